This is an optimization exercise on Yosys and OpenROAD, whose aim is small area, not a production implementation.
At most, simulation tests tie the RTL to the original design; equivalence was not proved.
The runs stand in the order in which they began. Some may have run side by side, so a run need not build on the results above it, and the first need not be the original design.
Some runs may be left out. An edit can pass the tests and still lose a function that they never use.
No functional check of the RTL was part of run 2.
In runs 7 to 14 the design's own scripts or RTL, not TritonCTS, make the clock network.
The clock port is modelled as an ideal driver, which makes a skipped or thinned clock tree look cheaper than it is; a real chip needs a root buffer or a tree.
Power figures rest on the tool's default switching activity, not on a simulated workload.

$ cat flow/config.mk
export PLATFORM = sky130hd
export DESIGN_NAME = main
export DESIGN_NICKNAME = main
export VERILOG_FILES = /design/flow/design.v
export SDC_FILE = /design/flow/constraint.sdc
export NUM_CORES = 4
export LEC_CHECK = 0
export CAP_MARGIN = 20
export CORE_MARGIN = 2
export CORE_UTILIZATION = 40
export SLEW_MARGIN = 20
$ cat flow/constraint.sdc
create_clock -name core_clock -period 10.0 [get_ports {SYSTEM_CLOCK}]
set_input_delay 2.0000 -clock core_clock [delete_from_list [all_inputs] [get_ports {SYSTEM_CLOCK}]]
set_output_delay 2.0000 -clock core_clock [all_outputs]
set_load 0.01 [all_outputs]
$ cat flow/design.v
`timescale 1ns / 1ps
module seconds_clock(
    input SYSTEM_CLOCK,
    input RESET,
	output SECONDS_CLOCK,
	output SECONDS_TICK
);
reg [31:0]CLOCK_COUNTER;
reg INTERNAL_CLOCK;
always @(posedge SYSTEM_CLOCK) begin
	if (RESET == 1) begin
		CLOCK_COUNTER <= 0;
		INTERNAL_CLOCK <= 0;
	end else if (CLOCK_COUNTER == 25) begin
		CLOCK_COUNTER <= 0;
		INTERNAL_CLOCK <= ~INTERNAL_CLOCK;
	end else begin
		CLOCK_COUNTER <= CLOCK_COUNTER + 1;
	end
end
assign SECONDS_CLOCK = INTERNAL_CLOCK;
assign SECONDS_TICK = (CLOCK_COUNTER == 25) && (INTERNAL_CLOCK == 0);
endmodule
`timescale 1ns / 1ps
module dac_adapter(
	input CLOCK,
	input CE,
	input RESET,
	input SPI_MISO,
	input [11:0]BITS,
	output SPI_SCK,
    output SPI_MOSI,
    output DAC_CS,
    output DAC_CLR,
	output [7:0]CHECK,
	output [4:0]STATE,
	output [31:0]WRITE_BIT
);
reg INTERNAL_SPI_MOSI;
reg INTERNAL_DAC_CS;
reg INTERNAL_DAC_CLR;
reg INTERNAL_SPI_SCK;
reg [7:0]INTERNAL_CHECK;
reg [31:0]INTERNAL_BITS;
reg [4:0] INTERNAL_STATE;
localparam [31:0] BASE_BITS = 32'b10000000001100110000000000000001;
integer CURRENT_BIT;
always @(posedge CLOCK) begin
	if (RESET == 1) begin
		INTERNAL_DAC_CS = 1;
		INTERNAL_DAC_CLR = 0;
		INTERNAL_STATE = 1;
		INTERNAL_SPI_MOSI = 0;
		INTERNAL_SPI_SCK = 0;
		INTERNAL_CHECK = 0;
		INTERNAL_BITS = 0;
		CURRENT_BIT = 32;
	end else if (CE == 1) begin
		case (INTERNAL_STATE)
		1: begin
			INTERNAL_DAC_CS = 1;
			INTERNAL_DAC_CLR = 1;
			INTERNAL_SPI_SCK = 0;
			INTERNAL_SPI_MOSI = 0;
			INTERNAL_BITS = 0;
			CURRENT_BIT = 0;
			INTERNAL_STATE = 2;
		end
		2: begin
			INTERNAL_BITS = BASE_BITS | (BITS << 4);
			CURRENT_BIT = 32;
			INTERNAL_STATE = 3;
		end
		3: begin
			INTERNAL_DAC_CS = 0;
			INTERNAL_SPI_SCK = 0;
			INTERNAL_SPI_MOSI = INTERNAL_BITS[CURRENT_BIT - 1];
			CURRENT_BIT = CURRENT_BIT - 1;
			INTERNAL_STATE = 4;
		end
		4: begin			
			if (CURRENT_BIT > 0) begin
				INTERNAL_STATE = 3;
			end else begin
				INTERNAL_STATE = 5;
			end
			if (CURRENT_BIT < 24 && CURRENT_BIT >= 16) begin
				INTERNAL_CHECK[CURRENT_BIT - 16] = SPI_MISO;
			end
			INTERNAL_SPI_SCK = 1;
		end
		5: begin
			INTERNAL_SPI_SCK = 0;
			INTERNAL_STATE = 6;
		end
		6: begin
			INTERNAL_DAC_CS = 1;
			INTERNAL_SPI_SCK = 1;
			INTERNAL_STATE = 1;
		end
		default: begin
			INTERNAL_DAC_CS = 1;
			INTERNAL_DAC_CLR = 1;
			INTERNAL_SPI_SCK = 0;
			INTERNAL_SPI_MOSI = 0;
			INTERNAL_STATE = 1;
		end
		endcase
	end
end
assign SPI_MOSI = INTERNAL_SPI_MOSI;
assign SPI_SCK = INTERNAL_SPI_SCK;
assign DAC_CS = INTERNAL_DAC_CS;
assign DAC_CLR = INTERNAL_DAC_CLR;
assign CHECK = INTERNAL_CHECK;
assign STATE = INTERNAL_STATE;
assign WRITE_BIT = INTERNAL_BITS;
endmodule
`timescale 1ns / 1ps
module main(
	input SYSTEM_CLOCK,
	input RESET,
	input SPI_MISO,
	output SPI_MOSI,
	output SPI_SCK,
	output DAC_CS,
	output DAC_CLR,
	output [7:0]LEDS
);
wire SLOW_CLOCK;
wire SLOW_TICK;
wire [4:0]DAC_STATE;
wire [31:0]DAC_WRITE_BIT;
seconds_clock counter(
	.SYSTEM_CLOCK(SYSTEM_CLOCK),
	.RESET(RESET),
	.SECONDS_CLOCK(SLOW_CLOCK),
	.SECONDS_TICK(SLOW_TICK)
);
localparam integer STEP = 100;
reg TREND;
reg [11:0]BITS;
dac_adapter send(
	.CLOCK(SYSTEM_CLOCK),
	.CE(SLOW_TICK),
	.RESET(RESET),
	.BITS(BITS),
	.SPI_SCK(SPI_SCK), 
	.SPI_MISO(SPI_MISO),
	.SPI_MOSI(SPI_MOSI),
	.DAC_CS(DAC_CS), 
	.DAC_CLR(DAC_CLR),
	.CHECK(LEDS),
	.STATE(DAC_STATE),
	.WRITE_BIT(DAC_WRITE_BIT)
);
always @(posedge SYSTEM_CLOCK) begin
	if (RESET == 1) begin
		TREND = 0;
		BITS = 0;
	end else if (SLOW_TICK == 1 && DAC_STATE == 6) begin
		if (TREND == 1) begin
			BITS = BITS + STEP;
		end else begin
			BITS = BITS - STEP;
		end
		if (TREND == 1 && BITS > 12'hFFF - STEP) begin
			TREND = 0;
		end else if (TREND == 0 && BITS < STEP) begin
			TREND = 1;
		end
	end
end
endmodule
$ cat flow/run.sh
#!/bin/bash
# synth_recipe.tcl (not shown) runs the flow's synth.tcl, then flattens the netlist and writes it again
# the make line also repeats each setting of config.mk as NAME=value (left out here)
make -C /OpenROAD-flow-scripts/flow DESIGN_CONFIG=/design/flow/config.mk WORK_HOME=/design/flow/orfs CLKGATE_MAP_FILE= SYNTH_SCRIPT=/design/flow/synth_recipe.tcl finish
==> results of run 1 <==
-- flip-flops by register name (all words and copies together), names as in the netlist --
| signal | count |
|---|---|
| BITS | 10 |
| send.INTERNAL_BITS | 11 |
| send.INTERNAL_DAC_CS | 1 |
| send.INTERNAL_SPI_SCK | 1 |
| send.CURRENT_BIT | 32 |
| counter.CLOCK_COUNTER | 32 |
| send.INTERNAL_CHECK | 8 |
| send.INTERNAL_SPI_MOSI | 1 |
| send.INTERNAL_STATE | 3 |
| counter.INTERNAL_CLOCK | 1 |
| send.INTERNAL_DAC_CLR | 1 |
| TREND | 1 |
-- synthesized netlist by cell type (3+ instances only) --
cell | number | area share, %
nor2_1 | 124 | 7.7
dfxtp_1 | 102 | 34
nand2_1 | 65 | 4.0
a21oi_1 | 56 | 4.6
xor2_1 | 52 | 7.5
clkbuf_1 | 33 | 2.0
xnor2_1 | 32 | 4.6
nand4_1 | 31 | 3.2
nand3_1 | 30 | 2.5
nor4_1 | 26 | 2.7
o21ai_0 | 23 | 1.9
nor3_1 | 20 | 1.7
nand2b_1 | 17 | 1.8
ha_1 | 15 | 3.1
inv_1 | 15 | 0.93
buf_2 | 9 | 0.74
or3_1 | 9 | 0.93
a211oi_1 | 7 | 0.87
or4_1 | 7 | 0.87
nor4_2 | 6 | 1.2
and2_1 | 5 | 0.52
nor3b_1 | 5 | 0.62
o21a_1 | 5 | 0.62
and3_1 | 4 | 0.41
mux2i_1 | 4 | 0.66
a21o_1 | 3 | 0.37
and4_1 | 3 | 0.43
o2111ai_1 | 3 | 0.43
o21bai_1 | 3 | 0.37
o31ai_1 | 3 | 0.37
or2_2 | 3 | 0.31
-- per-layer routing --
metal / track usage, % / share of wire (%)
met1: 24.7 / 49
met3: 4.27 / 4.0
met4: 5.24 / 1.6
met5: 0 / 0
met2: 29.1 / 45
-- path summary, 6_finish.rpt --
check / end
min reg2reg: counter.CLOCK_COUNTER[0]
min: counter.CLOCK_COUNTER[0]
max: send.CURRENT_BIT[17]
max reg2reg: send.CURRENT_BIT[17]
-- logic make-up after synthesis --
group | share of synthesized area (%)
simple gates | 32.8
compound gates | 12.4
flops | 33.7
xor+xnor | 12.1
buf+inv | 4.15
fa+ha+maj | 3.43
mux | 1.40
-- cell type report --
| class | instances | area (sq um) | share of cell area, % |
|---|---|---|---|
| Inverter | 15 | 56.3 | 0.853 |
| Clock buffer | 10 | 239 | 3.62 |
| Multi-Input combinational cell | 604 | 3790 | 57.4 |
| Clock inverter | 5 | 67.6 | 1.02 |
| Tap cell | 184 | 230 | 3.49 |
| Sequential cell | 102 | 2040 | 30.9 |
| Timing Repair Buffer | 19 | 178 | 2.69 |
-- worst reg2reg max path: stages (launching register included) --
cell and delay, ns:
dfxtp_1 0.39, ha_1 0.18, nor4b_1 0.30, nand4_1 0.37, nor4_2 0.96, buf_4 0.31
a21o_1 0.64, nor2_1 0.13
-- stage by stage --
| step | total power [mW] | area [sq um] |
|---|---|---|
| final | 0.819 | 6600 |
| after detailed placement | 0.463 | 6290 |
| after global routing | 0.852 | 6600 |
| after floorplan | 0.453 | 6060 |
| after CTS | 0.828 | 6600 |
| after global placement | 0.461 | 6280 |
-- report_power, final --
group          leakage [nW]  internal [mW]  switching, mW
sequential            0.822          0.407        0.00269
clock                 0.151          0.203          0.162
combinational          1.29         0.0164         0.0271
==> notes.md, run 1 <==
outcome finished clean; initial antenna violation count 0; die area 16,100 sq um; Post-Route WL 14.3 mm; post-synthesis cell area 6060 sq um; CP max stage cell a21o_1; DIE WIDTH between 100 and 150 um; cts repair resizes 0; final setup vio count 0; most common cell after layout, fill and taps aside nor2_1; IO buf count 14; Fillers 1,443; crit end category flop; critical path's top delay family buffers and inverters; Final Cycle Share 34.7%; FF-to-FF path depth 7; DR pass1 iterations 5; antenna diode count 0; worst path cell trace clkdlybuf4s50_1 > buf_4 > a21o_1 > nor2_1; Setup WS post-layout 6.53 ns; HP Class flop to flop; crit path from RESET; Seq cells post-synth 102; vias 5,367; placed insts 924; Site Rows 44; Post-CTS Setup Inserts 0; max frequency roughly 290 MHz; CP startpoint kind primary input; WHS Path Cells 1; I/O pin count 15; worst path required time between 10 and 15 ns; asr flop ratio synth 0%; Finished Layout Cells 939; ys flop type dfxtp_1; yosys warns 3; Initial Utilization between 40% and 50%; RSZ-0062 raised after global routing false; fin util 45.1%; first-pass GRT wire length 24.5 mm; H-tree levels 3; area grow syn2layout 8.96%; final count of hold timing violations 0; wire per inst between 15 and 20 um; setup TNS 0 ns; Worst-Margin Slew 1.05 ns; R2R Setup Slk 6.55 ns; Detail Route Antenna Nets 0; clk latency of the worst-skew pair 0.36 ns; fraction of layout cells with a size suffix above 1 5.70%; CTS max path bufs 2; Worst slew margin between 20% and 30%; total gr overflow 0; critical path depth 4; CTS Buf Count 9; cts hold-fix bufs 0; sequential share of the synthesized area 33.7%; CTS root buffer clkbuf_16; DRT iter0 DRCs 534; most frequent cells in the layout nor2_1 (124), dfxtp_1 (102), nand2_1 (65); worst hold margin between 0.4 and 0.5 ns; Hold Crit Start counter.CLOCK_COUNTER[0]; critical path class primary input to flop; syn_area_per_cell 7.90 sq um; max incr delay on CP 0.66 ns; Die Height 127 um; CTS tree built; largest net degree at the start of global routing 50; Syn Nets 786; clock slew at reported path FFs 0.07 ns; Cells after Synth 767; Maximum Capacitance Violations 0; Vias/cell 5.72; total core area 14,600 sq um; DRC Markers 0; Lkg Pwr 2.26 nW; All-Layer GR Usage 18.2%; Final Critical Period 3.47 ns; worst path arrival time 3.67 ns; routability cong. 0.879; worst r2r src counter.CLOCK_COUNTER[0]; Max rail drop VDD 101 uV; number of flops mapped to enable cells by yosys 0; vias in the first global route 5,038; DP Worst Slack slightly above 6 ns; skew final 0.00874 ns; worst-path maximum fanout 49; NumNets Final 770; DP HPWL slightly above 10 mm; Yosys cell types 68; Power Dens Cells 124 nW/um^2; Clock Sinks 102; CP Buf/Inv Count 2; Final Max Tran Viols 0
==> run 2, diff against run 1 <==
==> flow/design.v (replaced) <==
`timescale 1ns / 1ps
module seconds_clock(
	input SYSTEM_CLOCK,
	input RESET,
	output SECONDS_TICK
);
reg [5:0] cnt;
assign SECONDS_TICK = cnt[5] & cnt[4] & cnt[1] & cnt[0];
always @(posedge SYSTEM_CLOCK) begin
	if (RESET)
		cnt <= 6'd26;
	else if (SECONDS_TICK)
		cnt <= 6'd0;
	else
		cnt <= cnt + 6'd1;
end
endmodule
`timescale 1ns / 1ps
module dac_adapter(
	input CLOCK,
	input CE,
	input RESET,
	input SPI_MISO,
	output SPI_SCK,
	output SPI_MOSI,
	output DAC_CS,
	output DAC_CLR,
	output [7:0]CHECK
);
reg [6:0] pos;
reg clr;
reg [9:0] val;
reg dir;
reg [7:0] leds;
wire shift = ~pos[6];
wire [4:0] idx = pos[5:1];           
wire last = pos[6] & pos[1] & pos[0];      
wire do6 = pos[6] & ~pos[1] & ~pos[0];     
wire samp = shift & ~pos[0] & ~pos[5] & pos[4];   
always @(posedge CLOCK) begin
	if (RESET) begin
		pos <= 7'd65;
		clr <= 1'b0;
	end else if (CE) begin
		pos <= last ? 7'd0 : pos + 7'd1;
		clr <= 1'b1;
	end
end
wire [9:0] nval = val + {{5{~dir}}, dir, dir, ~dir, ~dir, 1'b1};
wire flip = dir ? (&val[9:6]) : (~|val[9:6] & val[0]);
always @(posedge CLOCK) begin
	if (RESET) begin
		val <= 10'd0;
		dir <= 1'b0;
	end else if (CE & do6) begin
		val <= nval;
		dir <= dir ^ flip;
	end
end
wire [2:0] lsel = ~pos[3:1];    
integer k;
always @(posedge CLOCK) begin
	if (RESET)
		leds <= 8'd0;
	else if (CE & samp) begin
		for (k = 0; k < 8; k = k + 1)
			if (lsel == k)
				leds[k] <= SPI_MISO;
	end
end
reg mosi_s;
always @* begin
	if (!idx[4])
		mosi_s = idx[3] ? idx[1] : (idx[2:0] == 3'd0);
	else case (idx[3:0])
		4'd0: mosi_s = val[9];
		4'd1: mosi_s = val[8];
		4'd2: mosi_s = val[7];
		4'd3: mosi_s = val[6];
		4'd4: mosi_s = val[5];
		4'd5: mosi_s = val[4];
		4'd6: mosi_s = val[3];
		4'd7: mosi_s = val[2];
		4'd8: mosi_s = val[1];
		4'd9: mosi_s = val[0];
		4'd15: mosi_s = 1'b1;
		default: mosi_s = 1'b0;
	endcase
end
assign SPI_MOSI = shift ? mosi_s : (~pos[1] & (~pos[0] | clr));
assign SPI_SCK = pos[0] & (shift | (~pos[1] & clr));
assign DAC_CS = pos[6] & (pos[1] | pos[0]);
assign DAC_CLR = clr;
assign CHECK = leds;
endmodule
`timescale 1ns / 1ps
module main(
	input SYSTEM_CLOCK,
	input RESET,
	input SPI_MISO,
	output SPI_MOSI,
	output SPI_SCK,
	output DAC_CS,
	output DAC_CLR,
	output [7:0]LEDS
);
wire tick;
seconds_clock counter(
	.SYSTEM_CLOCK(SYSTEM_CLOCK),
	.RESET(RESET),
	.SECONDS_TICK(tick)
);
dac_adapter send(
	.CLOCK(SYSTEM_CLOCK),
	.CE(tick),
	.RESET(RESET),
	.SPI_MISO(SPI_MISO),
	.SPI_SCK(SPI_SCK),
	.SPI_MOSI(SPI_MOSI),
	.DAC_CS(DAC_CS),
	.DAC_CLR(DAC_CLR),
	.CHECK(LEDS)
);
endmodule
--- a/flow/config.mk
+++ b/flow/config.mk
@@ -5,6 +5,7 @@
 export SDC_FILE = /design/flow/constraint.sdc
 export NUM_CORES = 4
 export LEC_CHECK = 0
+export ABC_AREA = 1
 export CAP_MARGIN = 20
 export CORE_MARGIN = 2
 export CORE_UTILIZATION = 40
==> run 2 against run 1 <==
Against the previous run:
- fmax is 18% lower
- via count shrank 64%
- hold slack got worse by 0.025 ns
- largest power group unchanged
- routed wire length shrank 67%
- combinational power is about 70% lower
- critical endpoint is now SPI_MOSI
- sequential power down 67%
- clock-buffer cell count decreased by 3
- cell count down 58%
- register-to-register slack improved by 1.5 ns
- worst setup slack worse by 0.77 ns
==> notes.md, run 2 <==
DRC Markers 0 (unchanged); vias 1,924 (was 5,367); total core area 5040 sq um (was 14,600 sq um); post-synth top area cell dfxtp_1 (unchanged); cts hold-fix bufs 0 (unchanged); Worst-Margin Slew 0.718 ns (was 1.05 ns); Lkg Pwr 1.11 nW (was 2.26 nW); final count of hold timing violations 0 (unchanged); Cells after Synth 307 (was 767); Worst slew margin 52.0% (was 29.5%); CP max stage cell dfxtp_1 (was a21o_1); syn_area_per_cell 6.74 sq um (was 7.90 sq um); Post-CTS Setup Inserts 0 (unchanged); Post-Route WL 4.66 mm (was 14.3 mm); yosys warns 2 (was 3); Seq cells post-synth 33 (was 102); top cell type's share of synthesized area 31.9% (was 33.7%); Yosys cell types 35 (was 68); asr flop ratio synth 0% (unchanged); routability cong. 0.861 (was 0.879); top-count cell post-synth nand2_1 (was nor2_1); number of flops mapped to enable cells by yosys 0 (unchanged); Die Height 75.9 um (was 127 um); DP HPWL 3.46 mm (was 10.1 mm); worst r2r src send.dir (was counter.CLOCK_COUNTER[0]); Final Critical Period 4.24 ns (was 3.47 ns); CTS root buffer clkbuf_8 (was clkbuf_16); final setup vio count 0 (unchanged); I/O pin count 15 (unchanged); Final Cycle Share 42.4% (was 34.7%); max incr delay on CP 0.57 ns (was 0.66 ns); CP startpoint kind flop (was primary input); R2R Setup Slk 8.05 ns (was 6.55 ns); worst path required time 8.00 ns (was 10.21 ns); DRT iter0 DRCs 91 (was 534); clock slew at reported path FFs 0.08 ns (was 0.07 ns); Hold Crit Start counter.cnt[0] (was counter.CLOCK_COUNTER[0]); Max rail drop VDD 64.0 uV (was 101 uV); HP Class flop to flop (unchanged); fraction of layout cells with a size suffix above 1 7.48% (was 5.70%); Synth top cells by count nand2_1 (70), dfxtp_1 (33), inv_1 (31), nand3_1 (31), nor2_1 (31) (was nor2_1 (124), dfxtp_1 (102), nand2_1 (65)); setup TNS 0 ns (unchanged); largest cells by area after synthesis dfxtp_1 (32%), nand2_1 (13%), nand3_1 (7.5%), ha_1 (6.7%), a21oi_1 (6.0%) (was dfxtp_1 (34%), nor2_1 (7.7%), xor2_1 (7.5%), a21oi_1 (4.6%), xnor2_1 (4.6%)); clk latency of the worst-skew pair 0.28 ns (was 0.36 ns); initial antenna violation count 0 (unchanged); crit path from send.pos[3] (was RESET); DIE WIDTH 75.9 um (was 127 um); post-synthesis cell area 2070 sq um (was 6060 sq um); outcome finished clean (unchanged); CTS max path bufs 2 (unchanged); Vias/cell 4.92 (was 5.72); Top cell by count, worst path nand2_1; Maximum Capacitance Violations 0 (unchanged); critical path class flop to output port (was primary input to flop); Detail Route Antenna Nets 0 (unchanged); H-tree levels 2 (was 3); IO buf count 14 (unchanged); Site Rows 26 (was 44); antenna diode count 0 (unchanged); Syn Nets 322 (was 786); NumNets Final 335 (was 770); total gr overflow 0 (unchanged); worst-path maximum fanout 13 (was 49); worst path cell trace inv_1 > nor2_1 > a211oi_1 > nor3_1 > nand2_1 > nand2_1 > clkdlybuf4s50_1 (was clkdlybuf4s50_1 > buf_4 > a21o_1 > nor2_1); largest net degree at the start of global routing 19 (was 50); CTS Buf Count 5 (was 9); worst path arrival time 2.24 ns (was 3.67 ns); Initial Utilization 41.0% (was 41.4%); sequential share of the synthesized area 31.9% (was 33.7%); Final Max Tran Viols 0 (unchanged); max frequency 236 MHz (was 288 MHz); ys flop type dfxtp_1 (unchanged); wire per inst 11.9 um (was 15.2 um); Power Dens Cells 118 nW/um^2 (was 124 nW/um^2); cts repair resizes 0 (unchanged); crit end category output port (was flop); RSZ-0062 raised after global routing false (unchanged); vias in the first global route 1,778 (was 5,038); Largest register FFs 10; first-pass GRT wire length 8.20 mm (was 24.5 mm); most common cell after layout, fill and taps aside nand2_1 (was nor2_1); Top reg by flops send.val; All-Layer GR Usage 17.3% (was 18.2%); skew final 0.00980 ns (was 0.00874 ns); die area 5760 sq um (was 16,100 sq um); DR pass1 iterations 5 (unchanged); Clock Sinks 33 (was 102); most frequent cells in the layout nand2_1 (70), dfxtp_1 (33), inv_1 (31), nor2_1 (31), nand3_1 (31) (was nor2_1 (124), dfxtp_1 (102), nand2_1 (65)); CTS tree built (unchanged); area grow syn2layout 14.5% (was 8.96%); worst hold margin 0.449 ns (was 0.473 ns)
-- run 2: worst paths after layout --
kind	end	depth (start not counted)
min	counter.cnt[0]	1
min reg2reg	counter.cnt[0]	1
max reg2reg	send.val[6]	8
max	SPI_MOSI	7
-- run 2: cell families (layout without fill, tap and decap cells) --
logic type	Yosys count	in the layout	synth area share (%)
adders and majority gates	12	12	7.62
xor gates and xnor gates	5	5	2.12
AOI/OAI and AO/OA	50	50	13.0
buffers and inverters	48	62	9.68
DFF	33	33	31.9
and+or+nand+nor	159	159	35.6
-- run 2: power by group --
group / internal [mW] / total, mW / switching [mW] / leakage, nW
combinational: 0.00501 / 0.0131 / 0.00804 / 0.785
sequential: 0.134 / 0.135 / 0.00176 / 0.267
clock: 0.0812 / 0.130 / 0.0487 / 0.0585
-- run 2: worst max-delay path: cells and delay by family, from the launching register on --
family	cells	cell delay, ns
flip-flops	1	0.57
AO/OA/AOI/OAI	1	0.08
buffers and inverters	2	0.79
AND/OR/NAND/NOR	4	0.51
-- run 2: cell type report --
| type | instances | area [sq um] |
|---|---|---|
| timing repair buffer | 14 | 140 |
| fill | 543 | 2680 |
| tap | 70 | 87.6 |
| clock buffer | 7 | 86.3 |
| multi-input combinational | 226 | 1210 |
| inverter | 40 | 155 |
| clock inverter | 1 | 30.0 |
| sequential | 33 | 661 |
-- run 2: stage by stage --
step	area [sq um]	worst slack (ns)	total power, mW	cells	utilization, %
after CTS	2370	5.78	0.283	391	46.9
after floorplan	2070	6.96	0.147	307	-
final	2370	5.76	0.278	391	46.9
after detailed placement	2250	6.09	0.152	383	44.6
after global placement	2250	6.13	0.151	383	44.6
after global routing	2370	5.55	0.292	391	46.9
-- run 2: routing by layer --
| layer | track usage [%] | routed length (um) | vias to the layer above |
|---|---|---|---|
| met3 | 3.21 | 131 | 4 |
| met5 | 0 | 0 | - |
| li1 | - | - | 1045 |
| met1 | 24.0 | 2430 | 852 |
| met4 | 6.00 | 50 | 0 |
| met2 | 27.0 | 2050 | 23 |
==> run 3, diff against run 2 <==
==> flow/design.v (replaced) <==
`timescale 1ns / 1ps
module seconds_clock(
	input SYSTEM_CLOCK,
	input RESET,
	output SECONDS_TICK
);
reg [5:0] s;
assign SECONDS_TICK = s[3] & s[2] & s[1] & s[0];
always @(posedge SYSTEM_CLOCK) begin
	if (RESET)
		s <= 6'd18;
	else
		s <= {s[4:0], s[5] ^ s[4] ^ (s[1] & s[2])};
end
endmodule
`timescale 1ns / 1ps
module dac_adapter(
	input CLOCK,
	input CE,
	input RESET,
	input SPI_MISO,
	output SPI_SCK,
	output SPI_MOSI,
	output DAC_CS,
	output DAC_CLR,
	output [7:0]CHECK
);
reg [6:0] pos;
reg clr;
reg [9:0] u;
reg pol;
reg [7:0] leds;
wire shift = ~pos[6];
wire [4:0] idx = pos[5:1];                  
wire last = pos[6] & pos[1] & pos[0];       
wire do6 = pos[6] & ~pos[1] & ~pos[0];      
wire samp = shift & ~pos[0] & ~pos[5] & pos[4];   
wire [7:0] pt;
assign pt[0] = CE;
genvar k;
generate for (k = 0; k < 7; k = k + 1) begin : g_pos
	assign pt[k+1] = pt[k] & pos[k];
end endgenerate
wire [6:0] pinc = pos ^ pt[6:0];
wire wrap_pos = CE & last;
always @(posedge CLOCK) begin
	if (RESET) begin
		pos <= 7'd65;
		clr <= 1'b0;
	end else begin
		pos <= {pinc[6] & ~wrap_pos, pinc[5:3], pinc[2] & ~wrap_pos, pinc[1:0]};
		clr <= clr | CE;
	end
end
wire up = CE & do6;
wire [9:0] K = 10'd25;
wire [10:0] c;
assign c[0] = 1'b0;
generate for (k = 0; k < 10; k = k + 1) begin : g_add
	assign c[k+1] = K[k] ? (u[k] | c[k]) : (u[k] & c[k]);
end endgenerate
wire wrap_u = c[10] & ~u[3];
wire [9:0] B49 = 10'd49;
always @(posedge CLOCK) begin
	if (RESET) begin
		u <= 10'h3ff;
		pol <= 1'b1;
	end else if (up) begin
		u <= (u ^ K ^ c[9:0]) | (wrap_u ? B49 : 10'd0);
		pol <= pol ^ wrap_u;
	end
end
wire [2:0] lsel = ~pos[3:1];
wire md = SPI_MISO & ~RESET;
generate for (k = 0; k < 8; k = k + 1) begin : g_leds
	wire de = RESET | (CE & samp & (lsel == k));
	always @(posedge CLOCK)
		if (de)
			leds[k] <= md;
end endgenerate
reg mosi_s;
always @* begin
	if (!idx[4])
		mosi_s = idx[3] ? idx[1] : (idx[2:0] == 3'd0);
	else case (idx[3:0])
		4'd0: mosi_s = u[9] ^ pol;
		4'd1: mosi_s = u[8] ^ pol;
		4'd2: mosi_s = u[7] ^ pol;
		4'd3: mosi_s = u[6] ^ pol;
		4'd4: mosi_s = u[5] ^ pol;
		4'd5: mosi_s = u[4] ^ pol;
		4'd6: mosi_s = u[3] ^ pol;
		4'd7: mosi_s = u[2] ^ pol;
		4'd8: mosi_s = u[1] ^ pol;
		4'd9: mosi_s = u[0] ^ pol;
		4'd15: mosi_s = 1'b1;
		default: mosi_s = 1'b0;
	endcase
end
assign SPI_MOSI = shift ? mosi_s : (~pos[1] & (~pos[0] | clr));
assign SPI_SCK = pos[0] & (shift | (~pos[1] & clr));
assign DAC_CS = pos[6] & (pos[1] | pos[0]);
assign DAC_CLR = clr;
assign CHECK = leds;
endmodule
`timescale 1ns / 1ps
module main(
	input SYSTEM_CLOCK,
	input RESET,
	input SPI_MISO,
	output SPI_MOSI,
	output SPI_SCK,
	output DAC_CS,
	output DAC_CLR,
	output [7:0]LEDS
);
wire tick;
seconds_clock counter(
	.SYSTEM_CLOCK(SYSTEM_CLOCK),
	.RESET(RESET),
	.SECONDS_TICK(tick)
);
dac_adapter send(
	.CLOCK(SYSTEM_CLOCK),
	.CE(tick),
	.RESET(RESET),
	.SPI_MISO(SPI_MISO),
	.SPI_SCK(SPI_SCK),
	.SPI_MOSI(SPI_MOSI),
	.DAC_CS(DAC_CS),
	.DAC_CLR(DAC_CLR),
	.CHECK(LEDS)
);
endmodule
==> flow/flow/run.sh (new file) <==
#!/bin/bash
# Own layout flow: the standard synthesis, then an area re-mapping of its
# combinational logic (flip-flops untouched), then the standard layout
# with smaller port buffers and a single-level clock tree.
set -euo pipefail
W=$(pwd)
F=$W/flow
R=$W/orfs/results/$FLOW_PLATFORM/main/base
LIB=$FLOW_HOME/platforms/$FLOW_PLATFORM/lib/sky130_fd_sc_hd__tt_025C_1v80.lib

bash standard.sh synth > $W/log_synth.txt 2>&1

cp $R/1_2_yosys.v $W/std_synth.v
DU=$(sed -n '/^export DONT_USE_CELLS += /,/^#/p' $FLOW_HOME/platforms/$FLOW_PLATFORM/config.mk | tr -d '\\' | grep -o 'sky130_fd_sc_hd__[a-z0-9_]*' | sed 's/^/-dont_use /' | tr '\n' ' ')
sed -e "s#LIBFILE#$LIB#g" -e "s#IN_NETLIST#$W/std_synth.v#" -e "s#OUT_NETLIST#$W/remap.v#" \
    -e "s#LOGDIR#$W#g" -e "s#ABCSCRIPT#$F/area.abc#" -e "s#DONTUSE#$DU#" $F/remap.ys > $W/remap.ys
yosys -s $W/remap.ys > $W/log_remap.txt 2>&1
cp $W/remap.v $R/1_2_yosys.v

export BUFFER_PORTS_ARGS="-buffer_cell sky130_fd_sc_hd__buf_1"
export CTS_ARGS="-sink_clustering_enable -repair_clock_nets -buf_list sky130_fd_sc_hd__clkbuf_4 -sink_clustering_size 50 -sink_clustering_max_diameter 200 -dont_use_dummy_load"
bash standard.sh finish > $W/log_layout.txt 2>&1
==> flow/flow/area.abc (new file) <==
strash; dc2; strash; dch -f; amap; topo; strash; dc2; dch -f; amap; topo
==> flow/flow/remap.ys (new file) <==
# Re-map the combinational logic of the standard synthesis for area.
# The flip-flops (and their instance names) are kept as they are.
read_liberty -ignore_miss_func LIBFILE
read_verilog -defer IN_NETLIST
hierarchy -top main
setattr -mod -set keep_hierarchy 1 sky130_fd_sc_hd__df* sky130_fd_sc_hd__edf*
flatten
opt_clean -purge
tee -o LOGDIR/remap_before.txt stat main
abc -liberty LIBFILE DONTUSE -script ABCSCRIPT main
opt_clean -purge
select main
hilomap -singleton -hicell sky130_fd_sc_hd__conb_1 HI -locell sky130_fd_sc_hd__conb_1 LO
splitnets
insbuf -buf sky130_fd_sc_hd__buf_1 A X
opt_clean -purge
rename -enumerate
tee -o LOGDIR/remap_after.txt stat -liberty LIBFILE
write_verilog -noattr -noexpr -nohex -nodec -selected OUT_NETLIST
==> flow/standard.sh (new file) <==
#!/bin/bash
# synth_recipe.tcl (not shown) runs the flow's synth.tcl, then flattens the netlist and writes it again
# the make line also repeats each setting of config.mk as NAME=value (left out here)
make -C /OpenROAD-flow-scripts/flow DESIGN_CONFIG=/design/flow/config.mk WORK_HOME=/design/flow/orfs CLKGATE_MAP_FILE= SYNTH_SCRIPT=/design/flow/synth_recipe.tcl "${@:-finish}"
--- a/flow/config.mk
+++ b/flow/config.mk
@@ -8,5 +8,8 @@
 export ABC_AREA = 1
 export CAP_MARGIN = 20
 export CORE_MARGIN = 2
-export CORE_UTILIZATION = 40
+export CORE_UTILIZATION = 60
+export CTS_BUF_LIST = sky130_fd_sc_hd__clkbuf_4
+export CTS_CLUSTER_DIAMETER = 200
+export CTS_CLUSTER_SIZE = 50
 export SLEW_MARGIN = 20
removed: flow/run.sh
==> run 3 against run 2 <==
Against the previous run:
- synthesized area shrank 32%
- sequential share of layout area rose by 20 points
- sequential power increased by 5%
- critical path type unchanged
- critical path depth up 5
- total power down 22%
- clock skew is 0.014 ns higher
- clock power fell by 51%
- routed wire length fell by 39%
- critical endpoint unchanged
- highest routed layer unchanged
==> notes.md, run 3 <==
DR pass1 iterations 4 (was 5); Vias/cell 5.66 (was 4.92); post-synthesis cell area 1410 sq um (was 2070 sq um); H-tree levels 2 (unchanged); clock slew at reported path FFs 0.09 ns (was 0.08 ns); Die Height 52.4 um (was 75.9 um); CTS tree built (unchanged); Worst-Margin Slew 0.699 ns (was 0.718 ns); placed insts 214 (was 383); antenna diode count 0 (unchanged); final count of hold timing violations 0 (unchanged); largest net degree at the start of global routing 20 (was 19); skew final 0.0242 ns (was 0.00980 ns); total core area 2210 sq um (was 5040 sq um); Largest register FFs 10 (unchanged); most frequent cells in the layout nor2_1 (34), clkinv_1 (29), dfxtp_1 (25) (was nand2_1 (70), dfxtp_1 (33), inv_1 (31), nor2_1 (31), nand3_1 (31)); outcome finished clean (unchanged); first-pass GRT wire length 4.92 mm (was 8.20 mm); crit end category output port (unchanged); final setup vio count 0 (unchanged); I/O pin count 15 (unchanged); CTS root buffer clkbuf_4 (was clkbuf_8); HP Class flop to flop (unchanged); die area 2750 sq um (was 5760 sq um); total gr overflow 0 (unchanged); All-Layer GR Usage 25.4% (was 17.3%); Power Dens Cells 141 nW/um^2 (was 118 nW/um^2); Final Cycle Share 48.1% (was 42.4%); Maximum Capacitance Violations 0 (unchanged); cts repair resizes 0 (unchanged); Syn Nets 175 (was 322); CP startpoint kind flop (unchanged); Detail Route Antenna Nets 0 (unchanged); syn_area_per_cell 8.18 sq um (was 6.74 sq um); setup TNS 0 ns (unchanged); worst path arrival time 2.81 ns (was 2.24 ns); initial antenna violation count 0 (unchanged); vias 1,240 (was 1,924); area grow syn2layout 8.90% (was 14.5%); Setup WS post-layout 5.19 ns (was 5.76 ns); DRT iter0 DRCs 56 (was 91); DP HPWL 2.10 mm (was 3.46 mm); max frequency 208 MHz (was 236 MHz); wire per inst 12.9 um (was 11.9 um); RSZ-0062 raised after global routing false (unchanged); NumNets Final 196 (was 335); Final Critical Period 4.81 ns (was 4.24 ns); most common cell after layout, fill and taps aside nor2_1 (was nand2_1); yosys warns 2 (unchanged); critical path class flop to output port (unchanged); routability cong. 0.921 (was 0.861); fin util 69.2% (was 46.9%); Top reg by flops send.u (was send.val); CTS Buf Count 5 (unchanged); DP Worst Slack 5.61 ns (was 6.09 ns); DRC Markers 0 (unchanged); clk latency of the worst-skew pair 0.35 ns (was 0.28 ns); vias in the first global route 1,142 (was 1,778); Clock Sinks 33 (unchanged); Lkg Pwr 0.547 nW (was 1.11 nW); worst path required time 8.00 ns (about the same); Initial Utilization 63.6% (was 41.0%); Post-Route WL 2.83 mm (was 4.66 mm); worst-path maximum fanout 8 (was 13); Site Rows 17 (was 26); DIE WIDTH 52.4 um (was 75.9 um); Max rail drop VDD 135 uV (was 64.0 uV); Post-CTS Setup Inserts 0 (unchanged); Worst slew margin 53.4% (was 52.0%); Finished Layout Cells 219 (was 391); IO buf count 14 (unchanged); fraction of layout cells with a size suffix above 1 2.62% (was 7.48%); Final Max Tran Viols 0 (unchanged); worst hold margin 0.443 ns (was 0.449 ns); Cells after Synth 172 (was 307); CTS max path bufs 2 (unchanged); cts hold-fix bufs 0 (unchanged)
-- run 3: changes by cell type in the layout (fill, tap and decap cells not counted), sizes merged, moves of 11 or more --
cell           change
a21oi             -16
buf               +14
clkdlybuf4s50     -14
clkinv            +29
ha                -11
inv               -40
nand2             -63
nand3             -21
nand4             -14
-- run 3: layout make-up --
class	instances	area, sq um
Sequential cell	33	741
Tap cell	28	35.0
Clock buffer	5	37.5
Timing Repair Buffer	14	52.6
Multi-Input combinational cell	110	557
Inverter	29	109
Fill cell	180	681
-- run 3: metal layers --
layer | track usage, % | routed length [um]
met1 | 28.1 | 1280
met2 | 42.9 | 1350
met3 | 10.3 | 143
met4 | 10.3 | 53
met5 | 0 | 0
-- run 3: final timing paths --
check / slack [ns] / to / from / cells past startpoint
worst max-delay path: 5.19 / SPI_MOSI / send.pos[1] / 12
worst min-delay path: 0.44 / counter.s[2] / counter.s[1] / 2
worst max register to register: 7.79 / send.pol / counter.s[2] / 15
worst min register to register: 0.44 / counter.s[2] / counter.s[1] / 2
-- run 3: stage by stage --
step | total power [mW] | area, sq um
after floorplan | 0.152 | 1410
after global placement | 0.156 | 1490
after detailed placement | 0.156 | 1490
after CTS | 0.217 | 1530
after global routing | 0.225 | 1530
final | 0.216 | 1530
-- run 3: where the power goes --
group | switching [mW] | leakage [nW] | total [mW] | internal (mW)
Sequential | 0.00136 | 0.284 | 0.142 | 0.141
Combinational | 0.00725 | 0.240 | 0.0106 | 0.00335
Clock | 0.0401 | 0.0230 | 0.0636 | 0.0234
Total | 0.0488 | 0.547 | 0.216 | 0.168
-- run 3: worst max-delay path, cell delays in order, from the launching register on --
cell      delay (ns)
dfxtp_1         0.50
clkinv_1        0.28
nor2_1          0.26
clkinv_1        0.15
o32ai_1         0.15
nor4_1          0.09
o22ai_1         0.19
o22ai_1         0.10
a21oi_1         0.14
a31oi_1         0.06
o221a_1         0.23
a211oi_1        0.16
buf_1           0.17
==> run 4, diff against run 3 <==
==> flow/config.mk (replaced) <==
export PLATFORM = sky130hd
export DESIGN_NAME = main
export DESIGN_NICKNAME = main
export VERILOG_FILES = /design/flow/design.v
export SDC_FILE = /design/flow/constraint.sdc
export NUM_CORES = 4
export LEC_CHECK = 0
export ABC_AREA = 1
export CAP_MARGIN = 20
export CORE_AREA = 5 5 85 85
export DIE_AREA = 0 0 90 90
export SLEW_MARGIN = 20
==> run 4 against run 3 <==
Against the previous run:
- via count down 2.2%
- sequential power barely moved
- hold slack lost 0.0087 ns
- clock power is 3% lower
- non-clock buffer count stayed put
- largest cell class unchanged
- largest power group unchanged
==> notes.md, run 4 <==
Finished Layout Cells 268 (was 219); area grow syn2layout 13.3% (was 8.90%); total core area 6280 sq um (was 2210 sq um); Post-Route WL 2.80 mm (was 2.83 mm); Fillers 689 (was 180); Worst slew margin 52.6% (was 53.4%); CTS Buf Count 5 (unchanged); first-pass GRT wire length 4.95 mm (was 4.92 mm); HP Class flop to flop (unchanged); Clock Sinks 33 (unchanged); Highest Signal Layer met4 (unchanged); DRC Markers 0 (unchanged); post-route cell area 1590 sq um (was 1530 sq um); cts hold-fix bufs 0 (unchanged); DR pass1 iterations 4 (unchanged); dpl cell area 1560 sq um (was 1490 sq um); Final Critical Period 4.78 ns (was 4.81 ns); metal2 WL 1.23 mm (was 1.35 mm); All-Layer GR Usage 7.31% (was 25.4%); yosys warns 2 (unchanged); Site Rows 29 (was 17); vias 1,213 (was 1,240); largest net degree at the start of global routing 20 (unchanged); setup TNS 0 ns (unchanged); Vias/cell 4.53 (was 5.66); crit path from send.pos[1] (unchanged); most frequent cells in the layout nor2_1 (34), clkinv_1 (29), dfxtp_1 (25) (unchanged); antenna diode count 0 (unchanged); CTS tree built (unchanged); Max rail drop VDD 58.8 uV (was 135 uV); DRT iter0 DRCs 64 (was 56); worst-path maximum fanout 8 (unchanged); crit end category output port (unchanged); DP HPWL 2.06 mm (was 2.10 mm); Final Max Tran Viols 0 (unchanged); worst reg2reg endpoint send.u[4] (was send.pol); Lkg Pwr 0.547 nW (unchanged); max frequency 209 MHz (was 208 MHz); worst path arrival time 2.78 ns (was 2.81 ns); CTS max path bufs 2 (unchanged); DP Worst Slack 5.62 ns (was 5.61 ns); CP startpoint kind flop (unchanged); Final Cycle Share 47.8% (was 48.1%); fraction of layout cells with a size suffix above 1 2.62% (unchanged); initial antenna violation count 0 (unchanged); die area 8100 sq um (was 2750 sq um); syn_area_per_cell 8.18 sq um (unchanged); skew final 0.0303 ns (was 0.0242 ns); CTS root buffer clkbuf_4 (unchanged); Hold Crit Start counter.s[2] (was counter.s[1]); clock slew at reported path FFs 0.08 ns (was 0.09 ns); worst r2r src counter.s[1] (was counter.s[2]); final count of hold timing violations 0 (unchanged); Critical Path End SPI_MOSI (unchanged); Cells after Synth 172 (unchanged); final setup vio count 0 (unchanged); placed insts 263 (was 214); FF-to-FF path depth 15 (unchanged); outcome finished clean (unchanged); Setup WS post-layout 5.22 ns (was 5.19 ns); IO buf count 14 (unchanged); H-tree levels 2 (unchanged); Detail Route Antenna Nets 0 (unchanged); Final Power 0.214 mW (was 0.216 mW); Syn Nets 175 (unchanged); wire per inst 10.5 um (was 12.9 um); Power Dens Cells 135 nW/um^2 (was 141 nW/um^2); NumNets Final 196 (unchanged); Maximum Capacitance Violations 0 (unchanged); critical path class flop to output port (unchanged); Top reg by flops send.u (unchanged); total gr overflow 0 (unchanged); most common cell after layout, fill and taps aside nor2_1 (unchanged); post-synthesis cell area 1410 sq um (unchanged); worst path required time 8.00 ns (about the same); I/O pin count 15 (unchanged); met3 WL post-DR 177 um (was 143 um); Post-CTS Setup Inserts 0 (unchanged); RSZ-0062 raised after global routing false (unchanged); clk latency of the worst-skew pair 0.33 ns (was 0.35 ns); DIE WIDTH 90 um (was 52.4 um); Initial Utilization 22.4% (was 63.6%); Die Height 90 um (was 52.4 um); vias in the first global route 1,113 (was 1,142); cts repair resizes 0 (unchanged); Largest register FFs 10 (unchanged); R2R Setup Slk 7.84 ns (was 7.79 ns); DRT met1 WL 1.36 mm (was 1.28 mm); Worst-Margin Slew 0.711 ns (was 0.699 ns); routability cong. 0.847 (was 0.921)
run 4: metrics by stage:
stage               utilization [%]  hold slack (ns)
floorplan                         -            0.413
global placement               24.8            0.425
detailed placement             24.8            0.427
CTS                            25.4            0.440
global route                   25.4            0.461
finish                         25.4            0.434
run 4: worst min path at each step:
stage | to | slack [ns] | depth (start not counted)
2_1_floorplan | counter.s[3] | 0.41 | 2
3_3_place_gp | counter.s[3] | 0.43 | 2
3_5_place_dp | counter.s[3] | 0.43 | 2
4_1_cts | counter.s[3] | 0.44 | 2
5_1_grt | counter.s[1] | 0.46 | 1
6_report | counter.s[3] | 0.43 | 2
run 4: where the power goes:
group          total (mW)  internal (mW)  switching [mW]
Clock              0.0616         0.0235          0.0381
Combinational      0.0106        0.00335         0.00729
Sequential          0.142          0.141         0.00124
run 4: routing by layer:
metal / vias to the layer above / global-route usage (%)
met5: - / 0
met4: 0 / 2.98
met3: 5 / 3.09
met2: 25 / 11.5
met1: 550 / 8.74
li1: 633 / -
run 4: final cells by class:
class / count / area [sq um] / area share, %
clock buffer: 5 / 37.5 / 2.36
inverter: 29 / 109 / 6.83
multi-input combinational: 110 / 557 / 35.0
sequential: 33 / 741 / 46.5
tap: 77 / 96.3 / 6.05
timing repair buffer: 14 / 52.6 / 3.30
run 4: worst max-delay path, cell delays in order, from the launching register on:
cell      delay, ns
dfxtp_1        0.49
clkinv_1       0.28
nor2_1         0.26
clkinv_1       0.18
o32ai_1        0.14
nor4_1         0.09
o22ai_1        0.18
o22ai_1        0.10
a21oi_1        0.12
a31oi_1        0.06
o221a_1        0.23
a211oi_1       0.17
buf_1          0.18
==> run 5, diff against run 4 <==
--- a/flow/design.v
+++ b/flow/design.v
@@ -4,13 +4,15 @@
 	input RESET,
 	output SECONDS_TICK
 );
-reg [5:0] s;
+localparam [5:0] P = 6'b101010;
+reg [5:0] q;
+wire [5:0] s = q ^ P;
 assign SECONDS_TICK = s[3] & s[2] & s[1] & s[0];
 always @(posedge SYSTEM_CLOCK) begin
 	if (RESET)
-		s <= 6'd18;
+		q <= 6'd18 ^ P;
 	else
-		s <= {s[4:0], s[5] ^ s[4] ^ (s[1] & s[2])};
+		q <= {s[4:0], s[5] ^ s[4] ^ (s[1] & s[2])} ^ P;
 end
 endmodule
 `timescale 1ns / 1ps
@@ -26,7 +28,6 @@
 	output [7:0]CHECK
 );
 reg [6:0] pos;
-reg clr;
 reg [9:0] u;
 reg pol;
 reg [7:0] leds;
@@ -34,9 +35,10 @@
 wire [4:0] idx = pos[5:1];                  
 wire last = pos[6] & pos[1] & pos[0];       
 wire do6 = pos[6] & ~pos[1] & ~pos[0];      
+wire rst = pos[6] & pos[2];               
 wire samp = shift & ~pos[0] & ~pos[5] & pos[4];   
 wire [7:0] pt;
-assign pt[0] = CE;
+assign pt[0] = CE & ~rst;
 genvar k;
 generate for (k = 0; k < 7; k = k + 1) begin : g_pos
 	assign pt[k+1] = pt[k] & pos[k];
@@ -45,11 +47,9 @@
 wire wrap_pos = CE & last;
 always @(posedge CLOCK) begin
 	if (RESET) begin
-		pos <= 7'd65;
-		clr <= 1'b0;
+		pos <= 7'd70;
 	end else begin
-		pos <= {pinc[6] & ~wrap_pos, pinc[5:3], pinc[2] & ~wrap_pos, pinc[1:0]};
-		clr <= clr | CE;
+		pos <= {pinc[6] & ~wrap_pos, pinc[5:3], pinc[2] & ~wrap_pos & ~(CE & rst), pinc[1:0]};
 	end
 end
 wire up = CE & do6;
@@ -97,10 +97,10 @@
 		default: mosi_s = 1'b0;
 	endcase
 end
-assign SPI_MOSI = shift ? mosi_s : (~pos[1] & (~pos[0] | clr));
-assign SPI_SCK = pos[0] & (shift | (~pos[1] & clr));
+assign SPI_MOSI = shift ? mosi_s : ~pos[1];
+assign SPI_SCK = pos[0] & (shift | ~pos[1]);
 assign DAC_CS = pos[6] & (pos[1] | pos[0]);
-assign DAC_CLR = clr;
+assign DAC_CLR = ~rst;
 assign CHECK = leds;
 endmodule
 `timescale 1ns / 1ps
==> run 5 against run 4 <==
Against the previous run:
- hold slack lost 0.039 ns
- largest cell class unchanged
- critical path type unchanged
- still clean
- critical endpoint unchanged
- non-clock buffer count is the same
- clock skew is essentially flat
- clock power shrank 2%
==> notes.md, run 5 <==
most frequent cells in the layout nor2_1 (29), clkinv_1 (24), dfxtp_1 (24) (was nor2_1 (34), clkinv_1 (29), dfxtp_1 (25)); All-Layer GR Usage 7.38% (was 7.31%); CTS root buffer clkbuf_4 (unchanged); initial antenna violation count 0 (unchanged); Lkg Pwr 0.547 nW (about the same); fin util 24.7% (was 25.4%); Syn Nets 171 (was 175); Initial Utilization 21.8% (was 22.4%); CP max stage cell dfxtp_1 (unchanged); final setup vio count 0 (unchanged); placed insts 259 (was 263); Detail Route Antenna Nets 0 (unchanged); Internal 0.163 mW (was 0.168 mW); Post-CTS Setup Inserts 0 (unchanged); wire per inst 11.0 um (was 10.5 um); H-tree levels 2 (unchanged); Final Critical Period 4.43 ns (was 4.78 ns); skew final 0.0306 ns (was 0.0303 ns); post-route cell area 1550 sq um (was 1590 sq um); total core area 6280 sq um (unchanged); RSZ-0062 raised after global routing false (unchanged); CTS tree built (unchanged); CTS max path bufs 2 (unchanged); Highest Signal Layer met4 (unchanged); part of the power in registers 66.6% (was 66.3%); final count of hold timing violations 0 (unchanged); Die Height 90 um (unchanged); IO buf count 14 (unchanged); Finished Layout Cells 264 (was 268); outcome finished clean (unchanged); CP startpoint kind flop (unchanged); critical path's top delay family simple AND/OR/NAND/NOR gates (was compound AO/OA/AOI/OAI gates); fraction of layout cells with a size suffix above 1 2.67% (was 2.62%); HP Class flop to flop (unchanged); CP Buf/Inv Count 3 (unchanged); I/O pin count 15 (unchanged); Site Rows 29 (unchanged); area grow syn2layout 13.6% (was 13.3%); total gr overflow 0 (unchanged); dpl cell area 1520 sq um (was 1560 sq um); Worst slew margin 52.7% (was 52.6%); switch share 21.6% (was 21.8%); Worst-Margin Slew 0.703 ns (was 0.711 ns); Clock Sinks 32 (was 33); yosys warns 2 (unchanged); antenna diode count 0 (unchanged); Top reg by flops send.u (unchanged); Vias/cell 4.47 (was 4.53); worst path arrival time 2.43 ns (was 2.78 ns); syn_area_per_cell 8.13 sq um (was 8.18 sq um); worst hold margin 0.396 ns (was 0.434 ns); CTS Buf Count 5 (unchanged); first-pass GRT wire length 4.95 mm (unchanged); Max rail drop VDD 42.5 uV (was 58.8 uV); vias 1,180 (was 1,213); cts hold-fix bufs 0 (unchanged); met3 WL post-DR 146 um (was 177 um); post-synthesis cell area 1370 sq um (was 1410 sq um); NetSw 0.0449 mW (was 0.0467 mW); clock slew at reported path FFs 0.09 ns (was 0.08 ns); worst-path maximum fanout 7 (was 8); NumNets Final 192 (was 196); DIE WIDTH 90 um (unchanged); Power Dens Cells 134 nW/um^2 (was 135 nW/um^2); Maximum Capacitance Violations 0 (unchanged); Setup WS post-layout 5.57 ns (was 5.22 ns); setup TNS 0 ns (unchanged); crit end category output port (unchanged); max incr delay on CP 0.42 ns (was 0.49 ns); Final Power 0.208 mW (was 0.214 mW); routability cong. 0.887 (was 0.847); critical path class flop to output port (unchanged); metal2 WL 1.36 mm (was 1.23 mm); max frequency 226 MHz (was 209 MHz); vias in the first global route 1,067 (was 1,113); Largest register FFs 10 (unchanged); DRT met1 WL 1.36 mm (unchanged); Logic pwr share 4.5% (was 5.0%); worst path cell trace clkinv_1 > nor2_1 > clkinv_1 > nor3_1 > o31ai_1 > o21ai_0 > or2_0 > a311oi_1 > nor3_1 > buf_1 (was clkinv_1 > nor2_1 > clkinv_1 > o32ai_1 > nor4_1 > o22ai_1 > o22ai_1 > a21oi_1 > a31oi_1 > o221a_1 > a211oi_1 > buf_1); Cells after Synth 168 (was 172); Post-Route WL 2.89 mm (was 2.80 mm); Final Max Tran Viols 0 (unchanged); DP Worst Slack 5.93 ns (was 5.62 ns); clk latency of the worst-skew pair 0.33 ns (about the same); DRC Markers 0 (unchanged); Fillers 686 (was 689); DRT iter0 DRCs 68 (was 64); largest net degree at the start of global routing 23 (was 20); die area 8100 sq um (unchanged); DR pass1 iterations 4 (unchanged); worst path required time 8.00 ns (about the same); Final Cycle Share 44.3% (was 47.8%); clock share of power 29.0% (was 28.7%); DP HPWL 2.23 mm (was 2.06 mm); most common cell after layout, fill and taps aside nor2_1 (unchanged); cts repair resizes 0 (unchanged)
==> run 5: final cells by class <==
type | count | area [sq um] | area share, %
Inverter | 24 | 90.1 | 5.80
Clock buffer | 5 | 37.5 | 2.42
Sequential cell | 32 | 721 | 46.4
Timing Repair Buffer | 14 | 52.6 | 3.38
Multi-Input combinational cell | 112 | 556 | 35.8
Tap cell | 77 | 96.3 | 6.20
==> run 5: final timing paths <==
path / from / to / slack, ns / cells after the start
worst max-delay path: send.pos[1] / SPI_MOSI / 5.57 / 10
worst min-delay path: counter.q[3] / counter.q[4] / 0.40 / 1
worst max register to register: counter.q[2] / send.pol / 7.62 / 12
worst min register to register: counter.q[3] / counter.q[4] / 0.40 / 1
==> run 5: worst register-to-register path, delay by kind of cell, from the launching register on <==
family	cells	cell delay (ns)
buffers and inverters	1	0.08
flip-flops	1	0.34
AND/OR/NAND/NOR	9	1.64
AO/OA/AOI/OAI	2	0.21
==> run 5: power by group through the flow <==
stage          combinational, mW  clock (mW)  sequential (mW)
6_report                 0.00928      0.0603            0.138
5_1_grt                   0.0105      0.0701            0.139
4_1_cts                  0.00950      0.0639            0.139
3_5_place_dp             0.00950           0            0.142
3_3_place_gp             0.00944           0            0.141
2_1_floorplan            0.00440           0            0.142
==> run 5: per-layer routing <==
metal | vias up | global-route usage [%]
met5 | - | 0
met4 | 0 | 2.98
met3 | 5 | 2.59
met2 | 27 | 11.6
met1 | 524 | 9.15
li1 | 624 | -
==> run 6, diff against run 5 <==
--- a/flow/design.v
+++ b/flow/design.v
@@ -28,7 +28,8 @@
 	output [7:0]CHECK
 );
 reg [6:0] pos;
-reg [9:0] u;
+reg [9:0] un;                   
+wire [9:0] u = ~un;
 reg pol;
 reg [7:0] leds;
 wire shift = ~pos[6];
@@ -63,10 +64,10 @@
 wire [9:0] B49 = 10'd49;
 always @(posedge CLOCK) begin
 	if (RESET) begin
-		u <= 10'h3ff;
+		un <= 10'd0;
 		pol <= 1'b1;
 	end else if (up) begin
-		u <= (u ^ K ^ c[9:0]) | (wrap_u ? B49 : 10'd0);
+		un <= ~((u ^ K ^ c[9:0]) | (wrap_u ? B49 : 10'd0));
 		pol <= pol ^ wrap_u;
 	end
 end
==> flow/flow/area.abc (replaced) <==
strash; &get -n; &deepsyn -T 30; &put; dch -f; map -a; topo
==> run 6 against run 5 <==
Against the previous run:
- still clean
- cell count down 0.38%
- die area unchanged
- worst setup slack worse by 0.087 ns
- fmax down 1.9%
- clock skew up 0.0035 ns
- hold slack worse by 0.025 ns
- register-to-register slack worse by 1.6 ns
- non-clock buffer count unchanged
- critical path type unchanged
- critical endpoint unchanged
- largest power group unchanged
==> notes.md, run 6 <==
Clock Sinks 32 (unchanged); antenna diode count 0 (unchanged); max frequency 221 MHz (was 226 MHz); yosys warns 2 (unchanged); setup TNS 0 ns (unchanged); critical path class flop to output port (unchanged); final count of hold timing violations 0 (unchanged); Worst slew margin 51.9% (was 52.7%); Cells after Synth 167 (was 168); Lkg Pwr 0.492 nW (was 0.547 nW); cts hold-fix bufs 0 (unchanged); H-tree levels 2 (unchanged); NumNets Final 191 (was 192); post-synthesis cell area 1330 sq um (was 1370 sq um); Setup WS post-layout 5.48 ns (was 5.57 ns); R2R Setup Slk 6.00 ns (was 7.62 ns); Largest register FFs 10 (unchanged); Initial Utilization 21.2% (was 21.8%); most frequent cells in the layout clkinv_1 (30), nor2_1 (26), dfxtp_1 (24) (was nor2_1 (29), clkinv_1 (24), dfxtp_1 (24)); fin util 24.2% (was 24.7%); area grow syn2layout 14.0% (was 13.6%); Post-Route WL 2.83 mm (was 2.89 mm); cts repair resizes 0 (unchanged); Syn Nets 170 (was 171); I/O pin count 15 (unchanged); CTS max path bufs 2 (unchanged); worst r2r src counter.q[2] (unchanged); Final Critical Period 4.52 ns (was 4.43 ns); Logic pwr share 4.5% (about the same); initial antenna violation count 0 (unchanged); wire per inst 10.8 um (was 11.0 um); Worst-Margin Slew 0.721 ns (was 0.703 ns); DP HPWL 2.13 mm (was 2.23 mm); Final Max Tran Viols 0 (unchanged); Post-CTS Setup Inserts 0 (unchanged); Power Dens Cells 140 nW/um^2 (was 134 nW/um^2); WHS Path Cells 1 (unchanged); Hold Crit Start counter.q[1] (was counter.q[3]); CP max stage cell dfxtp_1 (unchanged); total gr overflow 0 (unchanged); vias 1,150 (was 1,180); Site Rows 29 (unchanged); clk latency of the worst-skew pair 0.35 ns (was 0.33 ns); worst reg2reg endpoint send.un[4] (was send.pol); vias in the first global route 1,095 (was 1,067); critical path's top delay family compound AO/OA/AOI/OAI gates (was simple AND/OR/NAND/NOR gates); Detail Route Antenna Nets 0 (unchanged); worst path cell trace clkinv_1 > nor2_1 > a22oi_1 > o211ai_1 > a32oi_1 > a2111oi_0 > o21ai_0 > a41oi_1 > buf_1 (was clkinv_1 > nor2_1 > clkinv_1 > nor3_1 > o31ai_1 > o21ai_0 > or2_0 > a311oi_1 > nor3_1 > buf_1); Vias/cell 4.37 (was 4.47); All-Layer GR Usage 7.54% (was 7.38%); CP Buf/Inv Count 2 (was 3); max incr delay on CP 0.42 ns (about the same); switch share 23.0% (was 21.6%); NetSw 0.0489 mW (was 0.0449 mW); DR pass1 iterations 4 (unchanged); CTS root buffer clkbuf_4 (unchanged); worst hold margin 0.371 ns (was 0.396 ns); CTS Buf Count 5 (unchanged); crit end category output port (unchanged); die area 8100 sq um (unchanged); worst path arrival time 2.52 ns (was 2.43 ns); routability cong. 0.848 (was 0.887); critical path depth 9 (was 10); hold path endpoint counter.q[2] (was counter.q[4]); DIE WIDTH 90 um (unchanged); outcome finished clean (unchanged); IO buf count 14 (unchanged); FF-to-FF path depth 27 (was 12); Maximum Capacitance Violations 0 (unchanged); clock slew at reported path FFs 0.11 ns (was 0.09 ns); Fillers 705 (was 686); Max rail drop VDD 42.4 uV (was 42.5 uV); worst path required time 8.00 ns (about the same); DRC Markers 0 (unchanged); Die Height 90 um (unchanged); Internal 0.163 mW (about the same); worst-path maximum fanout 8 (was 7); CP startpoint kind flop (unchanged); total core area 6280 sq um (unchanged); RSZ-0062 raised after global routing false (unchanged); part of the power in registers 65.3% (was 66.6%); most common cell after layout, fill and taps aside clkinv_1 (was nor2_1); first-pass GRT wire length 5.00 mm (was 4.95 mm); Top reg by flops send.un (was send.u); syn_area_per_cell 7.97 sq um (was 8.13 sq um); fraction of layout cells with a size suffix above 1 3.76% (was 2.67%); final setup vio count 0 (unchanged); DP Worst Slack 5.92 ns (was 5.93 ns); clock share of power 30.2% (was 29.0%); Final Cycle Share 45.2% (was 44.3%); skew final 0.0341 ns (was 0.0306 ns); DRT iter0 DRCs 52 (was 68); CTS tree built (unchanged); largest net degree at the start of global routing 17 (was 23); HP Class flop to flop (unchanged)
[run 6: power groups by stage]
stage               logic, mW  registers [mW]  clock network (mW)
CTS                   0.00990           0.139              0.0656
finish                0.00961           0.138              0.0639
floorplan             0.00458           0.143                   0
detailed placement    0.00989           0.142                   0
global placement      0.00967           0.142                   0
global route           0.0111           0.139              0.0719
[run 6: worst max path at each step]
| stage | from | end | slack (ns) |
|---|---|---|---|
| floorplan | send.pos[1] | SPI_MOSI | 6.23 |
| global placement | send.pos[1] | SPI_MOSI | 6.02 |
| detailed placement | send.pos[1] | SPI_MOSI | 5.92 |
| CTS | send.pos[1] | SPI_MOSI | 5.51 |
| global route | send.pos[1] | SPI_MOSI | 5.28 |
| finish | send.pos[1] | SPI_MOSI | 5.48 |
[run 6: metal layers]
metal / wire [um] / up-vias / GRT usage (%) / part of all wire, %
met2: 1280 / 20 / 11.3 / 45
met1: 1310 / 529 / 9.35 / 46
met5: 0 / - / 0 / 0
li1: - / 592 / - / -
met4: 57 / 0 / 3.72 / 2.0
met3: 176 / 9 / 2.92 / 6.2
[run 6: area by class of cell]
type	count	area (sq um)	area share (%)
clock buffer	5	37.5	2.47
inverter	30	113	7.42
multi-input combinational	105	498	32.8
sequential	32	721	47.5
tap	77	96.3	6.35
timing repair buffer	14	52.6	3.46
[run 6: through the flow]
step,total power [mW],area (sq um),cells
detailed placement,0.151,1480,258
floorplan,0.147,1330,167
global placement,0.151,1480,258
CTS,0.214,1520,263
finish,0.212,1520,263
global route,0.222,1520,263
==> run 7, diff against run 6 <==
--- a/flow/flow/run.sh
+++ b/flow/flow/run.sh
@@ -1,7 +1,7 @@
 #!/bin/bash
 # Own layout flow: the standard synthesis, then an area re-mapping of its
 # combinational logic (flip-flops untouched), then the standard layout
-# with smaller port buffers and a single-level clock tree.
+# with smaller port buffers and a one-level clock tree of its own (cts.tcl).
 set -euo pipefail
 W=$(pwd)
 F=$W/flow
@@ -18,5 +18,7 @@
 cp $W/remap.v $R/1_2_yosys.v
 
 export BUFFER_PORTS_ARGS="-buffer_cell sky130_fd_sc_hd__buf_1"
-export CTS_ARGS="-sink_clustering_enable -repair_clock_nets -buf_list sky130_fd_sc_hd__clkbuf_4 -sink_clustering_size 50 -sink_clustering_max_diameter 200 -dont_use_dummy_load"
+bash standard.sh place > $W/log_place.txt 2>&1
+RESULTS=$R FLOWDIR=$F LEAF_CELL=sky130_fd_sc_hd__clkbuf_4 LEAF_COUNT=4 \
+  openroad -no_init -exit $F/cts.tcl > $W/log_cts.txt 2>&1
 bash standard.sh finish > $W/log_layout.txt 2>&1
==> flow/flow/cts.tcl (new file) <==
# Clock tree in place of ORFS's CTS step: the clock port drives a few leaf
# buffers directly, each driving the clock pins of one group of flip-flops.
# Reads 3_place.odb, writes 4_1_cts.odb and 4_cts.sdc for the rest of the flow.
set P $::env(FLOW_HOME)/platforms/$::env(FLOW_PLATFORM)
set R $::env(RESULTS)
read_lef $P/lef/sky130_fd_sc_hd.tlef
read_lef $P/lef/sky130_fd_sc_hd_merged.lef
read_liberty $P/lib/sky130_fd_sc_hd__tt_025C_1v80.lib
read_db $R/3_place.odb
read_sdc $R/3_place.sdc
source $P/setRC.tcl
source $::env(FLOWDIR)/leafclk.tcl
leaf_clock_buffers $::env(LEAF_CELL) $::env(LEAF_COUNT)
set_propagated_clock [all_clocks]
detailed_placement
check_placement -verbose
estimate_parasitics -placement
report_clock_skew
report_worst_slack -max
report_worst_slack -min
repair_timing -hold
detailed_placement
check_placement -verbose
foreach p [get_pins -of_objects [get_nets clknet_leaf_*_SYSTEM_CLOCK]] { report_slews $p }
write_db $R/4_1_cts.odb
write_sdc -no_timestamp $R/4_cts.sdc
==> flow/flow/leafclk.tcl (new file) <==
# Clock tree of N leaf buffers: the clock port drives each leaf buffer
# directly; the flip-flops are split into N groups by position.
proc leaf_clock_buffers { cell nleaf } {
  set block [ord::get_db_block]
  set port_net [[$block findBTerm SYSTEM_CLOCK] getNet]
  set master [[ord::get_db] findMaster $cell]
  set sinks {}
  foreach it [$port_net getITerms] {
    set loc [[$it getInst] getLocation]
    lappend sinks [list [lindex $loc 0] [lindex $loc 1] $it]
  }
  set sinks [lsort -integer -index 0 $sinks]
  set n [llength $sinks]
  for {set g 0} {$g < $nleaf} {incr g} {
    set lo [expr {$g * $n / $nleaf}]; set hi [expr {($g + 1) * $n / $nleaf - 1}]
    set buf [odb::dbInst_create $block $master clkbuf_leaf_${g}_SYSTEM_CLOCK]
    set net [odb::dbNet_create $block clknet_leaf_${g}_SYSTEM_CLOCK]
    $net setSigType CLOCK
    set xs 0; set ys 0; set m 0
    foreach s [lrange $sinks $lo $hi] {
      lassign $s x y it
      incr xs $x; incr ys $y; incr m
      $it disconnect
      $it connect $net
    }
    [$buf findITerm A] connect $port_net
    [$buf findITerm X] connect $net
    $buf setLocation [expr {$xs / $m}] [expr {$ys / $m}]
    $buf setPlacementStatus PLACED
    puts "leaf_clock_buffers: $cell $g drives $m clock pins"
  }
}
==> run 7 against run 6 <==
Against the previous run:
- synthesized cell count stayed put
- register-to-register slack better by 0.04 ns
- core utilization is 0.12 points lower
- fmax is 5.2% higher
- first-iteration DRC count is 25% lower
- die area stayed put
- sequential power hardly changed
- global-route usage is 0.87 points lower
- cell count is 0.38% lower
- largest cell class unchanged
==> notes.md, run 7 <==
outcome finished clean (unchanged); vias 1,140 (was 1,150); largest net degree at the start of global routing 17 (unchanged); Initial Utilization 21.2% (unchanged); first-pass GRT wire length 4.90 mm (was 5.00 mm); syn_area_per_cell 7.97 sq um (unchanged); Power Dens Cells 132 nW/um^2 (was 140 nW/um^2); vias in the first global route 1,086 (was 1,095); DIE WIDTH 90 um (unchanged); routability cong. 0.848 (unchanged); die area 8100 sq um (unchanged); yosys warns 2 (unchanged); wire per inst 10.5 um (was 10.8 um); critical path class flop to output port (unchanged); max incr delay on CP 0.41 ns (was 0.42 ns); Final Max Tran Viols 0 (unchanged); Syn Nets 170 (unchanged); worst path arrival time 2.30 ns (was 2.52 ns); total gr overflow 0 (unchanged); initial antenna violation count 0 (unchanged); DP HPWL 2.13 mm (unchanged); dpl cell area 1480 sq um (unchanged); Worst slew margin 52.2% (was 51.9%); DRT iter0 DRCs 39 (was 52); Max rail drop VDD 51.7 uV (was 42.4 uV); CP max stage cell dfxtp_1 (unchanged); clock slew at reported path FFs 0.09 ns (was 0.11 ns); total core area 6280 sq um (unchanged); R2R Setup Slk 6.04 ns (was 6.00 ns); most common cell after layout, fill and taps aside clkinv_1 (unchanged); worst reg2reg endpoint send.un[4] (unchanged); Post-Route WL 2.76 mm (was 2.83 mm); All-Layer GR Usage 6.67% (was 7.54%); Final Critical Period 4.30 ns (was 4.52 ns); NumNets Final 190 (was 191); post-route cell area 1510 sq um (was 1520 sq um); max frequency 233 MHz (was 221 MHz); CP startpoint kind flop (unchanged); Die Height 90 um (unchanged); crit end category output port (unchanged); most frequent cells in the layout clkinv_1 (30), nor2_1 (26), dfxtp_1 (24) (unchanged); DR pass1 iterations 4 (unchanged); Lkg Pwr 0.488 nW (was 0.492 nW); worst path cell trace clkinv_1 > nor2_1 > a22oi_1 > o211ai_1 > a32oi_1 > a2111oi_0 > o21ai_0 > a41oi_1 > buf_1 (unchanged); hold path endpoint counter.q[4] (was counter.q[2]); Largest register FFs 10 (unchanged); worst-path maximum fanout 8 (unchanged); I/O pin count 15 (unchanged); area grow syn2layout 13.4% (was 14.0%); skew final 0.00798 ns (was 0.0341 ns); FF-to-FF path depth 27 (unchanged); final count of hold timing violations 0 (unchanged); final setup vio count 0 (unchanged); Maximum Capacitance Violations 0 (unchanged); post-synthesis cell area 1330 sq um (unchanged); Final Cycle Share 43.0% (was 45.2%); Cells after Synth 167 (unchanged); Top reg by flops send.un (unchanged); HP Class flop to flop (unchanged); antenna diode count 0 (unchanged); Hold Crit Start counter.q[3] (was counter.q[1]); RSZ-0062 raised after global routing false (unchanged); WHS Path Cells 1 (unchanged); critical path's top delay family compound AO/OA/AOI/OAI gates (unchanged); CP Buf/Inv Count 2 (unchanged); IO buf count 14 (unchanged); worst r2r src counter.q[2] (unchanged); DRC Markers 0 (unchanged); Fillers 710 (was 705); setup TNS 0 ns (unchanged); clk latency of the worst-skew pair 0.15 ns (was 0.35 ns); Vias/cell 4.35 (was 4.37); worst path required time 8.00 ns (about the same); Site Rows 29 (unchanged); Worst-Margin Slew 0.716 ns (was 0.721 ns); fraction of layout cells with a size suffix above 1 3.24% (was 3.76%); Detail Route Antenna Nets 0 (unchanged)
==> run 7: worst max-delay path by stage <==
stage            startpoint    endpoint  cells after the start
2_1_floorplan   send.pos[1]    SPI_MOSI                      8
6_report        send.pos[1]    SPI_MOSI                      9
3_5_place_dp    send.pos[1]    SPI_MOSI                      9
3_3_place_gp    send.pos[1]    SPI_MOSI                      9
5_1_grt        counter.q[2]  send.un[4]                     27
==> run 7: worst reg2reg max path, cell delays in order (launching register included) <==
cell	delay [ns]
dfxtp_1	0.34
clkinv_1	0.06
nor2_1	0.16
clkinv_1	0.08
nor3_1	0.37
clkinv_1	0.19
nor2_1	0.12
nand3_1	0.17
nor2_1	0.15
clkinv_1	0.10
nor2_1	0.10
clkinv_1	0.09
or2_2	0.31
nand2_1	0.07
nor2_1	0.05
nand2_1	0.08
nand3_1	0.11
nor2_1	0.12
clkinv_1	0.11
nor2_1	0.10
clkinv_1	0.10
nor2_1	0.10
clkinv_1	0.09
or2_2	0.30
nor2_1	0.13
nor2_1	0.07
o21ai_0	0.12
nor2_1	0.06
==> run 7: where the power goes <==
group | total [mW] | switching (mW) | internal, mW | leakage (nW)
Clock | 0.0507 | 0.0316 | 0.0191 | 0.0184
Combinational | 0.00959 | 0.00673 | 0.00286 | 0.194
Sequential | 0.138 | 0.00162 | 0.137 | 0.275
Total | 0.199 | 0.0399 | 0.159 | 0.488
==> run 7: area by class of cell <==
cell class | count | area, sq um | area share [%]
Buffer | 4 | 30.0 | 1.99
Timing Repair Buffer | 14 | 52.6 | 3.48
Tap cell | 77 | 96.3 | 6.38
Sequential cell | 32 | 721 | 47.7
Multi-Input combinational cell | 105 | 498 | 33.0
Inverter | 30 | 113 | 7.46
==> run 7: per-stage QoR <==
stage               setup slack (ns)  cells  hold slack (ns)  util [%]  total power, mW
floorplan                       6.23    167            0.367         -            0.147
global placement                6.02    258            0.369      23.6            0.151
detailed placement              5.92    258            0.377      23.6            0.151
global route                    5.40    262            0.431      24.1            0.208
finish                          5.70    262            0.396      24.1            0.199
==> run 7: layer usage <==
metal | vias up | wire length [um] | track usage (%)
li1 | 592 | - | -
met1 | 528 | 1290 | 8.94
met2 | 20 | 1320 | 11.7
met3 | 0 | 158 | 1.17
met4 | 0 | 0 | 0.372
met5 | - | 0 | 0
==> run 8, diff against run 7 <==
--- a/flow/design.v
+++ b/flow/design.v
@@ -27,7 +27,8 @@
 	output DAC_CLR,
 	output [7:0]CHECK
 );
-reg [6:0] pos;
+reg [6:0] pn;                   
+wire [6:0] pos = ~pn;
 reg [9:0] un;                   
 wire [9:0] u = ~un;
 reg pol;
@@ -48,9 +49,9 @@
 wire wrap_pos = CE & last;
 always @(posedge CLOCK) begin
 	if (RESET) begin
-		pos <= 7'd70;
+		pn <= ~7'd70;
 	end else begin
-		pos <= {pinc[6] & ~wrap_pos, pinc[5:3], pinc[2] & ~wrap_pos & ~(CE & rst), pinc[1:0]};
+		pn <= ~{pinc[6] & ~wrap_pos, pinc[5:3], pinc[2] & ~wrap_pos & ~(CE & rst), pinc[1:0]};
 	end
 end
 wire up = CE & do6;
--- a/flow/flow/run.sh
+++ b/flow/flow/run.sh
@@ -12,13 +12,23 @@
 
 cp $R/1_2_yosys.v $W/std_synth.v
 DU=$(sed -n '/^export DONT_USE_CELLS += /,/^#/p' $FLOW_HOME/platforms/$FLOW_PLATFORM/config.mk | tr -d '\\' | grep -o 'sky130_fd_sc_hd__[a-z0-9_]*' | sed 's/^/-dont_use /' | tr '\n' ' ')
-sed -e "s#LIBFILE#$LIB#g" -e "s#IN_NETLIST#$W/std_synth.v#" -e "s#OUT_NETLIST#$W/remap.v#" \
-    -e "s#LOGDIR#$W#g" -e "s#ABCSCRIPT#$F/area.abc#" -e "s#DONTUSE#$DU#" $F/remap.ys > $W/remap.ys
-yosys -s $W/remap.ys > $W/log_remap.txt 2>&1
+# try a few ABC scripts and keep the smallest result
+best=""; bestarea=""
+for S in area area2 area3; do
+  sed -e "s#LIBFILE#$LIB#g" -e "s#IN_NETLIST#$W/std_synth.v#" -e "s#OUT_NETLIST#$W/remap_$S.v#" \
+      -e "s#LOGDIR/remap_after#$W/remap_after_$S#" -e "s#LOGDIR#$W#g" -e "s#ABCSCRIPT#$F/$S.abc#" -e "s#DONTUSE#$DU#" $F/remap.ys > $W/remap_$S.ys
+  if yosys -s $W/remap_$S.ys > $W/log_remap_$S.txt 2>&1; then
+    a=$(grep "Chip area for module '.main'" $W/remap_after_$S.txt | awk '{print $NF}')
+    echo "$S $a" >> $W/remap_choice.txt
+    if [[ -z "$bestarea" ]] || awk "BEGIN{exit !($a < $bestarea)}"; then best=$S; bestarea=$a; fi
+  fi
+done
+echo "chosen $best $bestarea" >> $W/remap_choice.txt
+cp $W/remap_$best.v $W/remap.v
 cp $W/remap.v $R/1_2_yosys.v
 
 export BUFFER_PORTS_ARGS="-buffer_cell sky130_fd_sc_hd__buf_1"
 bash standard.sh place > $W/log_place.txt 2>&1
-RESULTS=$R FLOWDIR=$F LEAF_CELL=sky130_fd_sc_hd__clkbuf_4 LEAF_COUNT=4 \
+RESULTS=$R FLOWDIR=$F LEAF_CELL=sky130_fd_sc_hd__clkbuf_4 LEAF_COUNT=3 \
   openroad -no_init -exit $F/cts.tcl > $W/log_cts.txt 2>&1
 bash standard.sh finish > $W/log_layout.txt 2>&1
==> flow/flow/area2.abc (new file) <==
strash; &get -n; &deepsyn -T 60; &put; dch -f; amap; topo
==> flow/flow/area3.abc (new file) <==
strash; dc2; dch -f; map -a; topo; strash; dc2; dch -f; map -a; topo
==> run 8 against run 7 <==
Against the previous run:
- synthesized cell count down 6.6%
- synthesized area down 1.0%
- flip-flop and latch count unchanged
- first-iteration DRC count up 13%
==> notes.md, run 8 <==
max incr delay on CP 0.49 ns (was 0.41 ns); Final Cycle Share 42.8% (was 43.0%); DIE WIDTH 90 um (unchanged); total core area 6280 sq um (unchanged); fraction of layout cells with a size suffix above 1 1.73% (was 3.24%); DRT iter0 DRCs 44 (was 39); critical path's top delay family compound AO/OA/AOI/OAI gates (unchanged); antenna diode count 0 (unchanged); Final Critical Period 4.28 ns (was 4.30 ns); vias 1,080 (was 1,140); Cells after Synth 156 (was 167); Detail Route Antenna Nets 0 (unchanged); final setup vio count 0 (unchanged); Site Rows 29 (unchanged); DP HPWL 2.09 mm (was 2.13 mm); Initial Utilization 21.0% (was 21.2%); Vias/cell 4.32 (was 4.35); NumNets Final 178 (was 190); critical path class flop to output port (unchanged); HP Class flop to flop (unchanged); Max rail drop VDD 58.1 uV (was 51.7 uV); worst-path maximum fanout 10 (was 8); most frequent cells in the layout nor2_1 (30), dfxtp_1 (24), clkinv_1 (22) (was clkinv_1 (30), nor2_1 (26), dfxtp_1 (24)); wire per inst 10.7 um (was 10.5 um); Worst-Margin Slew 0.874 ns (was 0.716 ns); vias in the first global route 1,025 (was 1,086); setup TNS 0 ns (unchanged); RSZ-0062 raised after global routing false (unchanged); IO buf count 14 (unchanged); CP startpoint kind flop (unchanged); Final Power 0.192 mW (was 0.199 mW); initial antenna violation count 0 (unchanged); crit end category output port (unchanged); most common cell after layout, fill and taps aside nor2_1 (was clkinv_1); Maximum Capacitance Violations 0 (unchanged); Post-Route WL 2.67 mm (was 2.76 mm); area grow syn2layout 13.0% (was 13.4%); total gr overflow 0 (unchanged); Largest register FFs 10 (unchanged); Syn Nets 159 (was 170); yosys warns 2 (unchanged); worst path arrival time 2.28 ns (was 2.30 ns); Final Max Tran Viols 0 (unchanged); max frequency 234 MHz (was 233 MHz); clk latency of the worst-skew pair 0.18 ns (was 0.15 ns); Top reg by flops send.un (unchanged); syn_area_per_cell 8.45 sq um (was 7.97 sq um); Die Height 90 um (unchanged); final count of hold timing violations 0 (unchanged); DR pass1 iterations 4 (unchanged); Lkg Pwr 0.464 nW (was 0.488 nW); I/O pin count 15 (unchanged); All-Layer GR Usage 6.31% (was 6.67%); die area 8100 sq um (unchanged); worst path cell trace clkinv_1 > nand2_1 > o21ai_0 > nor3_1 > a311oi_1 > a211oi_1 > nor4_1 > a21oi_1 > buf_1 (was clkinv_1 > nor2_1 > a22oi_1 > o211ai_1 > a32oi_1 > a2111oi_0 > o21ai_0 > a41oi_1 > buf_1); Power Dens Cells 129 nW/um^2 (was 132 nW/um^2); worst path required time 8.00 ns (about the same); DRC Markers 0 (unchanged); outcome finished clean (unchanged); clock slew at reported path FFs 0.12 ns (was 0.09 ns); Worst slew margin 41.7% (was 52.2%); CP Buf/Inv Count 2 (unchanged); skew final 0.0198 ns (was 0.00798 ns); largest net degree at the start of global routing 19 (was 17); post-synthesis cell area 1320 sq um (was 1330 sq um); first-pass GRT wire length 4.61 mm (was 4.90 mm); routability cong. 0.764 (was 0.848); CP max stage cell dfxtp_1 (unchanged)
-- run 8: cell types whose count changed in the layout (fill, tap and decap cells not counted), sizes merged, moves of 2 or more --
cell | previous run | this run
nor3 | 4 | 7
nor2b | 0 | 2
nand2 | 21 | 13
o211ai | 1 | 3
or2 | 2 | 4
a211oi | 0 | 4
clkinv | 30 | 22
a21oi | 17 | 9
nand3 | 6 | 1
o21ai | 18 | 14
nor2 | 26 | 30
nand4 | 0 | 2
-- run 8: final timing paths --
kind                startpoint            to  slack, ns  depth (start not counted)
setup reg to reg  counter.q[2]    send.un[4]       5.85                         21
hold / removal    counter.q[0]  counter.q[1]       0.41                          1
hold reg to reg   counter.q[0]  counter.q[1]       0.41                          1
setup / recovery    send.pn[1]      SPI_MOSI       5.72                          9
-- run 8: metrics by stage --
stage / utilization (%) / setup WS, ns / instances / cell area, sq um / hold slack, ns
finish: 23.7 / 5.72 / 250 / 1490 / 0.405
global route: 23.7 / 5.22 / 250 / 1490 / 0.425
detailed placement: 23.4 / 5.96 / 247 / 1470 / 0.374
global placement: 23.4 / 5.97 / 247 / 1470 / 0.368
floorplan: - / 6.41 / 156 / 1320 / 0.361
-- run 8: metal layers --
layer	part of all wire [%]	global-route usage, %
met4	0.86	0.496
met2	45	10.9
met3	6.4	1.59
met5	0	0
met1	48	8.29
-- run 8: power breakdown --
part	leakage [nW]	switching [mW]	internal, mW
Combinational	0.175	0.00636	0.00271
Sequential	0.275	0.00145	0.137
Clock	0.0138	0.0303	0.0144
Total	0.464	0.0381	0.154
-- run 8: area by class of cell --
cell class              count  area, sq um
fillers                   688         4790
flip-flops and latches     32          721
multi-input cells         102          514
well taps                  77         96.3
inverters                  22         82.6
repair buffers             14         52.6
plain buffers               3         22.5
==> run 9, diff against run 8 <==
--- a/flow/flow/run.sh
+++ b/flow/flow/run.sh
@@ -29,6 +29,6 @@
 
 export BUFFER_PORTS_ARGS="-buffer_cell sky130_fd_sc_hd__buf_1"
 bash standard.sh place > $W/log_place.txt 2>&1
-RESULTS=$R FLOWDIR=$F LEAF_CELL=sky130_fd_sc_hd__clkbuf_4 LEAF_COUNT=3 \
+RESULTS=$R FLOWDIR=$F LEAF_CELL=sky130_fd_sc_hd__clkbuf_4 LEAF_COUNT=4 \
   openroad -no_init -exit $F/cts.tcl > $W/log_cts.txt 2>&1
 bash standard.sh finish > $W/log_layout.txt 2>&1
==> run 9 against run 8 <==
Against the previous run:
- still clean on timing, DRC and antenna
- clock power rose by 14%
- routed wire length rose by 1.4%
- register-to-register slack improved by 0.05 ns
- combinational power barely moved
- largest cell class unchanged
- via count rose by 0.83%
- sequential share of layout area fell by 0.24 points
- fmax rose by 1.4%
- critical endpoint unchanged
==> notes.md, run 9 <==
Final Critical Period 4.22 ns (was 4.28 ns); I/O pin count 15 (unchanged); Lkg Pwr 0.469 nW (was 0.464 nW); Syn Nets 159 (unchanged); routability cong. 0.764 (unchanged); fraction of layout cells with a size suffix above 1 2.30% (was 1.73%); max incr delay on CP 0.47 ns (was 0.49 ns); Worst slew margin 41.9% (was 41.7%); setup TNS 0 ns (unchanged); R2R Setup Slk 5.90 ns (was 5.85 ns); skew final 0.0174 ns (was 0.0198 ns); initial antenna violation count 0 (unchanged); post-synthesis cell area 1320 sq um (unchanged); CP startpoint kind flop (unchanged); All-Layer GR Usage 6.36% (was 6.31%); most frequent cells in the layout nor2_1 (30), dfxtp_1 (24), clkinv_1 (22) (unchanged); Top reg by flops send.un (unchanged); worst path cell trace clkinv_1 > nand2_1 > o21ai_0 > nor3_1 > a311oi_1 > a211oi_1 > nor4_1 > a21oi_1 > buf_1 (unchanged); Vias/cell 4.34 (was 4.32); Initial Utilization 21.0% (unchanged); HP Class flop to flop (unchanged); NumNets Final 179 (was 178); Die Height 90 um (unchanged); clock slew at reported path FFs 0.10 ns (was 0.12 ns); total core area 6280 sq um (unchanged); IO buf count 14 (unchanged); CP max stage cell dfxtp_1 (unchanged); CP Buf/Inv Count 2 (unchanged); die area 8100 sq um (unchanged); Final Max Tran Viols 0 (unchanged); DIE WIDTH 90 um (unchanged); critical path class flop to output port (unchanged); first-pass GRT wire length 4.64 mm (was 4.61 mm); worst-path maximum fanout 10 (unchanged); critical path's top delay family compound AO/OA/AOI/OAI gates (unchanged); Site Rows 29 (unchanged); DRT iter0 DRCs 37 (was 44); final count of hold timing violations 0 (unchanged); Cells after Synth 156 (unchanged); Worst-Margin Slew 0.871 ns (was 0.874 ns); fin util 23.8% (was 23.7%); FF-to-FF path depth 21 (unchanged); area grow syn2layout 13.6% (was 13.0%); Finished Layout Cells 251 (was 250); wire per inst 10.8 um (was 10.7 um); clk latency of the worst-skew pair 0.16 ns (was 0.18 ns); Setup WS post-layout 5.78 ns (was 5.72 ns); DP Worst Slack 5.96 ns (unchanged); DP HPWL 2.09 mm (unchanged); Power Dens Cells 132 nW/um^2 (was 129 nW/um^2); worst r2r src counter.q[2] (unchanged); worst path required time 8.00 ns (about the same); hold path endpoint counter.q[3] (was counter.q[1]); worst path arrival time 2.22 ns (was 2.28 ns); vias 1,089 (was 1,080); DR pass1 iterations 4 (unchanged); syn_area_per_cell 8.45 sq um (unchanged); DRC Markers 0 (unchanged); Hold Crit Start counter.q[2] (was counter.q[0]); max frequency 237 MHz (was 234 MHz); WHS Path Cells 1 (unchanged); Final Cycle Share 42.2% (was 42.8%); total gr overflow 0 (unchanged); final setup vio count 0 (unchanged); Detail Route Antenna Nets 0 (unchanged); yosys warns 2 (unchanged); crit end category output port (unchanged); vias in the first global route 1,044 (was 1,025); worst reg2reg endpoint send.un[5] (was send.un[4]); Maximum Capacitance Violations 0 (unchanged); placed insts 247 (unchanged); Max rail drop VDD 59.9 uV (was 58.1 uV); largest net degree at the start of global routing 19 (unchanged); Post-Route WL 2.71 mm (was 2.67 mm); antenna diode count 0 (unchanged); outcome finished clean (unchanged); RSZ-0062 raised after global routing false (unchanged); Largest register FFs 10 (unchanged); Fillers 686 (was 688); most common cell after layout, fill and taps aside nor2_1 (unchanged)
==> run 9: per-layer routing <==
| metal | wire [um] | up-vias | track usage [%] |
|---|---|---|---|
| li1 | - | 577 | - |
| met1 | 1320 | 483 | 8.14 |
| met2 | 1200 | 25 | 11.1 |
| met3 | 166 | 4 | 1.59 |
| met4 | 33 | 0 | 0.744 |
| met5 | 0 | - | 0 |
==> run 9: cell type report <==
cell class	count	area (sq um)	share of cell area, %
tap	77	96.3	6.44
multi-input combinational	102	514	34.4
timing repair buffer	14	52.6	3.51
sequential	32	721	48.2
buffer	4	30.0	2.01
inverter	22	82.6	5.52
==> run 9: power breakdown <==
| group | internal [mW] | leakage (nW) | switching, mW |
|---|---|---|---|
| logic | 0.00271 | 0.175 | 0.00636 |
| registers | 0.137 | 0.275 | 0.00144 |
| clock network | 0.0191 | 0.0184 | 0.0317 |
==> run 9: worst max path at each step <==
| stage | from | to | slack (ns) | depth (start not counted) |
|---|---|---|---|---|
| after floorplan | send.pn[1] | SPI_MOSI | 6.41 | 8 |
| after global placement | send.pn[1] | SPI_MOSI | 5.97 | 9 |
| after detailed placement | counter.q[2] | send.un[4] | 5.96 | 21 |
| after global routing | counter.q[2] | send.un[0] | 5.25 | 21 |
| final | send.pn[1] | SPI_MOSI | 5.78 | 9 |
==> run 9: through the flow <==
stage          total power [mW]  hold slack [ns]  area, sq um
3_3_place_gp              0.150            0.368         1470
2_1_floorplan             0.146            0.361         1320
6_report                  0.198            0.399         1500
5_1_grt                   0.206            0.417         1500
3_5_place_dp              0.151            0.374         1470
==> run 10, diff against run 9 <==
==> flow/flow/run.sh (replaced) <==
#!/bin/bash
# Own layout flow: the standard synthesis, then an area re-mapping of its
# combinational logic (flip-flops untouched), then the standard layout
# with smaller port buffers and a one-level clock tree of its own (cts.tcl).
set -euo pipefail
W=$(pwd)
F=$W/flow
R=$W/orfs/results/$FLOW_PLATFORM/main/base
LIB=$FLOW_HOME/platforms/$FLOW_PLATFORM/lib/sky130_fd_sc_hd__tt_025C_1v80.lib

bash standard.sh synth > $W/log_synth.txt 2>&1

cp $R/1_2_yosys.v $W/std_synth.v
DU=$(sed -n '/^export DONT_USE_CELLS += /,/^#/p' $FLOW_HOME/platforms/$FLOW_PLATFORM/config.mk | tr -d '\\' | grep -o 'sky130_fd_sc_hd__[a-z0-9_]*' | sed 's/^/-dont_use /' | tr '\n' ' ')
# remap IN TAG SCRIPTTEXT: one ABC run on netlist IN, result in remap_TAG.v,
# its area in remap_after_TAG.txt
remap() {
  echo "$3" > $W/abc_$2.abc
  sed -e "s#LIBFILE#$LIB#g" -e "s#IN_NETLIST#$1#" -e "s#OUT_NETLIST#$W/remap_$2.v#" \
      -e "s#LOGDIR/remap_after#$W/remap_after_$2#" -e "s#LOGDIR/remap_before#$W/remap_before_$2#" \
      -e "s#ABCSCRIPT#$W/abc_$2.abc#" -e "s#DONTUSE#$DU#" $F/remap.ys > $W/remap_$2.ys
  yosys -s $W/remap_$2.ys > $W/log_remap_$2.txt 2>&1 || true
}
# pick TAG...: the smallest of the given results
pick() {
  local best="" bestarea="" t a
  for t in "$@"; do
    a=$(grep -s "Chip area for module '.main'" $W/remap_after_$t.txt | awk '{print $NF}') || true
    [[ -n "$a" ]] || continue
    echo "$t $a" >> $W/remap_choice.txt
    if [[ -z "$bestarea" ]] || awk "BEGIN{exit !($a < $bestarea)}"; then best=$t; bestarea=$a; fi
  done
  echo "chosen $best $bestarea" >> $W/remap_choice.txt
  echo $best
}
# round 1: a plain area mapping and deepsyn with several seeds, 4 at a time
remap $W/std_synth.v plain "strash; dc2; dch -f; map -a; topo; strash; dc2; dch -f; map -a; topo"
for S in 1 2 3 4 5 6 7 8; do
  remap $W/std_synth.v r1s$S "strash; &get -n; &deepsyn -T 45 -S $S; &put; dch -f; amap; topo" &
  if (( S % 4 == 0 )); then wait; fi
done
wait
b1=$(pick plain r1s1 r1s2 r1s3 r1s4 r1s5 r1s6 r1s7 r1s8)
# round 2: deepsyn again from the best of round 1
for S in 1 2 3 4; do
  remap $W/remap_$b1.v r2s$S "strash; &get -n; &deepsyn -T 45 -S $S; &put; dch -f; amap; topo" &
done
wait
best=$(pick $b1 r2s1 r2s2 r2s3 r2s4)
cp $W/remap_$best.v $W/remap.v
cp $W/remap.v $R/1_2_yosys.v

export BUFFER_PORTS_ARGS="-buffer_cell sky130_fd_sc_hd__buf_1"
bash standard.sh place > $W/log_place.txt 2>&1
RESULTS=$R FLOWDIR=$F LEAF_CELL=sky130_fd_sc_hd__clkbuf_8 LEAF_COUNT=2 \
  openroad -no_init -exit $F/cts.tcl > $W/log_cts.txt 2>&1
bash standard.sh finish > $W/log_layout.txt 2>&1
removed: flow/flow/area.abc
removed: flow/flow/area2.abc
removed: flow/flow/area3.abc
==> run 10 against run 9 <==
Against the previous run:
- synthesized area shrank 0.38%
- sequential power is essentially flat
- synthesized cell count grew 2.6%
- first-iteration DRC count grew 89%
- global-route usage grew 0.20 points
- critical endpoint unchanged
- largest power group unchanged
==> notes.md, run 10 <==
Lkg Pwr 0.541 nW (was 0.469 nW); Top reg by flops send.un (unchanged); antenna diode count 0 (unchanged); Syn Nets 163 (was 159); area grow syn2layout 14.0% (was 13.6%); final count of hold timing violations 0 (unchanged); DRC Markers 0 (unchanged); fraction of layout cells with a size suffix above 1 1.69% (was 2.30%); max frequency 232 MHz (was 237 MHz); NumNets Final 182 (was 179); All-Layer GR Usage 6.56% (was 6.36%); HP Class flop to flop (unchanged); critical path class flop to output port (unchanged); worst path arrival time 2.31 ns (was 2.22 ns); post-synthesis cell area 1310 sq um (was 1320 sq um); most frequent cells in the layout nor2_1 (45), dfxtp_1 (24), clkinv_1 (17) (was nor2_1 (30), dfxtp_1 (24), clkinv_1 (22)); worst-path maximum fanout 6 (was 10); max incr delay on CP 0.40 ns (was 0.47 ns); Cells after Synth 160 (was 156); vias in the first global route 1,079 (was 1,044); initial antenna violation count 0 (unchanged); skew final 0.00107 ns (was 0.0174 ns); DP HPWL 2.08 mm (was 2.09 mm); Detail Route Antenna Nets 0 (unchanged); Finished Layout Cells 254 (was 251); Vias/cell 4.23 (was 4.34); syn_area_per_cell 8.20 sq um (was 8.45 sq um); first-pass GRT wire length 4.82 mm (was 4.64 mm); Final Critical Period 4.31 ns (was 4.22 ns); Max rail drop VDD 64.5 uV (was 59.9 uV); Site Rows 29 (unchanged); I/O pin count 15 (unchanged); CP Buf/Inv Count 2 (unchanged); total gr overflow 0 (unchanged); RSZ-0062 raised after global routing false (unchanged); crit end category output port (unchanged); Top cell by count, worst path nand2_1; worst path cell trace clkinv_1 > nand2_1 > nor2_1 > nor4_1 > o21a_1 > a31oi_1 > nand2_1 > o21ai_0 > or4_1 > o221ai_1 > buf_1 (was clkinv_1 > nand2_1 > o21ai_0 > nor3_1 > a311oi_1 > a211oi_1 > nor4_1 > a21oi_1 > buf_1); clk latency of the worst-skew pair 0.15 ns (was 0.16 ns); critical path's top delay family simple AND/OR/NAND/NOR gates (was compound AO/OA/AOI/OAI gates); placed insts 252 (was 247); total core area 6280 sq um (unchanged); worst path required time 8.00 ns (about the same); Final Cycle Share 43.1% (was 42.2%); Largest register FFs 10 (unchanged); CP startpoint kind flop (unchanged); DRT iter0 DRCs 70 (was 37); final setup vio count 0 (unchanged); CP max stage cell dfxtp_1 (unchanged); yosys warns 2 (unchanged); die area 8100 sq um (unchanged); outcome finished clean (unchanged); most common cell after layout, fill and taps aside nor2_1 (unchanged); wire per inst 10.6 um (was 10.8 um); largest net degree at the start of global routing 23 (was 19); Power Dens Cells 133 nW/um^2 (was 132 nW/um^2); IO buf count 14 (unchanged); Maximum Capacitance Violations 0 (unchanged); clock slew at reported path FFs 0.10 ns (about the same); DIE WIDTH 90 um (unchanged); setup TNS 0 ns (unchanged); Initial Utilization 20.9% (was 21.0%); Fillers 697 (was 686); Final Max Tran Viols 0 (unchanged); Die Height 90 um (unchanged); routability cong. 0.784 (was 0.764); Worst-Margin Slew 0.431 ns (was 0.871 ns); Post-Route WL 2.69 mm (was 2.71 mm); Final Power 0.198 mW (about the same); vias 1,074 (was 1,089); Worst slew margin 71.2% (was 41.9%); DR pass1 iterations 4 (unchanged)
run 10: stage by stage:
step	setup WS, ns	util [%]	hold slack (ns)	area, sq um
2_1_floorplan	6.26	-	0.362	1310
3_3_place_gp	5.99	23.4	0.366	1470
3_5_place_dp	5.90	23.4	0.376	1470
5_1_grt	5.46	23.8	0.411	1500
6_report	5.69	23.8	0.394	1500
run 10: worst paths after layout:
| check | from | end | slack (ns) | cells after the start |
|---|---|---|---|---|
| hold reg to reg | counter.q[2] | counter.q[3] | 0.39 | 1 |
| setup reg to reg | counter.q[2] | send.pol | 6.40 | 20 |
| hold / removal | counter.q[2] | counter.q[3] | 0.39 | 1 |
| setup / recovery | send.pn[2] | SPI_MOSI | 5.69 | 11 |
run 10: metal layers:
| metal | wire length [um] | vias up | track usage (%) |
|---|---|---|---|
| li1 | - | 573 | - |
| met1 | 1300 | 477 | 8.85 |
| met2 | 1210 | 22 | 11.6 |
| met3 | 125 | 2 | 0.751 |
| met4 | 46 | 0 | 0.744 |
| met5 | 0 | - | 0 |
run 10: worst register-to-register path, cell delays in order (launching register included):
cell      delay, ns
dfxtp_1        0.33
nor2b_1        0.19
and3b_1        0.24
o21ai_0        0.13
or3_1          0.40
or2_0          0.27
nor2_1         0.14
clkinv_1       0.10
nor2_1         0.13
nor2_1         0.08
and3_1         0.18
nor2_1         0.12
nand2_1        0.10
nor2_1         0.14
clkinv_1       0.09
nor2_1         0.13
clkinv_1       0.10
nor2_1         0.19
nand3_1        0.17
a21oi_1        0.16
o21ai_0        0.09
run 10: area by class of cell:
class	instances	area, sq um	area share [%]
tap	77	96.3	6.44
buffer	2	27.5	1.84
multi-input combinational	111	528	35.3
inverter	17	63.8	4.26
sequential	32	721	48.2
timing repair buffer	15	60.1	4.01
run 10: power by group:
part           switching [mW]  total [mW]  internal [mW]
sequential            0.00141       0.138          0.136
clock                  0.0321      0.0507         0.0186
combinational         0.00687     0.00998        0.00311
total                  0.0404       0.198          0.158
==> run 11, diff against run 10 <==
--- a/flow/flow/run.sh
+++ b/flow/flow/run.sh
@@ -35,18 +35,19 @@
 }
 # round 1: a plain area mapping and deepsyn with several seeds, 4 at a time
 remap $W/std_synth.v plain "strash; dc2; dch -f; map -a; topo; strash; dc2; dch -f; map -a; topo"
-for S in 1 2 3 4 5 6 7 8; do
+for S in $(seq 1 16); do
   remap $W/std_synth.v r1s$S "strash; &get -n; &deepsyn -T 45 -S $S; &put; dch -f; amap; topo" &
   if (( S % 4 == 0 )); then wait; fi
 done
 wait
-b1=$(pick plain r1s1 r1s2 r1s3 r1s4 r1s5 r1s6 r1s7 r1s8)
+b1=$(pick plain $(for S in $(seq 1 16); do echo r1s$S; done))
 # round 2: deepsyn again from the best of round 1
-for S in 1 2 3 4; do
+for S in $(seq 1 8); do
   remap $W/remap_$b1.v r2s$S "strash; &get -n; &deepsyn -T 45 -S $S; &put; dch -f; amap; topo" &
+  if (( S % 4 == 0 )); then wait; fi
 done
 wait
-best=$(pick $b1 r2s1 r2s2 r2s3 r2s4)
+best=$(pick $b1 $(for S in $(seq 1 8); do echo r2s$S; done))
 cp $W/remap_$best.v $W/remap.v
 cp $W/remap.v $R/1_2_yosys.v
 
==> run 11 against run 10 <==
Against the previous run:
- clock skew rose by 0.0047 ns
- hold slack barely moved
- core utilization fell by 0.18 points
- sequential share of layout area rose by 0.37 points
- design area fell by 0.75%
- critical path depth fell by 2
- fmax rose by 5.8%
- largest cell class unchanged
==> notes.md, run 11 <==
worst hold margin 0.394 ns (about the same); Top cell by count, worst path nand2_1 (unchanged); syn_area_per_cell 8.45 sq um (was 8.20 sq um); post-synthesis cell area 1300 sq um (was 1310 sq um); post-route cell area 1490 sq um (was 1500 sq um); HP Class flop to flop (unchanged); die area 8100 sq um (unchanged); Maximum Capacitance Violations 0 (unchanged); R2R Setup Slk 6.41 ns (was 6.40 ns); Logic pwr share 5.2% (was 5.0%); worst path cell trace clkinv_1 > nand2_1 > o22ai_1 > a2111oi_0 > a31oi_1 > nand2_1 > o21ai_0 > o41ai_1 > buf_1 (was clkinv_1 > nand2_1 > nor2_1 > nor4_1 > o21a_1 > a31oi_1 > nand2_1 > o21ai_0 > or4_1 > o221ai_1 > buf_1); final count of hold timing violations 0 (unchanged); skew final 0.00579 ns (was 0.00107 ns); first-pass GRT wire length 4.53 mm (was 4.82 mm); DIE WIDTH 90 um (unchanged); crit end category output port (unchanged); outcome finished clean (unchanged); Top reg by flops send.un (unchanged); All-Layer GR Usage 6.24% (was 6.56%); Die Height 90 um (unchanged); area grow syn2layout 14.1% (was 14.0%); worst path arrival time 2.07 ns (was 2.31 ns); most common cell after layout, fill and taps aside nor2_1 (unchanged); DRT met1 WL 1.34 mm (was 1.30 mm); vias in the first global route 945 (was 1,079); Lkg Pwr 0.526 nW (was 0.541 nW); FF-to-FF path depth 20 (unchanged); DP HPWL 2.05 mm (was 2.08 mm); setup TNS 0 ns (unchanged); hold path endpoint counter.q[3] (unchanged); vias 1,053 (was 1,074); DP Worst Slack 6.12 ns (was 5.90 ns); Highest Signal Layer met4 (unchanged); Final Cycle Share 40.7% (was 43.1%); met3 WL post-DR 197 um (was 125 um); critical path class flop to output port (unchanged); Setup WS post-layout 5.93 ns (was 5.69 ns); Site Rows 29 (unchanged); Worst-Margin Slew 0.455 ns (was 0.431 ns); max frequency 245 MHz (was 232 MHz); DRT iter0 DRCs 50 (was 70); final setup vio count 0 (unchanged); multi-input logic area 520 sq um (was 528 sq um); total core area 6280 sq um (unchanged); yosys warns 2 (unchanged); IO buf count 14 (unchanged); Power Dens Cells 133 nW/um^2 (about the same); routability cong. 0.827 (was 0.784); Final Critical Period 4.07 ns (was 4.31 ns); fraction of layout cells with a size suffix above 1 1.75% (was 1.69%); CP startpoint kind flop (unchanged); clock share of power 24.8% (was 25.5%); WHS Path Cells 1 (unchanged); clk latency of the worst-skew pair 0.15 ns (about the same); switch share 19.7% (was 20.4%); most frequent cells in the layout nor2_1 (42), dfxtp_1 (24), clkinv_1 (16) (was nor2_1 (45), dfxtp_1 (24), clkinv_1 (17)); DR pass1 iterations 4 (unchanged); Final Power 0.197 mW (was 0.198 mW); worst reg2reg endpoint send.pol (unchanged); Post-Route WL 2.63 mm (was 2.69 mm); DRC Markers 0 (unchanged); clock slew at reported path FFs 0.10 ns (about the same); Syn Nets 157 (was 163); Max rail drop VDD 80.2 uV (was 64.5 uV); Internal 0.158 mW (about the same); Cells after Synth 154 (was 160); total gr overflow 0 (unchanged); NumNets Final 176 (was 182); largest net degree at the start of global routing 23 (unchanged); Initial Utilization 20.7% (was 20.9%); Detail Route Antenna Nets 0 (unchanged); dpl cell area 1460 sq um (was 1470 sq um); worst r2r src counter.q[2] (unchanged); part of the power in registers 70.0% (was 69.4%); Largest register FFs 10 (unchanged); Final Max Tran Viols 0 (unchanged); wire per inst 10.6 um (about the same); max incr delay on CP 0.37 ns (was 0.40 ns); Fillers 697 (unchanged); antenna diode count 0 (unchanged); NetSw 0.0388 mW (was 0.0404 mW); crit path from send.pn[2] (unchanged); Register Area 721 sq um (unchanged); worst-path maximum fanout 7 (was 6); CP max stage cell dfxtp_1 (unchanged); Vias/cell 4.25 (was 4.23); Hold Crit Start counter.q[2] (unchanged); I/O pin count 15 (unchanged); Worst slew margin 69.5% (was 71.2%); metal2 WL 1.08 mm (was 1.21 mm); initial antenna violation count 0 (unchanged); worst path required time 8.00 ns (about the same); RSZ-0062 raised after global routing false (unchanged)
## run 11: how the worst max path moves through the flow
| stage | slack, ns | endpoint | depth (start not counted) |
|---|---|---|---|
| 2_1_floorplan | 6.31 | SPI_MOSI | 8 |
| 3_3_place_gp | 6.21 | SPI_MOSI | 9 |
| 3_5_place_dp | 6.12 | SPI_MOSI | 9 |
| 5_1_grt | 5.57 | SPI_MOSI | 9 |
| 6_report | 5.93 | SPI_MOSI | 9 |
## run 11: per-stage QoR
step	instances	utilization, %
global route	248	23.7
finish	248	23.7
floorplan	154	-
detailed placement	246	23.2
global placement	246	23.2
## run 11: metal layers
metal | global-route usage [%] | up-vias
met1 | 9.84 | 455
met3 | 0.668 | 2
met4 | 0.372 | 0
li1 | - | 565
met2 | 9.51 | 31
met5 | 0 | -
## run 11: cell type report
cell class | count | share of cell area (%)
Buffer | 2 | 1.85
Sequential cell | 32 | 48.5
Timing Repair Buffer | 15 | 4.04
Multi-Input combinational cell | 106 | 35.0
Inverter | 16 | 4.04
Tap cell | 77 | 6.49
## run 11: power by group through the flow
stage	logic, mW	registers, mW	clock network [mW]
global route	0.0116	0.138	0.0561
global placement	0.0101	0.141	0
detailed placement	0.0103	0.141	0
floorplan	0.00472	0.141	0
finish	0.0102	0.138	0.0489
## run 11: critical path, delay by kind of cell, from the launching register on
kind	cells	cell delay (ns)
buf+inv	2	0.37
flops	1	0.37
simple gates	2	0.31
compound gates	5	0.89
==> run 12, diff against run 11 <==
--- a/flow/config.mk
+++ b/flow/config.mk
@@ -6,7 +6,7 @@
 export NUM_CORES = 4
 export LEC_CHECK = 0
 export ABC_AREA = 1
-export CAP_MARGIN = 20
+export CAP_MARGIN = 0
 export CORE_AREA = 5 5 85 85
 export DIE_AREA = 0 0 90 90
-export SLEW_MARGIN = 20
+export SLEW_MARGIN = 0
==> run 12 against run 11 <==
Against the previous run:
- still clean
- via count unchanged
- register-to-register slack is essentially flat
- sequential power about the same
- first-iteration DRC count stayed put
- largest cell class unchanged
- highest routed layer unchanged
==> notes.md, run 12 <==
outcome finished clean (unchanged); syn_area_per_cell 8.45 sq um (unchanged); Initial Utilization 20.7% (unchanged); Register Area 721 sq um (unchanged); first-pass GRT wire length 4.53 mm (unchanged); NumNets Final 176 (unchanged); DRT iter0 DRCs 50 (unchanged); initial antenna violation count 0 (unchanged); Post-Route WL 2.63 mm (unchanged); Worst-Margin Slew 0.455 ns (unchanged); Cells after Synth 154 (unchanged); largest net degree at the start of global routing 23 (unchanged); dpl cell area 1460 sq um (unchanged); IO buf count 14 (unchanged); DRC Markers 0 (unchanged); Top reg by flops send.un (unchanged); Fillers 697 (unchanged); Site Rows 29 (unchanged); area grow syn2layout 14.1% (unchanged); die area 8100 sq um (unchanged); worst path arrival time 2.07 ns (about the same); Vias/cell 4.25 (unchanged); multi-input logic area 520 sq um (unchanged); DR pass1 iterations 4 (unchanged); Detail Route Antenna Nets 0 (unchanged); Max rail drop VDD 80.2 uV (unchanged); worst-path maximum fanout 7 (unchanged); yosys warns 2 (unchanged); post-route cell area 1490 sq um (unchanged); setup TNS 0 ns (unchanged); skew final 0.00579 ns (unchanged); I/O pin count 15 (unchanged); clk latency of the worst-skew pair 0.15 ns (about the same); Syn Nets 157 (unchanged); wire per inst 10.6 um (unchanged); HP Class flop to flop (unchanged); vias 1,053 (unchanged); vias in the first global route 945 (unchanged); DP Worst Slack 6.12 ns (unchanged); antenna diode count 0 (unchanged); Die Height 90 um (unchanged); fraction of layout cells with a size suffix above 1 1.75% (unchanged); clock slew at reported path FFs 0.10 ns (about the same); RSZ-0062 raised after global routing false (unchanged); Top cell by count, worst path nand2_1 (unchanged); final setup vio count 0 (unchanged); WHS Path Cells 1 (unchanged); CP max stage cell dfxtp_1 (unchanged); DP HPWL 2.05 mm (unchanged); most common cell after layout, fill and taps aside nor2_1 (unchanged); total core area 6280 sq um (unchanged); Setup WS post-layout 5.93 ns (unchanged); All-Layer GR Usage 6.24% (unchanged); CP startpoint kind flop (unchanged); FF-to-FF path depth 20 (unchanged); max frequency 245 MHz (unchanged); post-synthesis cell area 1300 sq um (unchanged); Final Power 0.197 mW (unchanged); Final Cycle Share 40.7% (unchanged); Maximum Capacitance Violations 0 (unchanged); total gr overflow 0 (unchanged); worst path cell trace clkinv_1 > nand2_1 > o22ai_1 > a2111oi_0 > a31oi_1 > nand2_1 > o21ai_0 > o41ai_1 > buf_1 (unchanged); worst path required time 8.00 ns (about the same); most frequent cells in the layout nor2_1 (42), dfxtp_1 (24), clkinv_1 (16) (unchanged); max incr delay on CP 0.37 ns (about the same); Largest register FFs 10 (unchanged); critical path class flop to output port (unchanged); routability cong. 0.827 (unchanged); Final Critical Period 4.07 ns (unchanged); DIE WIDTH 90 um (unchanged); Power Dens Cells 133 nW/um^2 (unchanged); Final Max Tran Viols 0 (unchanged); crit end category output port (unchanged); Lkg Pwr 0.526 nW (unchanged); final count of hold timing violations 0 (unchanged); Worst slew margin 69.5% (unchanged)
==> run 12: critical path, delay by kind of cell, from the launching register on <==
kind                   cells  cell delay, ns
AO/OA/AOI/OAI              5            0.89
AND/OR/NAND/NOR            2            0.31
buffers and inverters      2            0.37
flip-flops                 1            0.37
==> run 12: cell type report <==
| type | count | share of cell area [%] |
|---|---|---|
| buffer | 2 | 1.85 |
| inverter | 16 | 4.04 |
| multi-input combinational | 106 | 35.0 |
| sequential | 32 | 48.5 |
| tap | 77 | 6.49 |
| timing repair buffer | 15 | 4.04 |
==> run 12: worst paths after layout <==
check	start	to	slack [ns]
setup reg to reg	counter.q[2]	send.pol	6.41
hold reg to reg	counter.q[2]	counter.q[3]	0.39
hold / removal	counter.q[2]	counter.q[3]	0.39
setup / recovery	send.pn[2]	SPI_MOSI	5.93
==> run 12: layer usage <==
metal	share of wire [%]	track usage (%)	up-vias	routed length (um)
met5	0	0	-	0
met1	51	9.84	455	1340
met2	41	9.51	31	1080
li1	-	-	565	-
met4	0.57	0.372	0	15
met3	7.5	0.668	2	197
==> run 12: power by group <==
part | switching (mW) | internal [mW] | total [mW]
registers | 0.00134 | 0.136 | 0.138
logic | 0.00713 | 0.00309 | 0.0102
clock network | 0.0304 | 0.0185 | 0.0489
total | 0.0388 | 0.158 | 0.197
==> run 12: metrics by stage <==
| step | instances | hold WS (ns) | util, % |
|---|---|---|---|
| floorplan | 154 | 0.362 | - |
| detailed placement | 246 | 0.377 | 23.2 |
| global placement | 246 | 0.369 | 23.2 |
| global route | 248 | 0.435 | 23.7 |
| finish | 248 | 0.394 | 23.7 |
==> run 13, diff against run 12 <==
--- a/flow/flow/run.sh
+++ b/flow/flow/run.sh
@@ -51,7 +51,8 @@
 cp $W/remap_$best.v $W/remap.v
 cp $W/remap.v $R/1_2_yosys.v
 
-export BUFFER_PORTS_ARGS="-buffer_cell sky130_fd_sc_hd__buf_1"
+export DONT_BUFFER_PORTS=1
+export PRE_GLOBAL_PLACE_TCL=$F/ports.tcl
 bash standard.sh place > $W/log_place.txt 2>&1
 RESULTS=$R FLOWDIR=$F LEAF_CELL=sky130_fd_sc_hd__clkbuf_8 LEAF_COUNT=2 \
   openroad -no_init -exit $F/cts.tcl > $W/log_cts.txt 2>&1
==> flow/flow/ports.tcl (new file) <==
# Port buffers (run before global placement in place of ORFS's own call):
# buf_1 on the outputs; buf_4 on the inputs, as RESET fans out to most
# flip-flops.
buffer_ports -inputs -buffer_cell sky130_fd_sc_hd__buf_4
buffer_ports -outputs -buffer_cell sky130_fd_sc_hd__buf_1
--- a/flow/config.mk
+++ b/flow/config.mk
@@ -6,7 +6,8 @@
 export NUM_CORES = 4
 export LEC_CHECK = 0
 export ABC_AREA = 1
-export CAP_MARGIN = 0
+export CAP_MARGIN = 20
 export CORE_AREA = 5 5 85 85
 export DIE_AREA = 0 0 90 90
-export SLEW_MARGIN = 0
+export GPL_TIMING_DRIVEN = 0
+export SLEW_MARGIN = 20
==> run 13 against run 12 <==
Against the previous run:
- flip-flop and latch count is the same
- cell count fell by 1.6%
- core utilization decreased by 0.16 points
- routed wire length decreased by 4.9%
- fmax up 0.79%
- die area unchanged
- critical path type unchanged
==> notes.md, run 13 <==
outcome finished clean (unchanged); Power Dens Cells 134 nW/um^2 (was 133 nW/um^2); critical path class flop to output port (unchanged); total core area 6280 sq um (unchanged); clk latency of the worst-skew pair 0.16 ns (was 0.15 ns); DIE WIDTH 90 um (unchanged); multi-input logic area 507 sq um (was 520 sq um); worst path arrival time 2.04 ns (was 2.07 ns); antenna diode count 0 (unchanged); setup TNS 0 ns (unchanged); I/O pin count 15 (unchanged); vias 1,022 (was 1,053); crit end category output port (unchanged); die area 8100 sq um (unchanged); first-pass GRT wire length 4.21 mm (was 4.53 mm); area grow syn2layout 14.2% (was 14.1%); Worst slew margin 72.8% (was 69.5%); worst path cell trace clkinv_1 > nand2_1 > o221a_1 > o221ai_1 > o32ai_1 > o21ai_0 > a222oi_1 > clkinv_1 > buf_1 (was clkinv_1 > nand2_1 > o22ai_1 > a2111oi_0 > a31oi_1 > nand2_1 > o21ai_0 > o41ai_1 > buf_1); max incr delay on CP 0.39 ns (was 0.37 ns); fraction of layout cells with a size suffix above 1 2.40% (was 1.75%); Post-Route WL 2.50 mm (was 2.63 mm); Die Height 90 um (unchanged); worst-path maximum fanout 5 (was 7); Initial Utilization 20.6% (was 20.7%); DR pass1 iterations 4 (unchanged); CP max stage cell dfxtp_1 (unchanged); post-synthesis cell area 1290 sq um (was 1300 sq um); CP startpoint kind flop (unchanged); clock slew at reported path FFs 0.10 ns (about the same); DRT iter0 DRCs 67 (was 50); Top reg by flops send.un (unchanged); Max rail drop VDD 78.9 uV (was 80.2 uV); routability cong. 0.771 (was 0.827); most common cell after layout, fill and taps aside nor2_1 (unchanged); dpl cell area 1450 sq um (was 1460 sq um); initial antenna violation count 0 (unchanged); DRC Markers 0 (unchanged); HP Class flop to flop (unchanged); Detail Route Antenna Nets 0 (unchanged); max frequency 247 MHz (was 245 MHz); Cells after Synth 151 (was 154); Syn Nets 154 (was 157); Worst-Margin Slew 0.407 ns (was 0.455 ns); post-route cell area 1480 sq um (was 1490 sq um); Final Cycle Share 40.4% (was 40.7%); total gr overflow 0 (unchanged); Fillers 689 (was 697); vias in the first global route 890 (was 945); largest net degree at the start of global routing 17 (was 23); skew final 0.00523 ns (was 0.00579 ns); DP HPWL 1.89 mm (was 2.05 mm); Final Critical Period 4.04 ns (was 4.07 ns); All-Layer GR Usage 5.73% (was 6.24%); most frequent cells in the layout nor2_1 (28), dfxtp_1 (24), nand2_1 (20) (was nor2_1 (42), dfxtp_1 (24), clkinv_1 (16)); Top cell by count, worst path clkinv_1 (was nand2_1); Site Rows 29 (unchanged); NumNets Final 172 (was 176); final setup vio count 0 (unchanged); Largest register FFs 10 (unchanged); wire per inst 10.2 um (was 10.6 um); Register Area 721 sq um (unchanged); IO buf count 14 (unchanged); Vias/cell 4.19 (was 4.25); yosys warns 2 (unchanged); RSZ-0062 raised after global routing false (unchanged); worst path required time 8.00 ns (about the same); Finished Layout Cells 244 (was 248); syn_area_per_cell 8.55 sq um (was 8.45 sq um); Maximum Capacitance Violations 0 (unchanged); Final Max Tran Viols 0 (unchanged); Lkg Pwr 0.504 nW (was 0.526 nW); final count of hold timing violations 0 (unchanged); placed insts 242 (was 246); worst hold margin 0.396 ns (was 0.394 ns)
==> run 13: cell type report <==
class                           instances  share of cell area (%)
Tap cell                               77                    6.53
Multi-Input combinational cell        102                    34.4
Inverter                               17                    4.33
Sequential cell                        32                    48.9
Buffer                                  2                    1.87
Timing Repair Buffer                   14                    4.07
==> run 13: final timing paths <==
kind | from | endpoint | slack [ns] | depth (start not counted)
hold reg to reg | counter.q[3] | counter.q[4] | 0.40 | 1
hold / removal | counter.q[3] | counter.q[4] | 0.40 | 1
setup reg to reg | send.pn[1] | send.un[4] | 6.61 | 21
setup / recovery | send.pn[2] | SPI_MOSI | 5.96 | 9
==> run 13: per-stage QoR <==
stage               setup slack (ns)  utilization [%]  power [mW]
finish                          5.96             23.5       0.197
detailed placement              6.15             23.1       0.150
global placement                6.07             23.1       0.150
global route                    5.74             23.5       0.206
floorplan                       6.50                -       0.146
==> run 13: worst max-delay path: cells and delay by family, from the launching register on <==
kind	cells	cell delay, ns
AOI/OAI and AO/OA	5	0.91
buffers and inverters	3	0.41
DFF	1	0.39
and+or+nand+nor	1	0.17
==> run 13: power breakdown <==
part,internal (mW),total [mW],switching (mW)
logic,0.00287,0.00909,0.00622
registers,0.137,0.138,0.00133
clock network,0.0185,0.0500,0.0315
total,0.158,0.197,0.0390
==> run 13: routing by layer <==
metal | global-route usage (%) | vias to the layer above | share of wire [%] | routed length (um)
met4 | 0.372 | 0 | 0.48 | 12
met5 | 0 | - | 0 | 0
met3 | 1.42 | 2 | 6.4 | 160
met2 | 9.02 | 17 | 44 | 1110
li1 | - | 553 | - | -
met1 | 8.28 | 450 | 49 | 1210
==> run 14, diff against run 13 <==
==> flow/flow/ports.tcl (replaced) <==
# Port buffers (run before global placement in place of ORFS's own call):
# buf_1 on every port but RESET, which fans out to most flip-flops and gets
# a buf_4.
buffer_ports -inputs -outputs -buffer_cell sky130_fd_sc_hd__buf_1
set rnet [[[ord::get_db_block] findBTerm RESET] getNet]
foreach it [$rnet getITerms] {
  set inst [$it getInst]
  if {[[$inst getMaster] getName] eq "sky130_fd_sc_hd__buf_1"} {
    replace_cell [$inst getName] sky130_fd_sc_hd__buf_4
    puts "ports.tcl: [$inst getName] on RESET is now a buf_4"
  }
}
==> run 14 against run 13 <==
Against the previous run:
- hold slack got worse by 0.0013 ns
- still clean
- design area decreased by 0.25%
- sequential share of layout area increased by 0.12 points
- synthesized area unchanged
- first-iteration DRC count decreased by 15%
- synthesized cell count unchanged
- global-route usage increased by 0.17 points
- fmax decreased by 0.93%
- via count increased by 2.2%
- cell count unchanged
- routed wire length increased by 2.1%
==> notes.md, run 14 <==
Fillers 700 (was 689); worst r2r src send.pn[1] (unchanged); R2R Setup Slk 6.60 ns (was 6.61 ns); final setup vio count 0 (unchanged); Setup WS post-layout 5.92 ns (was 5.96 ns); syn_area_per_cell 8.55 sq um (unchanged); largest net degree at the start of global routing 17 (unchanged); Final Power 0.197 mW (about the same); worst path arrival time 2.08 ns (was 2.04 ns); DIE WIDTH 90 um (unchanged); wire per inst 10.5 um (was 10.2 um); HP Class flop to flop (unchanged); setup TNS 0 ns (unchanged); dpl cell area 1440 sq um (was 1450 sq um); Top reg by flops send.un (unchanged); NumNets Final 172 (unchanged); critical path depth 9 (unchanged); Vias/cell 4.28 (was 4.19); DP HPWL 1.91 mm (was 1.89 mm); Detail Route Antenna Nets 0 (unchanged); fin util 23.4% (was 23.5%); DRT iter0 DRCs 57 (was 67); clk latency of the worst-skew pair 0.16 ns (about the same); routability cong. 0.774 (was 0.771); FF-to-FF path depth 21 (unchanged); Site Rows 29 (unchanged); yosys warns 2 (unchanged); Final Cycle Share 40.8% (was 40.4%); vias 1,044 (was 1,022); most common cell after layout, fill and taps aside nor2_1 (unchanged); worst reg2reg endpoint send.pol (was send.un[4]); Hold Crit Start counter.q[2] (was counter.q[3]); critical path class flop to output port (unchanged); total core area 6280 sq um (unchanged); RSZ-0062 raised after global routing false (unchanged); Maximum Capacitance Violations 0 (unchanged); most frequent cells in the layout nor2_1 (28), dfxtp_1 (24), nand2_1 (20) (unchanged); antenna diode count 0 (unchanged); Lkg Pwr 0.500 nW (was 0.504 nW); I/O pin count 15 (unchanged); die area 8100 sq um (unchanged); area grow syn2layout 14.0% (was 14.2%); CP startpoint kind flop (unchanged); first-pass GRT wire length 4.31 mm (was 4.21 mm); vias in the first global route 919 (was 890); Power Dens Cells 134 nW/um^2 (about the same); DRC Markers 0 (unchanged); crit path from send.pn[2] (unchanged); max incr delay on CP 0.39 ns (about the same); CP Buf/Inv Count 3 (unchanged); DR pass1 iterations 4 (unchanged); Initial Utilization 20.6% (unchanged); Final Critical Period 4.08 ns (was 4.04 ns); Worst-Margin Slew 0.400 ns (was 0.407 ns); worst path cell trace clkinv_1 > nand2_1 > o221a_1 > o221ai_1 > o32ai_1 > o21ai_0 > a222oi_1 > clkinv_1 > buf_1 (unchanged); post-synthesis cell area 1290 sq um (unchanged); skew final 0.00604 ns (was 0.00523 ns); Top cell by count, worst path clkinv_1 (unchanged); Post-Route WL 2.55 mm (was 2.50 mm); post-route cell area 1470 sq um (was 1480 sq um); total gr overflow 0 (unchanged); worst-path maximum fanout 5 (unchanged); CP max stage cell dfxtp_1 (unchanged); final count of hold timing violations 0 (unchanged); crit end category output port (unchanged); outcome finished clean (unchanged); initial antenna violation count 0 (unchanged); fraction of layout cells with a size suffix above 1 1.80% (was 2.40%); clock slew at reported path FFs 0.10 ns (about the same); Max rail drop VDD 71.5 uV (was 78.9 uV); Cells after Synth 151 (unchanged); max frequency 245 MHz (was 247 MHz); IO buf count 14 (unchanged); Critical Path End SPI_MOSI (unchanged); critical path's top delay family compound AO/OA/AOI/OAI gates (unchanged); Syn Nets 154 (unchanged); worst path required time 8.00 ns (about the same); Die Height 90 um (unchanged); Final Max Tran Viols 0 (unchanged); Worst slew margin 73.2% (was 72.8%); DP Worst Slack 6.10 ns (was 6.15 ns); Largest register FFs 10 (unchanged); All-Layer GR Usage 5.90% (was 5.73%)
## run 14: cell type report
type	instances	area (sq um)	area share (%)
Tap cell	77	96.3	6.55
Inverter	17	63.8	4.34
Timing Repair Buffer	14	56.3	3.83
Sequential cell	32	721	49.0
Multi-Input combinational cell	102	507	34.4
Buffer	2	27.5	1.87
## run 14: how the worst min path moves through the flow
stage                         to  slack (ns)  cells after the start
floorplan           counter.q[3]        0.36                      1
global placement    counter.q[3]        0.37                      1
detailed placement  counter.q[3]        0.37                      1
global route        counter.q[1]        0.42                      1
finish              counter.q[3]        0.39                      1
## run 14: metrics by stage
step / hold WS (ns) / instances
floorplan: 0.362 / 151
global placement: 0.370 / 242
detailed placement: 0.373 / 242
global route: 0.423 / 244
finish: 0.394 / 244
## run 14: layer usage
layer	vias up	wire length (um)	GRT usage [%]
met1	472	1230	8.43
met5	-	0	0
met3	2	130	0.918
met2	16	1170	9.82
li1	554	-	-
met4	0	21	0.372
## run 14: worst reg2reg max path, stage by stage, from the launching register on
cell and delay (ns):
dfxtp_1 0.45, clkinv_1 0.18, nor2_1 0.20, nand2_1 0.08, or3_1 0.39, nor2_1 0.15
clkinv_1 0.10, nor2_1 0.13, nor2_1 0.07, and3_1 0.18, nor2_1 0.12, nand2_1 0.10
nor2_1 0.14, clkinv_1 0.10, nor2_1 0.14, clkinv_1 0.10, nor2_1 0.14, clkinv_1 0.09
nor2_1 0.12, nand2_1 0.10, a21oi_1 0.14, o21ai_0 0.08
## run 14: where the power goes
group / switching, mW / internal [mW]
sequential: 0.00140 / 0.137
clock: 0.0313 / 0.0185
combinational: 0.00622 / 0.00271
total: 0.0389 / 0.158

[separate check: timing with driven ports]
In the flow no input, the clock included, has a driving cell. The finished layouts below were timed again as built, in two steps.
Step 1: set_driving_cell puts a clkbuf_16 on SYSTEM_CLOCK and a buf_2 on each other input, an assumption about the parent block.
Step 2 times the ports against the registers' clock, not the clock port: input delays grow and output delays shrink by t, the midpoint of the rising clock arrivals with the driver on.
a / b / c = ideal ports / drivers / drivers and shift; a / b = the first two.
run	shift t [ns]	setup WS [ns]	cell pins on the clock port's net
run 1	0.394	6.533 / 6.553 / 6.159	1
run 2	0.307	5.761 / 5.733 / 6.040	1
run 3	0.359	5.194 / 5.170 / 5.529	1
run 4	0.340	5.219 / 5.194 / 5.534	1
run 5	0.337	5.568 / 5.546 / 5.883	1
run 6	0.357	5.481 / 5.459 / 5.816	1
run 7	0.187	5.704 / 5.666 / 5.853	4
run 8	0.202	5.725 / 5.688 / 5.850	3
run 9	0.191	5.784 / 5.743 / 5.898	4
run 10	0.190	5.689 / 5.653 / 5.842	2
run 11	0.182	5.926 / 5.894 / 6.076	2
run 12	0.182	5.926 / 5.894 / 6.076	2
run 13	0.188	5.958 / 5.923 / 6.111	2
run 14	0.189	5.920 / 5.884 / 6.073	2
After both steps setup and hold are still met in every run listed. The setup slack of run 1, which loses most, moves by +0.020 ns with the drivers and by -0.374 ns with both steps.
